What follows belongs to an exercise in optimizing a design on an open flow for small area; a production flow would make more cautious choices.
At most, simulation tests tie the RTL to the original design; equivalence was not proved.
Order is by start time. A run may have started before the one above it ended, and the first run may already hold edits.
Not every run is shown, and edits may drop behaviour that the tests do not exercise.
Function not checked in runs 10 and 11: the RTL went through the layout flow alone.
No activity file was given, so power comes from the tool's default toggle rates.

File: flow/design.v
module audio_serial_to_parallel (
	input AUD_BCK,     
	input rst,         
	input AUD_LRCK,    
	input AUD_ADCDAT,
	output reg [15:0] AUD_outL,
	output reg [15:0] AUD_outR
);
reg [3:0] counter;
reg LRprev;
reg newR;
reg newL;
reg outDone;  
reg [15:0] audL_temp;
reg [15:0] audR_temp;
always@(posedge AUD_BCK)  
begin	
	if (rst) begin
		counter = 4'b1111;
		LRprev = 1'b0;
		outDone = 1'b1;
		audL_temp = 16'b0;
		audR_temp = 16'b0;
		newL = 1'b0;
		newR = 1'b0;
		AUD_outL <= 16'b0;
		AUD_outR <= 16'b0;
	end else begin
	newL = LRprev && ~AUD_LRCK;
	newR = ~LRprev && AUD_LRCK;
	LRprev = AUD_LRCK;
	if(~outDone) begin  
		if(AUD_LRCK) begin
			audR_temp[counter] = AUD_ADCDAT;
		end else begin
			audL_temp[counter] = AUD_ADCDAT;
		end
	end
	if(counter > 4'b0) begin
		counter = counter - 4'b1;
	end else begin
		outDone = 1'b1;
	end
	if(newR || newL) begin
		counter = 4'b1111;
		outDone = 1'b0;
		if(newR) begin
			AUD_outL <= audL_temp;
		end else if (newL) begin
			AUD_outR <= audR_temp;
		end
	end
	end
end
endmodule
module movingAverageFilter(
	output reg [17:0] addr_out,
	output reg signed [15:0] data_out,
	output reg rwb,
	input wire BCK,
	input wire rst,  
	input wire LRCK,
	input wire signed [15:0] inL,
	input wire signed [15:0] inR,
	input wire signed [15:0] memoryRead,
	output reg signed [15:0] outL,
	output reg signed [15:0] outR
);
	reg LRCK_prev;
	localparam signed [15:0] avgLength = 80;  
	integer accumulatorL;
	integer accumulatorR;
	reg [7:0] BCKCounter;  
	localparam integer gain = 2;
always @(posedge BCK) begin
	if (rst) begin
		BCKCounter = 8'b0;
		accumulatorL = 0;
		accumulatorR = 0;
		LRCK_prev = LRCK;
		addr_out <= 18'b0;
		data_out <= 16'sb0;
		rwb <= 1'b1;
		outL <= 16'sb0;
		outR <= 16'sb0;
	end else begin
	BCKCounter = (LRCK != LRCK_prev)?8'b1:BCKCounter + 1;  
	case (BCKCounter)
		8'd2:	rwb <= 1;
		8'd3: begin
			accumulatorL = LRCK ? (accumulatorL+inL-memoryRead) : accumulatorL;
			accumulatorR = LRCK ? accumulatorR : (accumulatorR+inR-memoryRead);
			outL <= LRCK?(accumulatorL/avgLength*gain):outL ;  
			outR <= LRCK? outR:(accumulatorR/avgLength*gain);
			data_out <= LRCK?inL:inR;
			rwb <= 0;  
		end
		8'd4: rwb <= 1;
		8'd5: addr_out <= (addr_out == (avgLength-1))? 18'b0:(addr_out + 1);  
	endcase
	LRCK_prev = LRCK;
	end
end
endmodule
module audio_parallel_to_serial (
	input AUD_BCK,     
	input rst,         
	input AUD_LRCK,    
	output reg AUD_DATA,
	input [15:0] AUD_inL,
	input [15:0] AUD_inR
);
reg [3:0] counter;
reg LRprev;
reg go;
reg LorR;
always@(negedge AUD_BCK)  
begin
	if (rst) begin
		counter = 4'hF;
		LorR = 1'b0;
		AUD_DATA = 1'b0;
	end else begin
		if(go == 1'b1) begin
			counter = 4'hF;
			LorR = AUD_LRCK;  
		end
		AUD_DATA = LorR?(AUD_inR[counter]):(AUD_inL[counter]);
		if(counter != 4'b0) begin
			counter = counter - 1;
		end
	end
end
always @(posedge AUD_BCK) begin
	if (rst) begin
		go = 1'b0;
		LRprev = 1'b0;
	end else begin
	if(LRprev != AUD_LRCK) begin
			go = 1'b1;  
		end else begin
			go = 1'b0;
	end
	LRprev = AUD_LRCK;
	end
end
endmodule
module i2s_mavg (
	input         clk,         
	input         rst,         
	input         lrck,        
	input         adcdat,      
	input         dsp_en,      
	input  [15:0] sram_rdata,  
	output [17:0] sram_addr,   
	output [15:0] sram_wdata,  
	output        sram_we_n,   
	output        dacdat       
);
	wire [15:0] inL, inR;
	wire [15:0] fL, fR;
	wire dat_dsp, dat_pass;
	audio_serial_to_parallel u_des (
		.AUD_BCK(clk), .rst(rst), .AUD_LRCK(lrck), .AUD_ADCDAT(adcdat),
		.AUD_outL(inL), .AUD_outR(inR)
	);
	movingAverageFilter u_mavg (
		.addr_out(sram_addr), .data_out(sram_wdata), .rwb(sram_we_n),
		.BCK(clk), .rst(rst), .LRCK(lrck), .inL(inL), .inR(inR),
		.memoryRead(sram_rdata), .outL(fL), .outR(fR)
	);
	audio_parallel_to_serial u_ser_dsp (
		.AUD_BCK(clk), .rst(rst), .AUD_LRCK(lrck), .AUD_DATA(dat_dsp),
		.AUD_inL(fL), .AUD_inR(fR)
	);
	audio_parallel_to_serial u_ser_pass (
		.AUD_BCK(clk), .rst(rst), .AUD_LRCK(lrck), .AUD_DATA(dat_pass),
		.AUD_inL(inL), .AUD_inR(inR)
	);
	assign dacdat = dsp_en ? dat_dsp : dat_pass;
endmodule
File: flow/run.sh
#!/bin/bash
# synth_recipe.tcl (not shown) runs the flow's synth.tcl, then flattens the netlist and writes it again
# the make line also repeats each setting of config.mk as NAME=value (left out here)
make -C /OpenROAD-flow-scripts/flow DESIGN_CONFIG=/design/flow/config.mk WORK_HOME=/design/flow/orfs CLKGATE_MAP_FILE= SYNTH_SCRIPT=/design/flow/synth_recipe.tcl finish
File: flow/config.mk
export PLATFORM = sky130hd
export DESIGN_NAME = i2s_mavg
export DESIGN_NICKNAME = i2s_mavg
export VERILOG_FILES = /design/flow/design.v
export SDC_FILE = /design/flow/constraint.sdc
export NUM_CORES = 4
export LEC_CHECK = 0
export CAP_MARGIN = 20
export CORE_MARGIN = 2
export CORE_UTILIZATION = 40
export SLEW_MARGIN = 20
File: flow/constraint.sdc
create_clock -name core_clock -period 20.0 [get_ports {clk}]
set_input_delay 4.0000 -clock core_clock [delete_from_list [all_inputs] [get_ports {clk}]]
set_output_delay 4.0000 -clock core_clock [all_outputs]
set_load 0.01 [all_outputs]
==> results by group, run 1 <==
Outcome
  – Status: finished clean

Detailed routing
  – Post-route ant nets: 0
  – WL/cell: 18.3 µm
  – Post-Route WL: 75700 µm
  – Drt first pass iters: 6
  – Via Count: 24900
  – Detailed Route Iter0 Violations: 2253
  – Vias per cell: 6.03
  – DRC viols: 0

Placed design
  – RD Place Congestion: 0.914
  – Post-DP HPWL: 57200 µm
  – Placed cell areas: 25700 µm²
  – # port buffers: 56

Die
  – Rows: 91
  – Die H: 253 µm
  – Initial Util: 40.2%
  – Die area: 63900 µm²
  – IO Pins: 57
  – Die X-Extent: 253 µm
  – Core outline area: 61500 µm²

STA
  – Highest clock rate: 54.5 MHz
  – Clock skew: 60.7 ps
  – Unrepaired setup endpoints after global routing: false
  – Slew of the pin with the lowest slew margin: 1090 ps
  – WHS: 455 ps
  – Fin crit period: 18360 ps
  – Setup TNS: 0 ps
  – Worst slew margin: 27.0%
  – Final Hold Viols: 0
  – Final Cycle Share: 91.8%
  – Slew Limit Fails: 0
  – Setup violators final: 0

Logic synthesis
  – Synth cell types: 138
  – Asr flop ratio synth: 0%
  – Yosys warnings: 3
  – Mapped Cells: 3371
  – Synthesized flop and latch total: 221
  – Sequential share of the synthesized area: 17.9%
  – Number of synthesized flops with an enable pin: 0
  – Ys flop type: dfxtp_1
  – Netlist Area Pre-Place: 24700 µm²
  – Synthesized Nets: 3534
  – Synthesized area per cell: 7.34 µm²

Worst setup path
  – CP required: 20480 ps
  – Critical path buffers and inverters: 4
  – Crit path max-delay family: compound AO/OA/AOI/OAI gates
  – Worst Path Max Fanout: 18
  – Crit path kind: primary input to flip-flop
  – Crit path DAT: 18840 ps
  – CP peak stage delay: 870 ps
  – Startpoint types: primary input
  – CP endpoint kind: flip-flop
  – Worst path slowest cell: o211ai_1

Clock tree
  – Resized Gates After CTS: 0
  – Clk pin slew, worst setup/hold paths: 60 ps
  – CTS Buffer Depth: 3
  – CTS Root Cell: clkbuf_16
  – CTS tree: done
  – Clk latency of the worst-skew pair: 610 ps
  – TritonCTS Sinks: 221
  – # hold bufs at CTS: 0
  – Post-CTS Setup Bufs: 0
  – Cts bufs inserted: 27
  – H-Tree Depth: 1

Global routing
  – Antenna violations before repair: 0
  – Vias in the first global route: 22500
  – Grt ovf: 0
  – Global-route usage over all layers: 23.1%
  – First-pass GRT wire length: 122000 µm
  – Largest net degree at the start of global routing: 79

Cells and area
  – Layout area overhead: 8.06%
  – Filler cell count: 6361
  – Design area: 26700 µm²
  – Share of cells above drive strength 1: 7.33%
  – Commonest non-fill, non-tap cell in the layout: nor2_1
  – # nets final: 3486
  – Number of diodes: 0
  – Most frequent cells in the layout: 408 x nor2_1, 352 x nand2_1, 259 x inv_1

Job
  – Max Cap Viol: 0

Hold path
  – Hold/Removal Path Class: flip-flop to flip-flop
final cells by class:
class	count	area [µm²]	area share, %
sequential	221	4420	16.5
tap	790	988	3.70
inverter	248	931	3.48
clock inverter	28	211	0.791
multi-input combinational	2726	18600	69.7
clock buffer	31	733	2.74
timing repair buffer	87	808	3.02
cells by family after synthesis:
| family | Yosys count | synth area share (%) |
|---|---|---|
| and+or+nand+nor | 1303 | 25.3 |
| xor gates and xnor gates | 189 | 6.72 |
| buffers and inverters | 424 | 6.98 |
| adders and majority gates | 145 | 9.18 |
| DFF | 221 | 17.9 |
| AOI/OAI and AO/OA | 995 | 29.2 |
| muxes | 94 | 4.78 |
state kept, by name (all words and copies together), names as in the netlist, 8 cells and up:
| signal | cells |
|---|---|
| u_des.AUD_outL | 16 |
| u_des.AUD_outR | 16 |
| u_des.audL_temp | 16 |
| u_des.audR_temp | 16 |
| u_mavg.BCKCounter | 8 |
| u_mavg.accumulatorL | 32 |
| u_mavg.accumulatorR | 32 |
| u_mavg.addr_out | 18 |
| u_mavg.data_out | 16 |
| u_mavg.outL | 15 |
| u_mavg.outR | 15 |
layer usage:
metal  vias up  wire, µm  track usage [%]
li1      12200         -                -
met1     11800     36400             33.5
met2       724     33700             36.6
met3       103      3820             1.92
met4         0      1800             5.78
met5         -         0                0
cell usage after synthesis, types with 12 or more instances:
library cell  number  area share [%]
a211oi_1          93             2.8
a21o_1            39             1.2
a21oi_1          208             4.2
a21oi_2           12            0.42
a221oi_1          13            0.46
a22oi_1           33             1.0
a31oi_1           51             1.3
and2_1            24            0.61
and3_1            36            0.91
buf_2             28            0.57
buf_4             15            0.46
clkbuf_1         118             1.8
dfxtp_1          221              18
fa_1              62             5.0
ha_1              80             4.0
inv_1            248             3.8
mux2_2            15            0.68
mux2i_1           59             2.4
mux4_2            17             1.5
nand2_1          354             5.4
nand2b_1          24            0.61
nand3_1          104             2.1
nand4_1           45             1.1
nor2_1           410             6.2
nor2b_1           14            0.35
nor3_1           111             2.2
nor4_1            40             1.0
o2111ai_1         22            0.78
o211ai_1          52             1.6
o21a_1            33             1.0
o21ai_0          125             2.5
o21ai_1           29            0.59
o221ai_1          19            0.67
o22ai_1           13            0.33
o31ai_1           30            0.91
or2_2             14            0.35
or3_1             25            0.63
xnor2_1          104             3.7
xor2_1            84             3.0
per-stage QoR:
stage	worst slack [ps]	utilization [%]	std cells
finish	1640	43.5	4131
global route	432	43.5	4131
floorplan	1780	-	3371
detailed placement	1410	41.9	4070
global placement	1260	41.9	4070
CTS	1940	43.4	4128
final timing paths:
| check | from | to | slack [ps] | cells past startpoint |
|---|---|---|---|---|
| hold / removal | u_mavg.accumulatorL[10] | u_mavg.accumulatorL[10] | 460 | 2 |
| setup reg to reg | u_des.AUD_outL[15] | u_mavg.outL[7] | 4850 | 48 |
| setup / recovery | sram_rdata[15] | u_mavg.outL[7] | 1640 | 48 |
| hold reg to reg | u_mavg.accumulatorL[10] | u_mavg.accumulatorL[10] | 460 | 2 |
worst register-to-register path, delay by kind of cell, from the launching register on:
family | cells | cell delay, ps
adders and majority gates | 3 | 1100
AOI/OAI and AO/OA | 22 | 7030
buffers and inverters | 4 | 890
and+or+nand+nor | 16 | 4590
xor gates and xnor gates | 3 | 890
DFF | 1 | 550
Power of run 1 is left out: the tool's default activity adds up to more than one toggle a clock period on the data nets, which glitch-free logic cannot reach.
==> run 2, diff against run 1 <==
==> flow/design.v (replaced) <==
module i2s_mavg (
	input         clk,         
	input         rst,         
	input         lrck,        
	input         adcdat,      
	input         dsp_en,      
	input  [15:0] sram_rdata,  
	output [17:0] sram_addr,   
	output [15:0] sram_wdata,  
	output        sram_we_n,   
	output        dacdat       
);
	reg        lrp;     
	reg  [3:0] cnt;     
	reg        done;    
	reg [15:0] sL, sR;  
	wire tog = lrp ^ lrck;
	always @(posedge clk) begin
		if (rst) begin
			lrp  <= 1'b0;
			cnt  <= 4'hF;
			done <= 1'b1;
		end else begin
			lrp <= lrck;
			if (tog) begin
				cnt  <= 4'hF;
				done <= 1'b0;
			end else if (cnt != 4'h0)
				cnt <= cnt - 4'h1;
			else
				done <= 1'b1;
		end
	end
	always @(posedge clk) begin
		if (rst) begin
			sL <= 16'h0;
			sR <= 16'h0;
		end else if (!done && !tog) begin
			if (lrck) sR[cnt] <= adcdat;
			else      sL[cnt] <= adcdat;
		end
	end
	localparam [2:0] C0 = 3'd0, C1 = 3'd1, C2 = 3'd2, C3 = 3'd3, C4 = 3'd4,
	                 C5 = 3'd5, P1 = 3'd6, P2 = 3'd7;
	reg [2:0] fc;
	reg       we_n;
	reg [6:0] addr;
	reg       d15;      
	always @(posedge clk) begin
		if (rst) begin
			fc   <= C0;
			we_n <= 1'b1;
			addr <= 7'd0;
			d15  <= 1'b0;
		end else begin
			case (fc)
				C0:      fc <= P1;
				P1:      fc <= tog ? P1 : P2;
				P2:      fc <= tog ? P1 : C3;
				C1:      fc <= tog ? C1 : C2;
				C2:      fc <= tog ? C1 : C3;
				C3:      fc <= tog ? C1 : C4;
				C4:      fc <= tog ? C1 : C5;
				default: fc <= tog ? C1 : C5;
			endcase
			if (!tog) begin
				if (fc == C1 || fc == P1) we_n <= 1'b1;
				if (fc == C2 || fc == P2) begin
					we_n <= 1'b0;
					d15  <= lrck ? sL[15] : sR[15];
				end
				if (fc == C3) we_n <= 1'b1;
				if (fc == C4) addr <= (addr == 7'd79) ? 7'd0 : addr + 7'd1;
			end
		end
	end
	wire showL = lrp ^ (fc == C1 || fc == C2);
	assign sram_wdata = {d15, showL ? sL[14:0] : sR[14:0]};
	reg z1, z2;
	always @(posedge clk) begin
		z1 <= z1 & ~rst;
		z2 <= z2 & ~rst;
	end
	wire wcyc = (fc == C3 && ((cnt == 4'd13 && !done) || (cnt == 4'd12 && done))
	                      && d15 == (lrp ? sL[15] : sR[15]))
	         || (fc == C1 && cnt == 4'hF && !done && d15 == (lrp ? sR[15] : sL[15]));
	assign sram_addr  = {{6{z1}}, {5{z2}}, addr};
	assign sram_we_n  = we_n | ~wcyc;
	reg signed [22:0] accA, accB;
	wire upd = (fc == C3);
	wire signed [22:0] sum = accB + {{7{sram_wdata[15]}}, sram_wdata}
	                              - {{7{sram_rdata[15]}}, sram_rdata};
	wire signed [22:0] nb = upd ? sum : accB;
	always @(posedge clk) begin
		if (rst) begin
			accA <= 23'sd0;
			accB <= 23'sd0;
		end else if (tog) begin
			accA <= nb;
			accB <= accA;
		end else
			accB <= nb;
	end
	wire go = (cnt == 4'hF) & ~done;
	reg  lor;
	wire lor_n = go ? lrck : lor;
	reg  dpass, ddsp;
	reg  [2:0] rr;
	wire [22:0] biased = accA + (accA[22] ? 23'd79 : 23'd0);
	wire [18:0] y = biased[22:4];
	reg  [2:0] r0;
	always @(*) begin
		case (y[18:15])
			4'd0, 4'd5, 4'd11:        r0 = 3'd0;  
			4'd1, 4'd6, 4'd12:        r0 = 3'd1;
			4'd2, 4'd7, 4'd8, 4'd13:  r0 = 3'd2;
			4'd3, 4'd9, 4'd14:        r0 = 3'd3;
			default:                  r0 = 3'd4;  
		endcase
	end
	wire [3:0] cm1 = cnt - 4'd1;
	wire [2:0] rc  = (cnt == 4'hF) ? r0 : rr;
	wire [3:0] t   = {rc, y[cm1]};
	wire       qb  = (t >= 4'd5);
	wire [3:0] tr  = qb ? t - 4'd5 : t;
	always @(negedge clk) begin
		if (rst) begin
			lor   <= 1'b0;
			dpass <= 1'b0;
			ddsp  <= 1'b0;
		end else begin
			lor <= lor_n;
			if (cnt != 4'h0 || !done)
				dpass <= lor_n ? sR[cnt] : sL[cnt];
			ddsp <= (cnt != 4'h0) & qb;
		end
		rr <= tr[2:0];
	end
	assign dacdat = dsp_en ? ddsp : dpass;
endmodule
==> run 2 against run 1 <==
Still clean. Wire length fell by 72%. Via count fell by 72%. Clock skew barely moved. Non-clock buffer count fell by 22. First-iteration DRC count fell by 76%. Synthesized cell count fell by 70%. Global-route usage fell by 1.8 points. Flip-flop and latch count fell by 117. Worst hold slack improved by 24 ps. Utilization rose by 2.2 points. Register-to-register slack improved by 1100 ps. Highest routed layer unchanged.
==> results by group, run 2 <==
Cells and area
  – Layout area overhead: 12.3%
  – Filler cell count: 1992 (-69%)
  – # nets final: 1089 (-69%)
  – Design area: 8850 µm² (-67%)
  – Commonest non-fill, non-tap cell in the layout: nor2_1
  – Number of diodes: 0 (unchanged)
  – Most frequent cells in the layout: 148 x nor2_1, 104 x dfxtp_1, 90 x nand2_1
  – Share of cells above drive strength 1: 6.42% (-0.91 points)

Worst setup path
  – CP required: 10290 ps (-10190 ps)
  – R2R setup slack: 5910 ps (+1060 ps)
  – Worst R2R End: rr[1]
  – Startpoint types: primary input
  – Crit path cell chain: clkdlybuf4s50_1 -> mux2i_1 -> buf_4 -> mux4_2 -> o2111ai_1 -> o211ai_1 -> o22ai_1 -> nor2_1
  – Critical path buffers and inverters: 2 (-2)
  – Crit path kind: primary input to flip-flop
  – Worst Path Max Fanout: 13 (-5)
  – CP endpoint kind: flip-flop
  – Crit path depth: 8 (-83%)
  – Reg2reg path depth: 14 (-71%)
  – Worst r2r src: accA[22]
  – Crit path max-delay family: buffers and inverters
  – CP peak stage delay: 630 ps (-240 ps)
  – Crit path DAT: 6000 ps (-12840 ps)
  – Worst path slowest cell: clkdlybuf4s50_1

Detailed routing
  – Detailed Route Iter0 Violations: 533 (-76%)
  – Vias per cell: 5.51 (-8.6%)
  – Post-Route WL: 21400 µm (-72%)
  – Via Count: 7033 (-72%)
  – WL/cell: 16.7 µm (-8.7%)
  – Post-route ant nets: 0 (unchanged)
  – DRC viols: 0 (unchanged)
  – Drt first pass iters: 5 (-1)

Logic synthesis
  – Sequential share of the synthesized area: 26.4% (+8.5 points)
  – Largest area contributor in the netlist: dfxtp_1
  – Count leader, synth: nor2_1
  – Synthesized area per cell: 7.90 µm² (+7.6%)
  – Ys flop type: dfxtp_1
  – Number of synthesized flops with an enable pin: 0 (unchanged)
  – Mapped Cells: 998 (-70%)
  – Top cells by area, synth: dfxtp_1 26%, nor2_1 7.0%, ha_1 6.2%
  – Netlist Area Pre-Place: 7880 µm² (-68%)
  – Synth cell types: 71 (-49%)
  – Yosys warnings: 1 (-2)
  – Post-synth top cells: 148 x nor2_1, 104 x dfxtp_1, 90 x nand2_1
  – Asr flop ratio synth: 0% (unchanged)
  – Yosys top cell area share: 26.4% (+8.5 points)
  – Synthesized Nets: 1080 (-69%)
  – Synthesized flop and latch total: 104 (-53%)

Global routing
  – Global-route usage over all layers: 21.3% (-1.8 points)
  – Grt ovf: 0 (unchanged)
  – Vias in the first global route: 6474 (-71%)
  – Largest net degree at the start of global routing: 80 (+1.3%)
  – Antenna violations before repair: 1 (+1)
  – First-pass GRT wire length: 34700 µm (-72%)

Clock tree
  – CTS Root Cell: clkbuf_16
  – Resized Gates After CTS: 0 (unchanged)
  – H-Tree Depth: 3 (+2)
  – CTS Buffer Depth: 2 (-1)
  – TritonCTS Sinks: 104 (-53%)
  – # hold bufs at CTS: 0 (unchanged)
  – Post-CTS Setup Bufs: 0 (unchanged)
  – Cts bufs inserted: 9 (-67%)
  – Clk pin slew, worst setup/hold paths: 70 ps (about the same)
  – CTS tree: done
  – Clk latency of the worst-skew pair: 420 ps (-190 ps)

Die
  – Die area: 20800 µm² (-67%)
  – Initial Util: 40.6% (+0.39 points)
  – Die H: 144 µm (-43%)
  – Rows: 51 (-44%)
  – Die X-Extent: 144 µm (-43%)
  – Core outline area: 19400 µm² (-68%)
  – IO Pins: 57 (unchanged)

STA
  – Unrepaired setup endpoints after global routing: false
  – Worst slew margin: 41.7% (+15 points)
  – Slew Limit Fails: 0 (unchanged)
  – Clock skew: 60.5 ps (-0.204 ps)
  – Final Hold Viols: 0 (unchanged)
  – Setup violators final: 0 (unchanged)
  – Slew of the pin with the lowest slew margin: 869 ps (-221 ps)
  – Setup TNS: 0 ps (unchanged)

Hold path
  – Hold/Removal Path Class: flip-flop to flip-flop
  – Hold path startpoint: we_n
  – Hold endpoint: we_n
  – Cell count of the worst hold path: 1 (-1)

Placed design
  – Post-DP HPWL: 15800 µm (-72%)
  – Placed cell areas: 8540 µm² (-67%)
  – # port buffers: 56 (unchanged)
  – RD Place Congestion: 0.881 (-3.6%)

Outcome
  – Status: finished clean

Job
  – Max Cap Viol: 0 (unchanged)

Pwr
  – Maximum vdd drop: 33.5 µV
  – Static Leakage: 3.56 nW
  – Pwr dens: 72.5 nW/µm²
  – Tot Pwr: 642 µW
run 2: changes by cell type after synthesis, moves of 53 or more:
cell / previous run / this run
dfxtp_1: 221 / 104
xnor2_1: 104 / 16
clkbuf_1: 118 / 50
nor2_1: 410 / 148
nand3_1: 104 / 17
a21oi_1: 208 / 50
xor2_1: 84 / 11
a211oi_1: 93 / 40
inv_1: 248 / 55
nand2_1: 354 / 90
o21ai_0: 125 / 35
nor3_1: 111 / 21
run 2: stage by stage:
| stage | cells | util [%] | setup slack (ps) | hold slack, ps |
|---|---|---|---|---|
| 6_report | 1277 | 45.6 | 4290 | 480 |
| 3_3_place_gp | 1256 | 44.0 | 3960 | 465 |
| 4_1_cts | 1277 | 45.6 | 4310 | 484 |
| 3_5_place_dp | 1256 | 44.0 | 3900 | 464 |
| 2_1_floorplan | 998 | - | 4430 | 448 |
| 5_1_grt | 1277 | 45.6 | 4130 | 495 |
run 2: report_power, final:
part / internal [mW] / switching, mW / total [mW] / leakage (nW)
sequential: 0.224 / 0.0212 / 0.245 / 0.850
clock: 0.0999 / 0.0892 / 0.189 / 0.175
combinational: 0.0853 / 0.122 / 0.207 / 2.53
run 2: how the worst max path moves through the flow:
| stage | from | end | slack (ps) |
|---|---|---|---|
| after global routing | lrck | dpass | 4130 |
| after global placement | lrck | dpass | 3960 |
| after CTS | lrck | dpass | 4310 |
| final | lrck | dpass | 4290 |
| after floorplan | lrck | dpass | 4430 |
| after detailed placement | lrck | dpass | 3900 |
run 2: kinds of logic (layout without fill, tap and decap cells):
kind of cell               Yosys count  in the layout  synth area share, %
muxes                               52             52                 7.52
DFF                                104            104                 26.4
adders and majority gates           61             61                 11.8
xor gates and xnor gates            27             27                 3.00
buffers and inverters              128            142                 6.81
AOI/OAI and AO/OA                  253            253                 22.0
and+or+nand+nor                    373            373                 22.5
run 2: metal layers:
metal,vias up,GRT usage (%),part of all wire [%]
met2,151,32.8,45
li1,3570,-,-
met4,0,7.72,2.6
met1,3278,29.9,48
met5,-,0,0
met3,34,3.64,4.3
run 2: final cells by class:
| class | count | area [µm²] | area share (%) |
|---|---|---|---|
| timing repair buffer | 65 | 623 | 7.04 |
| tap | 265 | 332 | 3.75 |
| clock buffer | 11 | 233 | 2.63 |
| inverter | 55 | 206 | 2.33 |
| sequential | 104 | 2080 | 23.5 |
| multi-input combinational | 766 | 5300 | 59.8 |
| clock inverter | 11 | 82.6 | 0.933 |
run 2: worst register-to-register path: stages (launching register included):
cell and delay [ps]:
dfxtp_1 750, ha_1 340, or3_4 150, o221ai_1 210, o31a_2 490, o21ai_0 230
nand2_1 130, ha_1 250, or4bb_1 470, mux2i_1 140, a221oi_1 70, a22oi_1 180
nand3_1 170, a21oi_2 260, mux2i_1 210
==> run 3, diff against run 2 <==
--- a/flow/design.v
+++ b/flow/design.v
@@ -86,28 +86,63 @@
 	         || (fc == C1 && cnt == 4'hF && !done && d15 == (lrp ? sR[15] : sL[15]));
 	assign sram_addr  = {{6{z1}}, {5{z2}}, addr};
 	assign sram_we_n  = we_n | ~wcyc;
-	reg signed [22:0] accA, accB;
+	reg [22:0] accA, accB;
 	wire upd = (fc == C3);
-	wire signed [22:0] sum = accB + {{7{sram_wdata[15]}}, sram_wdata}
-	                              - {{7{sram_rdata[15]}}, sram_rdata};
-	wire signed [22:0] nb = upd ? sum : accB;
+	wire [16:0] e;
+	wire [16:0] ec;
+	assign ec[0] = 1'b1;
+	genvar gi;
+	generate
+		for (gi = 0; gi < 16; gi = gi + 1) begin : g_sub
+			wire a = sram_wdata[gi], b = ~sram_rdata[gi];
+			assign e[gi] = a ^ b ^ ec[gi];
+			if (gi < 15) assign ec[gi+1] = (a & b) | (ec[gi] & (a ^ b));
+			else         assign ec[16]   = (a & b) | (ec[gi] & (a ^ b));
+		end
+	endgenerate
+	assign e[16] = sram_wdata[15] ^ ~sram_rdata[15] ^ ec[16];
+	wire [22:0] g = {{6{e[16] & upd}}, e & {17{upd}}};
+	wire [22:0] sum;
+	wire [23:0] sc;
+	assign sc[0] = 1'b0;
+	generate
+		for (gi = 0; gi < 23; gi = gi + 1) begin : g_acc
+			assign sum[gi]  = accB[gi] ^ g[gi] ^ sc[gi];
+			assign sc[gi+1] = (accB[gi] & g[gi]) | (sc[gi] & (accB[gi] ^ g[gi]));
+		end
+	endgenerate
 	always @(posedge clk) begin
 		if (rst) begin
-			accA <= 23'sd0;
-			accB <= 23'sd0;
+			accA <= 23'd0;
+			accB <= 23'd0;
 		end else if (tog) begin
-			accA <= nb;
+			accA <= sum;
 			accB <= accA;
 		end else
-			accB <= nb;
+			accB <= sum;
 	end
 	wire go = (cnt == 4'hF) & ~done;
 	reg  lor;
 	wire lor_n = go ? lrck : lor;
 	reg  dpass, ddsp;
 	reg  [2:0] rr;
-	wire [22:0] biased = accA + (accA[22] ? 23'd79 : 23'd0);
-	wire [18:0] y = biased[22:4];
+	wire sg = accA[22];
+	wire [18:0] ah = accA[22:4];
+	wire [18:0] y;
+	wire [19:0] yc;
+	assign yc[0] = sg & (accA[3:0] != 4'd0);
+	assign y[0] = ah[0] ^ yc[0];
+	assign yc[1] = ah[0] & yc[0];
+	assign y[1] = ah[1] ^ yc[1];
+	assign yc[2] = ah[1] & yc[1];
+	assign y[2] = ah[2] ^ sg ^ yc[2];
+	assign yc[3] = (ah[2] & sg) | (yc[2] & (ah[2] ^ sg));
+	generate
+		for (gi = 3; gi < 19; gi = gi + 1) begin : g_y
+			assign y[gi] = ah[gi] ^ yc[gi];
+			assign yc[gi+1] = ah[gi] & yc[gi];
+		end
+	endgenerate
 	reg  [2:0] r0;
 	always @(*) begin
 		case (y[18:15])
==> flow/flow/run.sh (new file) <==
#!/bin/bash
# Standard synthesis, then the combinational logic re-mapped by ABC for area
# (flip-flops untouched), then the standard layout with the ports buffered by
# the smallest buffer cell.
set -euo pipefail
R=$(pwd)/orfs/results/${FLOW_PLATFORM}/i2s_mavg/base
LIB=${FLOW_HOME}/platforms/${FLOW_PLATFORM}/lib/sky130_fd_sc_hd__tt_025C_1v80.lib
bash standard.sh synth > synth.log 2>&1
cp $R/1_2_yosys.v $R/1_2_yosys_standard.v
sed -e "s#LIBFILE#$LIB#g" -e "s#NETIN#$R/1_2_yosys_standard.v#" -e "s#NETOUT#$R/1_2_yosys_area.v#" \
    -e "s#TOP#${FLOW_TOP}#" -e "s#ABCSCRIPT#$(pwd)/flow/area.abc#" flow/reabc.ys > reabc_run.ys
yosys -l reabc.log reabc_run.ys > /dev/null 2>&1
cp $R/1_2_yosys_area.v $R/1_2_yosys.v
export BUFFER_PORTS_ARGS="-buffer_cell sky130_fd_sc_hd__buf_1"
bash standard.sh finish > finish.log 2>&1
==> flow/flow/area.abc (new file) <==
strash
&get -n
&deepsyn -T 10
&put
dch -f
map -a
==> flow/flow/reabc.ys (new file) <==
# Re-map the combinational logic of the standard synthesis for area.
# The flip-flops are kept as they are (same cells, names and connections).
read_liberty -ignore_miss_func LIBFILE
read_verilog NETIN
hierarchy -top TOP
blackbox sky130_fd_sc_hd__dfxtp_1 sky130_fd_sc_hd__dfxtp_2 sky130_fd_sc_hd__dfxtp_4
flatten
rename -hide w:*.*
opt -purge
techmap
opt -purge
abc -liberty LIBFILE -script ABCSCRIPT -dont_use *probe* -dont_use *lpflow* -dont_use *clkdly* -dont_use *dlygate* -dont_use *clkbuf* -dont_use *clkinv*
opt_clean -purge
hilomap -singleton -hicell sky130_fd_sc_hd__conb_1 HI -locell sky130_fd_sc_hd__conb_1 LO
setundef -zero
insbuf -buf sky130_fd_sc_hd__buf_1 A X
check
stat -liberty LIBFILE
write_verilog -noattr -nohex -nodec NETOUT
==> flow/standard.sh (new file) <==
#!/bin/bash
# synth_recipe.tcl (not shown) runs the flow's synth.tcl, then flattens the netlist and writes it again
# the make line also repeats each setting of config.mk as NAME=value (left out here)
make -C /OpenROAD-flow-scripts/flow DESIGN_CONFIG=/design/flow/config.mk WORK_HOME=/design/flow/orfs CLKGATE_MAP_FILE= SYNTH_SCRIPT=/design/flow/synth_recipe.tcl "${@:-finish}"
--- a/flow/config.mk
+++ b/flow/config.mk
@@ -8,4 +8,5 @@
 export CAP_MARGIN = 20
 export CORE_MARGIN = 2
 export CORE_UTILIZATION = 40
+export CTS_BUF_LIST = sky130_fd_sc_hd__clkbuf_8
 export SLEW_MARGIN = 20
removed: flow/run.sh
==> run 3 against run 2 <==
Sequential power fell by 6%. Cell count fell by 16%. Still clean on timing, DRC and antenna. First-iteration DRC count fell by 48%. Die area decreased by 28%. Count of clock-buffer cells in the layout shrank 2. Utilization down 0.41 points. Via count down 22%. Synthesized area fell by 29%. Flip-flop and latch count stayed put. Combinational power down 45%. Wire length shrank 32%. Global-route usage shrank 0.84 points.
==> results by group, run 3 <==
Detailed routing
  – Post-route ant nets: 0 (unchanged)
  – WL/cell: 13.6 µm (-19%)
  – Via Count: 5495 (-22%)
  – Post-Route WL: 14600 µm (-32%)
  – Drt first pass iters: 5 (unchanged)
  – DRC viols: 0 (unchanged)
  – Vias per cell: 5.12 (-7.1%)
  – Detailed Route Iter0 Violations: 279 (-48%)

Logic synthesis
  – Yosys warnings: 1 (unchanged)
  – Synthesized area per cell: 6.77 µm² (-14%)
  – Netlist Area Pre-Place: 5580 µm² (-29%)
  – Synthesized Nets: 845 (-22%)
  – Mapped Cells: 824 (-17%)

STA
  – Clock skew: 48.7 ps (-11.8 ps)
  – Slew Limit Fails: 0 (unchanged)
  – Worst slew margin: 47.2% (+5.6 points)
  – Setup TNS: 0 ps (unchanged)
  – Slew of the pin with the lowest slew margin: 783 ps (-85.9 ps)
  – Setup violators final: 0 (unchanged)
  – Final Hold Viols: 0 (unchanged)
  – Unrepaired setup endpoints after global routing: false

Clock tree
  – Post-CTS Setup Bufs: 0 (unchanged)
  – TritonCTS Sinks: 104 (unchanged)
  – CTS Buffer Depth: 2 (unchanged)
  – Resized Gates After CTS: 0 (unchanged)
  – Clk latency of the worst-skew pair: 430 ps (about the same)
  – Cts bufs inserted: 9 (unchanged)
  – CTS tree: done
  – CTS Root Cell: clkbuf_8
  – H-Tree Depth: 3 (unchanged)
  – Clk pin slew, worst setup/hold paths: 90 ps (+20 ps)
  – # hold bufs at CTS: 0 (unchanged)

Die
  – Rows: 43 (-16%)
  – Initial Util: 40.5% (-0.11 points)
  – Core outline area: 13800 µm² (-29%)
  – IO Pins: 57 (unchanged)
  – Die X-Extent: 122 µm (-15%)
  – Die area: 14900 µm² (-28%)
  – Die H: 122 µm (-15%)

Global routing
  – Vias in the first global route: 4961 (-23%)
  – Largest net degree at the start of global routing: 40 (-50%)
  – First-pass GRT wire length: 23900 µm (-31%)
  – Antenna violations before repair: 0 (-1)
  – Global-route usage over all layers: 20.4% (-0.84 points)
  – Grt ovf: 0 (unchanged)

Worst setup path
  – Crit path kind: flip-flop to output pin
  – Worst R2R End: rr[1]
  – Crit path DAT: 11160 ps (+5160 ps)
  – Startpoint types: flip-flop
  – Critical Path End: dacdat
  – Reg2reg path depth: 33 (+19)
  – Crit path launch: dpass
  – CP required: 16000 ps (+5710 ps)
  – Worst r2r src: accA[1]
  – CP endpoint kind: output pin
  – R2R setup slack: 5650 ps (-260 ps)
  – Worst Path Max Fanout: 2 (-11)

Pwr
  – Maximum vdd drop: 43.9 µV (+31%)
  – Pwr dens: 77.6 nW/µm² (+7.1%)
  – Static Leakage: 2.43 nW (-32%)
  – Tot Pwr: 484 µW (-25%)

Cells and area
  – Final Util: 45.2% (-0.41 points)
  – Share of cells above drive strength 1: 3.58% (-2.8 points)
  – Layout area overhead: 11.6%
  – # nets final: 910 (-16%)
  – Number of diodes: 0 (unchanged)
  – Commonest non-fill, non-tap cell in the layout: inv_1
  – Most frequent cells in the layout: 149 x inv_1, 132 x o21ai_0, 116 x nand2_1

Job
  – Max Cap Viol: 0 (unchanged)

Placed design
  – Post-DP HPWL: 11000 µm (-30%)
  – # port buffers: 56 (unchanged)
  – RD Place Congestion: 0.939 (+6.6%)

Hold path
  – Hold/Removal Path Class: flip-flop to flip-flop

Outcome
  – Status: finished clean
## run 3: layer usage
metal | vias to the layer above | share of wire (%) | track usage (%)
li1 | 2866 | - | -
met1 | 2473 | 49 | 28.0
met2 | 132 | 44 | 31.9
met3 | 24 | 5.2 | 3.70
met4 | 0 | 2.3 | 7.90
met5 | - | 0 | 0
## run 3: per-stage QoR
step | area (µm²) | worst slack, ps | instances | hold WS [ps]
after floorplan | 5580 | 5050 | 824 | 448
after global placement | 6020 | 4720 | 1053 | 462
after detailed placement | 6020 | 4700 | 1053 | 459
after CTS | 6230 | 4840 | 1074 | 475
after global routing | 6230 | 4720 | 1074 | 509
final | 6230 | 4840 | 1074 | 473
## run 3: worst min path at each step
stage	startpoint	endpoint	slack (ps)	depth (start not counted)
detailed placement	addr[3]	addr[3]	460	2
global placement	z2	z2	460	2
finish	addr[3]	addr[3]	470	2
floorplan	z2	z2	450	2
global route	addr[3]	addr[3]	510	2
CTS	addr[3]	addr[3]	480	2
## run 3: where the power goes
| part | switching [mW] | total, mW | internal (mW) |
|---|---|---|---|
| logic | 0.0774 | 0.114 | 0.0363 |
| clock network | 0.0752 | 0.139 | 0.0639 |
| registers | 0.00927 | 0.231 | 0.222 |
| total | 0.162 | 0.484 | 0.322 |
## run 3: area by class of cell
class                      count  area (µm²)
sequential                   104        2080
tap                          180         225
clock buffer                   9         124
clock inverter                13        92.6
multi-input combinational    567        2930
fill                        1511        7540
timing repair buffer          61         248
inverter                     140         526
## run 3: critical path: stages, from the launching register on
cell and delay [ps]:
dfxtp_1 290, inv_1 40, o21ai_0 210, buf_1 200
==> run 4, diff against run 3 <==
--- a/flow/design.v
+++ b/flow/design.v
@@ -87,28 +87,18 @@
 	assign sram_addr  = {{6{z1}}, {5{z2}}, addr};
 	assign sram_we_n  = we_n | ~wcyc;
 	reg [22:0] accA, accB;
+	wire upr = (fc == C2 || fc == P2) && !tog;
 	wire upd = (fc == C3);
-	wire [16:0] e;
-	wire [16:0] ec;
-	assign ec[0] = 1'b1;
+	wire [15:0] xo = ({16{upd}} & sram_wdata) | ({16{upr}} & ~sram_rdata);
+	wire [22:0] x  = {{7{xo[15]}}, xo};
+	wire [22:0] sum;
+	wire [23:0] sc;
+	assign sc[0] = upr;
 	genvar gi;
 	generate
-		for (gi = 0; gi < 16; gi = gi + 1) begin : g_sub
-			wire a = sram_wdata[gi], b = ~sram_rdata[gi];
-			assign e[gi] = a ^ b ^ ec[gi];
-			if (gi < 15) assign ec[gi+1] = (a & b) | (ec[gi] & (a ^ b));
-			else         assign ec[16]   = (a & b) | (ec[gi] & (a ^ b));
-		end
-	endgenerate
-	assign e[16] = sram_wdata[15] ^ ~sram_rdata[15] ^ ec[16];
-	wire [22:0] g = {{6{e[16] & upd}}, e & {17{upd}}};
-	wire [22:0] sum;
-	wire [23:0] sc;
-	assign sc[0] = 1'b0;
-	generate
 		for (gi = 0; gi < 23; gi = gi + 1) begin : g_acc
-			assign sum[gi]  = accB[gi] ^ g[gi] ^ sc[gi];
-			assign sc[gi+1] = (accB[gi] & g[gi]) | (sc[gi] & (accB[gi] ^ g[gi]));
+			assign sum[gi]  = accB[gi] ^ x[gi] ^ sc[gi];
+			assign sc[gi+1] = (accB[gi] & x[gi]) | (sc[gi] & (accB[gi] ^ x[gi]));
 		end
 	endgenerate
 	always @(posedge clk) begin
==> run 4 against run 3 <==
Synthesized area fell by 6.6%. Worst hold slack improved by 1.4 ps. Largest power group unchanged. Cell count decreased by 7.8%.
==> results by group, run 4 <==
Worst setup path
  – Startpoint types: primary input
  – Critical path buffers and inverters: 3 (+1)
  – Crit path DAT: 5750 ps (-5410 ps)
  – Crit path max-delay family: compound AO/OA/AOI/OAI gates
  – CP dominant cell by count: inv_1
  – CP peak stage delay: 360 ps (+70 ps)
  – CP endpoint kind: flip-flop
  – Worst path slowest cell: a221o_2
  – Crit path cell chain: buf_1 -> inv_1 -> nand2_1 -> o21ai_0 -> inv_1 -> o211ai_1 -> o2111ai_1 -> a221o_2 -> a32oi_1 -> a311oi_1
  – Worst Path Max Fanout: 7 (+5)
  – Crit path kind: primary input to flip-flop
  – CP required: 10280 ps (-5720 ps)

Pwr
  – Part of the power in registers: 49.2% (+1.4 points)
  – Tot Pwr: 478 µW (-1.3%)
  – Switching portion of total power: 34.5% (+1.0 points)
  – Static Leakage: 2.27 nW (-6.8%)
  – Psw: 165 µW (+1.7%)
  – Pwr dens: 81.8 nW/µm² (+5.4%)
  – Clock power share: 26.1% (-2.7 points)
  – Combinational share of power: 24.7% (+1.2 points)
  – Maximum vdd drop: 48.0 µV (+9.4%)
  – Internal power: 313 µW (-2.7%)

STA
  – Clock skew: 53.3 ps (+4.59 ps)
  – Slew Limit Fails: 0 (unchanged)
  – Slew of the pin with the lowest slew margin: 721 ps (-62.7 ps)
  – Setup TNS: 0 ps (unchanged)
  – Final Hold Viols: 0 (unchanged)
  – Setup violators final: 0 (unchanged)
  – Worst slew margin: 51.8% (+4.6 points)
  – Unrepaired setup endpoints after global routing: false

Cells and area
  – # nets final: 834 (-8.4%)
  – Design area: 5840 µm² (-6.3%)
  – Layout area overhead: 11.9%
  – Commonest non-fill, non-tap cell in the layout: o21ai_0
  – Final Util: 46.1% (+0.84 points)
  – Most frequent cells in the layout: 141 x o21ai_0, 121 x nand2_1, 111 x inv_1
  – Number of diodes: 0 (unchanged)
  – Final cell count without fillers: 990 (-7.8%)
  – Share of cells above drive strength 1: 2.81% (-0.77 points)
  – Filler cell count: 1329 (-12%)

Placed design
  – RD Place Congestion: 0.924 (-1.6%)
  – Placed cell areas: 5660 µm² (-6.0%)
  – # port buffers: 56 (unchanged)
  – Post-DP HPWL: 11100 µm (+0.94%)
  – Placed Cells: 969 (-8.0%)

Clock tree
  – Resized Gates After CTS: 0 (unchanged)
  – Cts bufs inserted: 9 (unchanged)
  – TritonCTS Sinks: 104 (unchanged)
  – CTS tree: done
  – Clk pin slew, worst setup/hold paths: 90 ps (about the same)
  – H-Tree Depth: 3 (unchanged)
  – CTS Buffer Depth: 2 (unchanged)
  – Post-CTS Setup Bufs: 0 (unchanged)
  – # hold bufs at CTS: 0 (unchanged)
  – CTS Root Cell: clkbuf_8
  – Clk latency of the worst-skew pair: 420 ps (about the same)

Logic synthesis
  – Netlist Area Pre-Place: 5220 µm² (-6.6%)
  – Mapped Cells: 746 (-9.5%)
  – Synthesized area per cell: 6.99 µm² (+3.2%)
  – Yosys warnings: 1 (unchanged)
  – Synthesized Nets: 767 (-9.2%)

Die
  – Initial Util: 41.2% (+0.63 points)
  – Die area: 14000 µm² (-6.4%)
  – Die X-Extent: 118 µm (-3.2%)
  – Die H: 118 µm (-3.2%)
  – IO Pins: 57 (unchanged)
  – Core outline area: 12700 µm² (-8.0%)
  – Rows: 41 (-4.7%)

Detailed routing
  – DRC viols: 0 (unchanged)
  – Post-Route WL: 14800 µm (+1.6%)
  – Drt first pass iters: 5 (unchanged)
  – Detailed Route Iter0 Violations: 457 (+64%)
  – Vias per cell: 5.32 (+3.9%)
  – Via Count: 5265 (-4.2%)
  – Post-route ant nets: 0 (unchanged)
  – WL/cell: 15.0 µm (+10%)

Global routing
  – Global-route usage over all layers: 21.9% (+1.5 points)
  – Largest net degree at the start of global routing: 29 (-28%)
  – First-pass GRT wire length: 24800 µm (+3.7%)
  – Grt ovf: 0 (unchanged)
  – Vias in the first global route: 4973 (+0.24%)
  – Antenna violations before repair: 0 (unchanged)

Outcome
  – Status: finished clean

Job
  – Max Cap Viol: 0 (unchanged)

Hold path
  – Hold/Removal Path Class: flip-flop to flip-flop
## run 4: per-stage QoR
| stage | worst slack [ps] | hold slack, ps |
|---|---|---|
| floorplan | 4540 | 439 |
| global placement | 4240 | 453 |
| detailed placement | 4140 | 461 |
| CTS | 4560 | 476 |
| global route | 4390 | 511 |
| finish | 4530 | 474 |
## run 4: power groups by stage
stage | Clock [mW] | Sequential, mW | Combinational [mW]
after floorplan | 0.00217 | 0.236 | 0.0856
after global placement | 0.00217 | 0.239 | 0.113
after detailed placement | 0.00217 | 0.239 | 0.116
after CTS | 0.128 | 0.235 | 0.116
after global routing | 0.137 | 0.237 | 0.134
final | 0.125 | 0.235 | 0.118
## run 4: final cells by class
class | count | area, µm² | share of cell area (%)
Inverter | 105 | 394 | 6.75
Tap cell | 172 | 215 | 3.69
Multi-Input combinational cell | 524 | 2690 | 46.1
Clock buffer | 9 | 124 | 2.12
Clock inverter | 13 | 62.6 | 1.07
Timing Repair Buffer | 63 | 270 | 4.63
Sequential cell | 104 | 2080 | 35.7
## run 4: worst paths after layout
check             startpoint  endpoint  slack, ps  depth (start not counted)
setup reg to reg     accA[3]     rr[1]       5720                         35
setup / recovery        lrck     dpass       4530                         10
hold reg to reg           z2        z2        470                          2
hold / removal            z2        z2        470                          2
## run 4: worst reg2reg max path: cells and delay by family, from the launching register on
kind,cells,cell delay [ps]
and+or+nand+nor,23,2790
buffers and inverters,9,710
AOI/OAI and AO/OA,3,390
DFF,1,320
## run 4: routing by layer
metal	vias up	part of all wire (%)	global-route usage [%]
met1	2412	47	30.5
met2	206	44	34.5
met4	0	0.96	4.89
li1	2636	-	-
met5	-	0	0
met3	11	8.0	4.97
==> run 5, diff against run 4 <==
==> flow/flow/area.abc (replaced) <==
strash
&get -n
&deepsyn -T 10
&put
dch -f
amap
==> run 5 against run 4 <==
Combinational power up 81%. Worst hold slack better by 24 ps. Count of clock-buffer cells in the layout up 1. Final area down 3.6%. Cell count down 5.6%. Register-to-register slack worse by 760 ps. Setup slack better by 83 ps. Global-route usage up 0.75 points. Die area down 4.0%. Critical endpoint unchanged. Largest cell class unchanged.
==> results by group, run 5 <==
Placed design
  – Placed cell areas: 5410 µm² (-4.4%)
  – Post-DP HPWL: 10800 µm (-3.1%)
  – # port buffers: 56 (unchanged)
  – RD Place Congestion: 0.923 (-0.12%)

Worst setup path
  – Worst R2R End: rr[0]
  – CP required: 10290 ps (about the same)
  – Crit path kind: primary input to flip-flop
  – Worst r2r src: accA[22]
  – Reg2reg path depth: 28 (-20%)
  – R2R setup slack: 4960 ps (-760 ps)
  – CP endpoint kind: flip-flop
  – Worst Path Max Fanout: 7 (unchanged)
  – Crit path DAT: 5680 ps (-70 ps)
  – Startpoint types: primary input

Logic synthesis
  – Yosys warnings: 1 (unchanged)
  – Netlist Area Pre-Place: 5000 µm² (-4.1%)
  – Synthesized Nets: 719 (-6.3%)
  – Synthesized area per cell: 7.16 µm² (+2.5%)
  – Mapped Cells: 698 (-6.4%)

Die
  – Rows: 40 (-2.4%)
  – Die area: 13400 µm² (-4.0%)
  – IO Pins: 57 (unchanged)
  – Die X-Extent: 116 µm (-2.0%)
  – Core outline area: 12100 µm² (-4.4%)
  – Initial Util: 41.3% (+0.13 points)
  – Die H: 116 µm (-2.0%)

STA
  – Slew of the pin with the lowest slew margin: 731 ps (+10.3 ps)
  – Clock skew: 48.6 ps (-4.68 ps)
  – Slew Limit Fails: 0 (unchanged)
  – Final Hold Viols: 0 (unchanged)
  – Setup violators final: 0 (unchanged)
  – Unrepaired setup endpoints after global routing: false
  – Worst slew margin: 50.8% (-1.0 points)
  – Setup TNS: 0 ps (unchanged)

Clock tree
  – Post-CTS Setup Bufs: 0 (unchanged)
  – Resized Gates After CTS: 0 (unchanged)
  – CTS tree: done
  – Cts bufs inserted: 9 (unchanged)
  – # hold bufs at CTS: 0 (unchanged)
  – H-Tree Depth: 3 (unchanged)
  – CTS Buffer Depth: 2 (unchanged)
  – Clk latency of the worst-skew pair: 420 ps (about the same)
  – Clk pin slew, worst setup/hold paths: 110 ps (+20 ps)
  – TritonCTS Sinks: 104 (unchanged)
  – CTS Root Cell: clkbuf_8

Detailed routing
  – Post-route ant nets: 0 (unchanged)
  – Via Count: 5240 (-0.47%)
  – Vias per cell: 5.60 (+5.4%)
  – Drt first pass iters: 5 (unchanged)
  – Detailed Route Iter0 Violations: 437 (-4.4%)
  – DRC viols: 0 (unchanged)
  – Post-Route WL: 14700 µm (-0.71%)
  – WL/cell: 15.7 µm (+5.1%)

Cells and area
  – # nets final: 783 (-6.1%)
  – Most frequent cells in the layout: 123 x nor2_1, 104 x dfxtp_1, 102 x o21ai_0
  – Filler cell count: 1285 (-3.3%)
  – Design area: 5630 µm² (-3.6%)
  – Share of cells above drive strength 1: 2.61% (-0.20 points)
  – Number of diodes: 0 (unchanged)
  – Layout area overhead: 12.5%
  – Commonest non-fill, non-tap cell in the layout: nor2_1

Hold path
  – Cell count of the worst hold path: 2 (unchanged)
  – Hold/Removal Path Class: flip-flop to flip-flop
  – Hold endpoint: accB[3]
  – Hold path startpoint: accA[3]

Pwr
  – Static Leakage: 2.09 nW (-7.9%)
  – Tot Pwr: 604 µW (+26%)
  – Maximum vdd drop: 61.4 µV (+28%)
  – Pwr dens: 107 nW/µm² (+31%)

Global routing
  – Grt ovf: 0 (unchanged)
  – Vias in the first global route: 4788 (-3.7%)
  – Global-route usage over all layers: 22.7% (+0.75 points)
  – Largest net degree at the start of global routing: 48 (+66%)
  – Antenna violations before repair: 0 (unchanged)
  – First-pass GRT wire length: 23700 µm (-4.3%)

Outcome
  – Status: finished clean

Job
  – Max Cap Viol: 0 (unchanged)
[run 5: area by class of cell]
cell class,instances,area (µm²),share of cell area [%]
Clock inverter,12,86.3,1.53
Inverter,89,334,5.94
Multi-Input combinational cell,492,2540,45.1
Sequential cell,104,2080,37.0
Tap cell,168,210,3.74
Clock buffer,10,138,2.45
Timing Repair Buffer,60,240,4.27
[run 5: worst max-delay path, cell delays in order]
cell and delay [ps]:
buf_1 150, nand2_1 70, o21ai_0 280, inv_1 270, o22ai_1 200, nor2_1 60
nor4_1 250, o21ai_0 110, a31oi_1 220, a211oi_1 70
[run 5: worst max-delay path by stage]
stage | slack, ps | end | cells past startpoint | start
global placement | 4410 | dpass | 9 | lrck
detailed placement | 4310 | dpass | 10 | lrck
floorplan | 4720 | dpass | 8 | lrck
global route | 4280 | rr[0] | 28 | accA[22]
finish | 4610 | dpass | 10 | lrck
CTS | 4700 | dpass | 10 | lrck
[run 5: stage by stage]
step | worst slack, ps | cells | hold WS, ps | utilization (%)
after floorplan | 4720 | 698 | 428 | -
after global placement | 4410 | 914 | 462 | 44.6
after detailed placement | 4310 | 914 | 466 | 44.6
after CTS | 4700 | 935 | 493 | 46.5
after global routing | 4280 | 935 | 511 | 46.5
final | 4610 | 935 | 498 | 46.5
[run 5: layer usage]
layer / GRT usage (%) / share of wire, % / vias to the layer above
li1: - / - / 2613
met1: 29.9 / 45 / 2389
met2: 36.5 / 45 / 208
met3: 5.75 / 7.7 / 30
met4: 7.14 / 2.2 / 0
met5: 0 / 0 / -
[run 5: power breakdown]
part           leakage [nW]  total, mW  internal [mW]  switching, mW
sequential            0.844      0.249          0.233         0.0166
combinational          1.11      0.213         0.0728          0.140
clock                 0.136      0.142         0.0633         0.0788
total                  2.09      0.604          0.369          0.235
==> run 6, diff against run 5 <==
--- a/flow/config.mk
+++ b/flow/config.mk
@@ -8,5 +8,6 @@
 export CAP_MARGIN = 20
 export CORE_MARGIN = 2
 export CORE_UTILIZATION = 40
-export CTS_BUF_LIST = sky130_fd_sc_hd__clkbuf_8
+export CTS_BUF_LIST = sky130_fd_sc_hd__clkbuf_16
+export CTS_CLUSTER_SIZE = 40
 export SLEW_MARGIN = 20
==> run 6 against run 5 <==
Still clean. Final area up 1.5%. Total power up 6.0%. Worst hold slack better by 0.93 ps. Die area unchanged. Via count about the same. Sequential power about the same. Utilization up 0.71 points. Clock power up 25%. Count of clock-buffer cells in the layout unchanged. Setup slack worse by 55 ps. Non-clock buffer count unchanged. Combinational power about the same. Largest cell class unchanged. Largest power group unchanged.
==> results by group, run 6 <==
Global routing
  – M1 GR Usage: 29.9% (-0.032 points)
  – Met3 Use GR: 5.44% (-0.31 points)
  – M2 GR Usage: 37.0% (+0.47 points)
  – Global-route usage over all layers: 22.5% (-0.14 points)
  – Antenna violations before repair: 0 (unchanged)
  – Vias in the first global route: 4769 (-0.40%)
  – Gr busiest metal: met2
  – Grt ovf: 0 (unchanged)
  – First-pass GRT wire length: 23700 µm (about the same)
  – Largest net degree at the start of global routing: 48 (unchanged)

Logic synthesis
  – Netlist Area Pre-Place: 5000 µm² (unchanged)
  – Synthesized area per cell: 7.16 µm² (unchanged)
  – Yosys warnings: 1 (unchanged)
  – Synthesized Nets: 719 (unchanged)
  – Mapped Cells: 698 (unchanged)

Clock tree
  – Cts bufs inserted: 9 (unchanged)
  – Resized Gates After CTS: 0 (unchanged)
  – Clk pin slew, worst setup/hold paths: 70 ps (-40 ps)
  – CTS Buffer Depth: 2 (unchanged)
  – Clk latency of the worst-skew pair: 410 ps (about the same)
  – CTS Root Cell: clkbuf_16
  – # hold bufs at CTS: 0 (unchanged)
  – TritonCTS Sinks: 104 (unchanged)
  – CTS tree: done
  – H-Tree Depth: 3 (unchanged)
  – Post-CTS Setup Bufs: 0 (unchanged)

Worst setup path
  – CP required: 10270 ps (-20 ps)
  – Crit path kind: primary input to flip-flop
  – CP peak stage delay: 290 ps (about the same)
  – Worst Path Max Fanout: 7 (unchanged)
  – Critical path buffers and inverters: 2 (unchanged)
  – Worst path slowest cell: o21ai_0
  – Crit path max-delay family: compound AO/OA/AOI/OAI gates
  – CP dominant cell by count: o21ai_0
  – Crit path depth: 10 (unchanged)
  – Reg2reg path depth: 28 (unchanged)
  – Crit path DAT: 5720 ps (+40 ps)
  – Startpoint types: primary input
  – CP endpoint kind: flip-flop
  – Crit path cell chain: buf_1 -> nand2_1 -> o21ai_0 -> inv_1 -> o22ai_1 -> nor2_1 -> nor4_1 -> o21ai_0 -> a31oi_1 -> a211oi_1

Placed design
  – Post-DP HPWL: 10800 µm (unchanged)
  – # port buffers: 56 (unchanged)
  – RD Place Congestion: 0.923 (unchanged)
  – Placed Cells: 914 (unchanged)

Die
  – IO Pins: 57 (unchanged)
  – Die X-Extent: 116 µm (unchanged)
  – Rows: 40 (unchanged)
  – Initial Util: 41.3% (unchanged)
  – Core outline area: 12100 µm² (unchanged)
  – Die H: 116 µm (unchanged)
  – Die area: 13400 µm² (unchanged)

Pwr
  – Psw: 241 µW (+2.3%)
  – Pwr dens: 112 nW/µm² (+4.4%)
  – Static Leakage: 2.13 nW (+2.0%)
  – Tot Pwr: 640 µW (+6.0%)
  – Maximum vdd drop: 72.0 µV (+17%)
  – Clock power share: 27.8% (+4.3 points)
  – Switching portion of total power: 37.6% (-1.3 points)
  – Part of the power in registers: 39.0% (-2.3 points)
  – Internal power: 399 µW (+8.3%)
  – Combinational share of power: 33.3% (-1.9 points)

Cells and area
  – Multi-input gate area: 2540 µm² (unchanged)
  – Filler cell count: 1277 (-0.62%)
  – Register area: 2080 µm² (unchanged)
  – Final cell count without fillers: 935 (unchanged)
  – Layout area overhead: 14.2%
  – Commonest non-fill, non-tap cell in the layout: nor2_1
  – Number of diodes: 0 (unchanged)
  – # nets final: 783 (unchanged)
  – Most frequent cells in the layout: 123 x nor2_1, 104 x dfxtp_1, 102 x o21ai_0
  – Final Util: 47.2% (+0.71 points)
  – Share of cells above drive strength 1: 2.61% (unchanged)

Detailed routing
  – Drt first pass iters: 7 (+2)
  – Detailed Route Iter0 Violations: 506 (+16%)
  – Via Count: 5244 (+0.076%)
  – Post-route ant nets: 0 (unchanged)
  – WL/cell: 15.7 µm (-0.14%)
  – DRC viols: 0 (unchanged)
  – Vias per cell: 5.61 (about the same)
  – Post-Route WL: 14700 µm (-0.14%)

Hold path
  – Cell count of the worst hold path: 2 (unchanged)
  – Hold/Removal Path Class: flip-flop to flip-flop

Outcome
  – Status: finished clean

STA
  – Worst slew margin: 49.7% (-1.0 points)
  – Unrepaired setup endpoints after global routing: false
  – Final Hold Viols: 0 (unchanged)
  – Clock skew: 67.4 ps (+18.8 ps)
  – Slew Limit Fails: 0 (unchanged)
  – Slew of the pin with the lowest slew margin: 746 ps (+15.6 ps)
  – Setup violators final: 0 (unchanged)
  – Setup TNS: 0 ps (unchanged)

Job
  – Max Cap Viol: 0 (unchanged)
run 6: worst paths after layout:
kind / endpoint / startpoint / slack [ps]
hold / removal: accB[3] / accA[3] / 500
setup reg to reg: rr[0] / accA[22] / 5070
setup / recovery: dpass / lrck / 4550
hold reg to reg: accB[3] / accA[3] / 500
run 6: power groups by stage:
stage | Sequential [mW] | Clock [mW] | Combinational [mW]
floorplan | 0.249 | 0.00217 | 0.152
global placement | 0.253 | 0.00217 | 0.204
detailed placement | 0.253 | 0.00217 | 0.210
CTS | 0.249 | 0.181 | 0.211
global route | 0.252 | 0.191 | 0.239
finish | 0.249 | 0.178 | 0.213
run 6: tightest hold or removal path, cell delays in order (launching register included):
cell and delay [ps]:
dfxtp_1 320, inv_1 70, o22ai_1 80
run 6: area by class of cell:
cell class | count | share of cell area, %
flip-flops and latches | 104 | 36.4
well taps | 168 | 3.68
repair buffers | 60 | 4.20
multi-input cells | 492 | 44.4
clock buffers | 10 | 4.38
inverters | 89 | 5.85
clock inverters | 12 | 1.05
run 6: through the flow:
step	instance area, µm²	hold WS [ps]	worst slack (ps)
CTS	5710	493	4680
finish	5710	499	4550
floorplan	5000	428	4720
global route	5710	512	4390
global placement	5410	462	4410
detailed placement	5410	466	4310
run 6: metal layers:
layer | up-vias | wire length (µm)
li1 | 2620 | -
met1 | 2401 | 6790
met2 | 208 | 6660
met3 | 15 | 1050
met4 | 0 | 202
met5 | - | 0
==> run 7, diff against run 6 <==
--- a/flow/config.mk
+++ b/flow/config.mk
@@ -8,6 +8,6 @@
 export CAP_MARGIN = 20
 export CORE_MARGIN = 2
 export CORE_UTILIZATION = 40
-export CTS_BUF_LIST = sky130_fd_sc_hd__clkbuf_16
-export CTS_CLUSTER_SIZE = 40
+export CTS_BUF_LIST = sky130_fd_sc_hd__clkbuf_8
+export CTS_CLUSTER_SIZE = 26
 export SLEW_MARGIN = 20
==> run 7 against run 6 <==
Still clean. Setup slack improved by 55 ps. Total power decreased by 5.6%. Synthesized area stayed put. Non-clock buffer count unchanged. Worst hold slack got worse by 0.93 ps. Critical path depth did not move. Die area unchanged. Via count about the same. Cell count unchanged. Critical path type unchanged. Critical endpoint unchanged. Largest power group unchanged.
==> results by group, run 7 <==
Detailed routing
  – DRC viols: 0 (unchanged)
  – Post-route ant nets: 0 (unchanged)
  – Post-Route WL: 14700 µm (+0.14%)
  – Drt first pass iters: 5 (-2)
  – Detailed Route Iter0 Violations: 437 (-14%)
  – WL/cell: 15.7 µm (+0.14%)
  – Via Count: 5240 (-0.076%)
  – Vias per cell: 5.60 (about the same)

STA
  – Slew Limit Fails: 0 (unchanged)
  – WHS: 498 ps (-0.925 ps)
  – Clock skew: 48.6 ps (-18.8 ps)
  – Slew of the pin with the lowest slew margin: 731 ps (-15.6 ps)
  – Final Hold Viols: 0 (unchanged)
  – Worst slew margin: 50.8% (+1.0 points)
  – Setup violators final: 0 (unchanged)
  – Setup TNS: 0 ps (unchanged)
  – PnR worst setup slack: 4610 ps (+54.9 ps)
  – Unrepaired setup endpoints after global routing: false

Placed design
  – RD Place Congestion: 0.923 (unchanged)
  – Dpl ws: 4310 ps (unchanged)
  – # port buffers: 56 (unchanged)
  – Post-DP HPWL: 10800 µm (unchanged)
  – Placed cell areas: 5410 µm² (unchanged)

Clock tree
  – CTS Buffer Depth: 2 (unchanged)
  – TritonCTS Sinks: 104 (unchanged)
  – H-Tree Depth: 3 (unchanged)
  – Resized Gates After CTS: 0 (unchanged)
  – CTS Root Cell: clkbuf_8
  – # hold bufs at CTS: 0 (unchanged)
  – Post-CTS Setup Bufs: 0 (unchanged)
  – CTS tree: done
  – Cts bufs inserted: 9 (unchanged)
  – Clk latency of the worst-skew pair: 420 ps (about the same)
  – Clk pin slew, worst setup/hold paths: 110 ps (+40 ps)

Worst setup path
  – Critical path buffers and inverters: 2 (unchanged)
  – Worst Path Max Fanout: 7 (unchanged)
  – CP endpoint kind: flip-flop
  – Crit path launch: lrck
  – CP dominant cell by count: o21ai_0
  – Worst r2r src: accA[22]
  – Crit path DAT: 5680 ps (-40 ps)
  – Crit path kind: primary input to flip-flop
  – Worst path slowest cell: o21ai_0
  – CP required: 10290 ps (+20 ps)
  – Startpoint types: primary input
  – CP peak stage delay: 280 ps (about the same)
  – Crit path cell chain: buf_1 -> nand2_1 -> o21ai_0 -> inv_1 -> o22ai_1 -> nor2_1 -> nor4_1 -> o21ai_0 -> a31oi_1 -> a211oi_1
  – Crit path max-delay family: compound AO/OA/AOI/OAI gates

Die
  – Die H: 116 µm (unchanged)
  – Core outline area: 12100 µm² (unchanged)
  – Rows: 40 (unchanged)
  – Die X-Extent: 116 µm (unchanged)
  – Initial Util: 41.3% (unchanged)
  – Die area: 13400 µm² (unchanged)
  – IO Pins: 57 (unchanged)

Cells and area
  – Share of cells above drive strength 1: 2.61% (unchanged)
  – Number of diodes: 0 (unchanged)
  – Design area: 5630 µm² (-1.5%)
  – Filler cell count: 1285 (+0.63%)
  – Layout area overhead: 12.5%
  – Final Util: 46.5% (-0.71 points)
  – # nets final: 783 (unchanged)
  – Most frequent cells in the layout: 123 x nor2_1, 104 x dfxtp_1, 102 x o21ai_0
  – Commonest non-fill, non-tap cell in the layout: nor2_1

Hold path
  – Hold/Removal Path Class: flip-flop to flip-flop
  – Hold path startpoint: accA[3]

Logic synthesis
  – Synthesized Nets: 719 (unchanged)
  – Synthesized area per cell: 7.16 µm² (unchanged)
  – Mapped Cells: 698 (unchanged)
  – Netlist Area Pre-Place: 5000 µm² (unchanged)
  – Yosys warnings: 1 (unchanged)

Outcome
  – Status: finished clean

Global routing
  – Grt ovf: 0 (unchanged)
  – Antenna violations before repair: 0 (unchanged)
  – Global-route usage over all layers: 22.7% (+0.14 points)
  – Vias in the first global route: 4788 (+0.40%)
  – First-pass GRT wire length: 23700 µm (about the same)
  – Largest net degree at the start of global routing: 48 (unchanged)

Pwr
  – Pwr dens: 107 nW/µm² (-4.2%)
  – Static Leakage: 2.09 nW (-1.9%)
  – Maximum vdd drop: 61.4 µV (-15%)

Job
  – Max Cap Viol: 0 (unchanged)
run 7: final timing paths:
check	slack, ps	endpoint	cells past startpoint
hold / removal	500	accB[3]	2
setup reg to reg	4960	rr[0]	28
setup / recovery	4610	dpass	10
hold reg to reg	500	accB[3]	2
run 7: worst register-to-register path, delay by kind of cell (launching register included):
kind	cells	cell delay, ps
AO/OA/AOI/OAI	7	1110
AND/OR/NAND/NOR	18	3150
buffers and inverters	3	320
flip-flops	1	410
run 7: metal layers:
layer | part of all wire (%) | track usage [%] | vias up
met5 | 0 | 0 | -
met4 | 2.2 | 7.14 | 0
met3 | 7.7 | 5.75 | 30
met2 | 45 | 36.5 | 208
met1 | 45 | 29.9 | 2389
li1 | - | - | 2613
run 7: power breakdown:
group          switching (mW)  total (mW)  internal, mW
sequential             0.0166       0.249         0.233
combinational           0.140       0.213        0.0728
clock                  0.0788       0.142        0.0633
total                   0.235       0.604         0.369
run 7: area by class of cell:
type / instances / area [µm²] / share of cell area (%)
inverter: 89 / 334 / 5.94
clock buffer: 10 / 138 / 2.45
timing repair buffer: 60 / 240 / 4.27
clock inverter: 12 / 86.3 / 1.53
tap: 168 / 210 / 3.74
multi-input combinational: 492 / 2540 / 45.1
sequential: 104 / 2080 / 37.0
run 7: through the flow:
step                      total power [mW]  instances
after floorplan                      0.402        698
after global placement               0.458        914
after detailed placement             0.465        914
after CTS                            0.606        935
after global routing                 0.648        935
final                                0.604        935
==> run 8, diff against run 7 <==
--- a/flow/design.v
+++ b/flow/design.v
@@ -112,9 +112,9 @@
 			accB <= sum;
 	end
 	wire go = (cnt == 4'hF) & ~done;
-	reg  lor;
+	reg  lor;           
 	wire lor_n = go ? lrck : lor;
-	reg  dpass, ddsp;
+	reg  dph;           
 	reg  [2:0] rr;
 	wire sg = accA[22];
 	wire [18:0] ah = accA[22:4];
@@ -148,18 +148,12 @@
 	wire [3:0] t   = {rc, y[cm1]};
 	wire       qb  = (t >= 4'd5);
 	wire [3:0] tr  = qb ? t - 4'd5 : t;
-	always @(negedge clk) begin
-		if (rst) begin
-			lor   <= 1'b0;
-			dpass <= 1'b0;
-			ddsp  <= 1'b0;
-		end else begin
-			lor <= lor_n;
-			if (cnt != 4'h0 || !done)
-				dpass <= lor_n ? sR[cnt] : sL[cnt];
-			ddsp <= (cnt != 4'h0) & qb;
-		end
-		rr <= tr[2:0];
+	wire dpass = rst ? 1'b0 : (cnt != 4'h0 || !done) ? (lor_n ? sR[cnt] : sL[cnt]) : dph;
+	wire ddsp  = ~rst & (cnt != 4'h0) & qb;
+	always @(posedge clk) begin
+		lor <= ~rst & lor_n;
+		dph <= dpass;
+		rr  <= tr[2:0];
 	end
 	assign dacdat = dsp_en ? ddsp : dpass;
 endmodule
--- a/flow/config.mk
+++ b/flow/config.mk
@@ -9,5 +9,4 @@
 export CORE_MARGIN = 2
 export CORE_UTILIZATION = 40
 export CTS_BUF_LIST = sky130_fd_sc_hd__clkbuf_8
-export CTS_CLUSTER_SIZE = 26
 export SLEW_MARGIN = 20
==> run 8 against run 7 <==
Sequential share of layout area rose by 0.15 points. Count of clock-buffer cells in the layout rose by 1. Combinational power rose by 8%. Wire length fell by 2.9%. Utilization fell by 0.25 points. Via count fell by 2.3%. Synthesized area fell by 1.2%. Critical path depth fell by 1. Worst hold slack got worse by 5.1 ps. Flip-flop and latch count fell by 1. Register-to-register slack improved by 8300 ps. Global-route usage fell by 0.35 points. Critical endpoint is now dacdat. Largest power group unchanged.
==> results by group, run 8 <==
Cells and area
  – Multi-input gate area: 2460 µm² (-2.8%)
  – Most frequent cells in the layout: 103 x dfxtp_1, 101 x o21ai_0, 100 x inv_1
  – # nets final: 765 (-2.3%)
  – Commonest non-fill, non-tap cell in the layout: dfxtp_1
  – Layout area overhead: 12.4%
  – Share of cells above drive strength 1: 2.54% (-0.071 points)
  – Final Util: 46.2% (-0.25 points)
  – Filler cell count: 1233 (-4.0%)
  – Number of diodes: 0 (unchanged)
  – Register area: 2060 µm² (-0.96%)

Placed design
  – # port buffers: 56 (unchanged)
  – RD Place Congestion: 0.953 (+3.2%)
  – Post-DP HPWL: 10400 µm (-3.8%)

Detailed routing
  – Post-Route WL: 14300 µm (-2.9%)
  – Post-route ant nets: 0 (unchanged)
  – WL/cell: 16.0 µm (+1.3%)
  – Drt first pass iters: 5 (unchanged)
  – Vias per cell: 5.72 (+2.0%)
  – Detailed Route Iter0 Violations: 433 (-0.92%)
  – Via Count: 5122 (-2.3%)
  – DRC viols: 0 (unchanged)

Die
  – Die X-Extent: 115 µm (-0.60%)
  – Rows: 40 (unchanged)
  – Initial Util: 41.1% (-0.17 points)
  – Die area: 13300 µm² (-1.2%)
  – Die H: 115 µm (-0.60%)
  – Core outline area: 12000 µm² (-0.83%)
  – IO Pins: 57 (unchanged)

Worst setup path
  – Crit path DAT: 6000 ps (+320 ps)
  – Crit path launch: lrck
  – Worst r2r src: fc[0]
  – Crit path kind: primary input to output pin
  – CP required: 16000 ps (+5710 ps)
  – Critical Path End: dacdat
  – Startpoint types: primary input
  – CP endpoint kind: output pin
  – Worst R2R End: accB[22]
  – Reg2reg path depth: 47 (+68%)
  – Worst Path Max Fanout: 5 (-2)
  – R2R setup slack: 13290 ps (+8330 ps)

Logic synthesis
  – Synthesized Nets: 705 (-1.9%)
  – Netlist Area Pre-Place: 4940 µm² (-1.2%)
  – Mapped Cells: 684 (-2.0%)
  – Synthesized area per cell: 7.22 µm² (+0.80%)
  – Yosys warnings: 1 (unchanged)

STA
  – Setup violators final: 0 (unchanged)
  – Clock skew: 8.84 ps (-39.8 ps)
  – Final Cycle Share: 50.0%
  – Slew of the pin with the lowest slew margin: 763 ps (+32.2 ps)
  – Fin crit period: 10000 ps
  – Worst slew margin: 49.0% (-1.8 points)
  – Slew Limit Fails: 0 (unchanged)
  – Setup TNS: 0 ps (unchanged)
  – Highest clock rate: 100 MHz
  – Final Hold Viols: 0 (unchanged)
  – Unrepaired setup endpoints after global routing: false

Clock tree
  – TritonCTS Sinks: 103 (-0.96%)
  – CTS tree: done
  – CTS Buffer Depth: 2 (unchanged)
  – Resized Gates After CTS: 0 (unchanged)
  – Clk latency of the worst-skew pair: 380 ps (-40 ps)
  – H-Tree Depth: 3 (unchanged)
  – Post-CTS Setup Bufs: 0 (unchanged)
  – CTS Root Cell: clkbuf_8
  – # hold bufs at CTS: 0 (unchanged)
  – Clk pin slew, worst setup/hold paths: 90 ps (-20 ps)
  – Cts bufs inserted: 9 (unchanged)

Global routing
  – Largest net degree at the start of global routing: 48 (unchanged)
  – Vias in the first global route: 4726 (-1.3%)
  – Global-route usage over all layers: 22.3% (-0.35 points)
  – Grt ovf: 0 (unchanged)
  – Antenna violations before repair: 0 (unchanged)
  – First-pass GRT wire length: 23300 µm (-1.7%)

Outcome
  – Status: finished clean

Pwr
  – Maximum vdd drop: 56.7 µV (-7.6%)
  – Pwr dens: 111 nW/µm² (+3.9%)
  – Tot Pwr: 619 µW (+2.5%)
  – Static Leakage: 2.05 nW (-1.7%)

Hold path
  – Hold/Removal Path Class: flip-flop to flip-flop

Job
  – Max Cap Viol: 0 (unchanged)
-- run 8: changes by cell type in the layout (fill, tap and decap cells not counted), sizes merged, moves of 3 or more --
cell     delta
a2111oi     +3
a21oi      -19
o22ai       +6
nor2       -26
a32oi       -4
and2        -3
nand3       -3
nand2      +20
a211oi      +6
-- run 8: area by class of cell --
class,count,share of cell area (%)
Clock inverter,5,1.31
Timing Repair Buffer,61,4.46
Clock buffer,11,2.73
Sequential cell,103,37.2
Inverter,98,6.63
Multi-Input combinational cell,471,44.4
Tap cell,147,3.31
-- run 8: how the worst min path moves through the flow --
stage	start	end	cells past startpoint	slack (ps)
5_1_grt	accA[0]	accB[0]	2	530
3_5_place_dp	accA[0]	accB[0]	2	480
4_1_cts	accA[0]	accB[0]	2	500
3_3_place_gp	accA[0]	accB[0]	2	480
6_report	accA[0]	accB[0]	2	490
2_1_floorplan	accA[0]	accA[0]	2	460
-- run 8: metal layers --
metal  global-route usage [%]  wire, µm  up-vias
li1                         -         -     2558
met5                        0         0        -
met3                     4.16       964       33
met1                     30.2      6610     2329
met4                     11.1       499        0
met2                     34.2      6220      202
-- run 8: critical path: stages --
cell and delay [ps]:
buf_1 120, o22ai_1 400, inv_1 180, a2111oi_0 500
nor4_1 130, nor3_1 240, inv_1 70, o32ai_1 150
buf_1 190
-- run 8: per-stage QoR --
stage               hold WS, ps  setup WS [ps]  cell area (µm²)  std cells
finish                      493          10000             5550        896
global route                530           9780             5550        896
CTS                         496          10070             5550        896
detailed placement          479          10080             5330        880
global placement            476          10280             5330        880
floorplan                   462          10740             4940        684
-- run 8: power by group --
| part | total, mW | internal (mW) | switching (mW) |
|---|---|---|---|
| logic | 0.231 | 0.0746 | 0.157 |
| clock network | 0.148 | 0.0764 | 0.0713 |
| registers | 0.240 | 0.227 | 0.0132 |
==> run 9, diff against run 8 <==
--- a/flow/config.mk
+++ b/flow/config.mk
@@ -7,6 +7,6 @@
 export LEC_CHECK = 0
 export CAP_MARGIN = 20
 export CORE_MARGIN = 2
-export CORE_UTILIZATION = 40
+export CORE_UTILIZATION = 70
 export CTS_BUF_LIST = sky130_fd_sc_hd__clkbuf_8
 export SLEW_MARGIN = 20
==> run 9 against run 8 <==
Total power decreased by 2.6%. Count of clock-buffer cells in the layout decreased by 1. Flip-flop and latch count unchanged. Synthesized area unchanged. Die area decreased by 42%. Setup slack improved by 180 ps. Combinational power about the same. Utilization increased by 34 points. Maximum frequency increased by 1.8%. Sequential share of layout area increased by 0.66 points. Clock skew increased by 2.6 ps. Worst hold slack improved by 10 ps. Critical endpoint unchanged. Largest power group unchanged.
==> results by group, run 9 <==
Detailed routing
  – Post-Route WL: 13800 µm (-3.7%)
  – Via Count: 5345 (+4.4%)
  – Post-route ant nets: 0 (unchanged)
  – Drt first pass iters: 6 (+1)
  – DRC viols: 0 (unchanged)
  – Detailed Route Iter0 Violations: 605 (+40%)
  – WL/cell: 16.3 µm (+2.2%)
  – Vias per cell: 6.33 (+11%)

Placed design
  – # port buffers: 56 (unchanged)
  – Post-DP HPWL: 9750 µm (-5.9%)
  – Dpl ws: 10290 ps (+209 ps)
  – RD Place Congestion: 1.02 (+7.4%)

STA
  – Fin crit period: 9830 ps (-176 ps)
  – Setup violators final: 0 (unchanged)
  – Slew Limit Fails: 0 (unchanged)
  – Highest clock rate: 102 MHz (+1.8%)
  – Unrepaired setup endpoints after global routing: false
  – PnR worst setup slack: 10180 ps (+176 ps)
  – Setup TNS: 0 ps (unchanged)
  – Final Hold Viols: 0 (unchanged)
  – Final Cycle Share: 49.1% (-0.88 points)
  – Slew of the pin with the lowest slew margin: 734 ps (-29.5 ps)
  – Clock skew: 11.5 ps (+2.63 ps)
  – Worst slew margin: 51.0% (+2.0 points)

Die
  – Die X-Extent: 88.0 µm (-24%)
  – Initial Util: 72.7% (+32 points)
  – Die area: 7740 µm² (-42%)
  – Rows: 30 (-25%)
  – Die H: 88.0 µm (-24%)
  – Core outline area: 6790 µm² (-43%)
  – IO Pins: 57 (unchanged)

Pwr
  – Static Leakage: 2.04 nW (-0.92%)
  – Pwr dens: 110 nW/µm² (-0.88%)
  – Maximum vdd drop: 94.6 µV (+67%)

Clock tree
  – # hold bufs at CTS: 0 (unchanged)
  – Clk latency of the worst-skew pair: 370 ps (about the same)
  – CTS Root Cell: clkbuf_8
  – CTS tree: done
  – H-Tree Depth: 3 (unchanged)
  – CTS Buffer Depth: 2 (unchanged)
  – TritonCTS Sinks: 103 (unchanged)
  – Cts bufs inserted: 9 (unchanged)
  – Resized Gates After CTS: 0 (unchanged)
  – Post-CTS Setup Bufs: 0 (unchanged)
  – Clk pin slew, worst setup/hold paths: 90 ps (about the same)

Logic synthesis
  – Synthesized area per cell: 7.22 µm² (unchanged)
  – Yosys warnings: 1 (unchanged)
  – Netlist Area Pre-Place: 4940 µm² (unchanged)
  – Mapped Cells: 684 (unchanged)
  – Synthesized Nets: 705 (unchanged)

Worst setup path
  – CP peak stage delay: 430 ps (-70 ps)
  – Crit path DAT: 5820 ps (-180 ps)
  – CP required: 16000 ps (about the same)
  – Crit path kind: primary input to output pin
  – Worst path slowest cell: a2111oi_0
  – Crit path cell chain: buf_1 -> o22ai_1 -> inv_1 -> a2111oi_0 -> nor4_1 -> nor3_1 -> inv_1 -> o32ai_1 -> buf_1
  – Worst Path Max Fanout: 5 (unchanged)
  – Startpoint types: primary input
  – Crit path max-delay family: compound AO/OA/AOI/OAI gates
  – CP endpoint kind: output pin
  – Critical path buffers and inverters: 4 (unchanged)

Cells and area
  – Commonest non-fill, non-tap cell in the layout: dfxtp_1
  – Number of diodes: 0 (unchanged)
  – Filler cell count: 491 (-60%)
  – Share of cells above drive strength 1: 2.54% (+0.0034 points)
  – Most frequent cells in the layout: 103 x dfxtp_1, 101 x o21ai_0, 99 x inv_1
  – Final Util: 80.3% (+34 points)
  – # nets final: 764 (-0.13%)
  – Layout area overhead: 10.4%

Outcome
  – Status: finished clean

Global routing
  – Vias in the first global route: 4682 (-0.93%)
  – Grt ovf: 0 (unchanged)
  – Antenna violations before repair: 0 (unchanged)
  – Global-route usage over all layers: 36.1% (+14 points)
  – First-pass GRT wire length: 21900 µm (-6.3%)
  – Largest net degree at the start of global routing: 48 (unchanged)

Hold path
  – Hold/Removal Path Class: flip-flop to flip-flop

Job
  – Max Cap Viol: 0 (unchanged)
==> run 9: report_power, final <==
part	internal [mW]	total [mW]	switching (mW)
sequential	0.227	0.240	0.0137
combinational	0.0739	0.230	0.156
clock	0.0609	0.132	0.0710
==> run 9: area by class of cell <==
class                      count  area (µm²)  area share (%)
inverter                      98         368            6.74
sequential                   103        2060            37.8
timing repair buffer          60         240            4.40
tap                           96         120            2.20
clock inverter                 6        61.3            1.12
multi-input combinational    471        2460            45.2
clock buffer                  10         138            2.52
==> run 9: worst paths after layout <==
kind	start	end	slack [ps]	cells after the start
worst max-delay path	lrck	dacdat	10180	9
worst min-delay path	sR[4]	sR[4]	500	2
worst max register to register	fc[0]	accA[22]	13180	47
worst min register to register	sR[4]	sR[4]	500	2
==> run 9: per-layer routing <==
| metal | vias up | global-route usage [%] | routed length [µm] |
|---|---|---|---|
| met5 | - | 0 | 0 |
| met4 | 0 | 16.8 | 563 |
| met3 | 62 | 9.52 | 1450 |
| met2 | 366 | 56.0 | 6230 |
| met1 | 2358 | 47.1 | 5520 |
| li1 | 2559 | - | - |
==> run 9: stage by stage <==
| stage | power (mW) | cells | hold WS, ps | cell area (µm²) |
|---|---|---|---|---|
| after CTS | 0.596 | 844 | 502 | 5450 |
| after global placement | 0.458 | 828 | 471 | 5260 |
| final | 0.603 | 844 | 503 | 5450 |
| after floorplan | 0.393 | 684 | 462 | 4940 |
| after detailed placement | 0.466 | 828 | 489 | 5260 |
| after global routing | 0.632 | 844 | 521 | 5450 |
==> run 9: worst min-delay path, cell delays in order, from the launching register on <==
cell and delay [ps]:
dfxtp_1 330, o21ai_0 60, o21ai_0 70
==> run 10, diff against run 9 <==
--- a/flow/design.v
+++ b/flow/design.v
@@ -114,7 +114,7 @@
 	wire go = (cnt == 4'hF) & ~done;
 	reg  lor;           
 	wire lor_n = go ? lrck : lor;
-	reg  dph;           
+	reg  dpass, ddsp;   
 	reg  [2:0] rr;
 	wire sg = accA[22];
 	wire [18:0] ah = accA[22:4];
@@ -148,12 +148,19 @@
 	wire [3:0] t   = {rc, y[cm1]};
 	wire       qb  = (t >= 4'd5);
 	wire [3:0] tr  = qb ? t - 4'd5 : t;
-	wire dpass = rst ? 1'b0 : (cnt != 4'h0 || !done) ? (lor_n ? sR[cnt] : sL[cnt]) : dph;
-	wire ddsp  = ~rst & (cnt != 4'h0) & qb;
 	always @(posedge clk) begin
 		lor <= ~rst & lor_n;
-		dph <= dpass;
 		rr  <= tr[2:0];
+	end
+	always @(negedge clk or posedge rst) begin
+		if (rst) begin
+			dpass <= 1'b0;
+			ddsp  <= 1'b0;
+		end else begin
+			if (cnt != 4'h0 || !done)
+				dpass <= lor_n ? sR[cnt] : sL[cnt];
+			ddsp <= (cnt != 4'h0) & qb;
+		end
 	end
 	assign dacdat = dsp_en ? ddsp : dpass;
 endmodule
--- a/flow/flow/run.sh
+++ b/flow/flow/run.sh
@@ -1,7 +1,7 @@
 #!/bin/bash
 # Standard synthesis, then the combinational logic re-mapped by ABC for area
 # (flip-flops untouched), then the standard layout with the ports buffered by
-# the smallest buffer cell.
+# the smallest buffer cell and a clock tree without dummy loads.
 set -euo pipefail
 R=$(pwd)/orfs/results/${FLOW_PLATFORM}/i2s_mavg/base
 LIB=${FLOW_HOME}/platforms/${FLOW_PLATFORM}/lib/sky130_fd_sc_hd__tt_025C_1v80.lib
@@ -12,4 +12,6 @@
 yosys -l reabc.log reabc_run.ys > /dev/null 2>&1
 cp $R/1_2_yosys_area.v $R/1_2_yosys.v
 export BUFFER_PORTS_ARGS="-buffer_cell sky130_fd_sc_hd__buf_1"
+# the standard clock tree arguments, without the dummy balancing loads
+export CTS_ARGS="-sink_clustering_enable -repair_clock_nets -buf_list sky130_fd_sc_hd__clkbuf_8 -dont_use_dummy_load"
 bash standard.sh finish > finish.log 2>&1
--- a/flow/flow/reabc.ys
+++ b/flow/flow/reabc.ys
@@ -3,7 +3,7 @@
 read_liberty -ignore_miss_func LIBFILE
 read_verilog NETIN
 hierarchy -top TOP
-blackbox sky130_fd_sc_hd__dfxtp_1 sky130_fd_sc_hd__dfxtp_2 sky130_fd_sc_hd__dfxtp_4
+blackbox sky130_fd_sc_hd__*df* sky130_fd_sc_hd__*dl*
 flatten
 rename -hide w:*.*
 opt -purge
--- a/flow/config.mk
+++ b/flow/config.mk
@@ -5,8 +5,8 @@
 export SDC_FILE = /design/flow/constraint.sdc
 export NUM_CORES = 4
 export LEC_CHECK = 0
-export CAP_MARGIN = 20
+export CAP_MARGIN = 0
 export CORE_MARGIN = 2
 export CORE_UTILIZATION = 70
 export CTS_BUF_LIST = sky130_fd_sc_hd__clkbuf_8
-export SLEW_MARGIN = 20
+export SLEW_MARGIN = 0
==> run 10 against run 9 <==
Still clean. First-iteration DRC count is 0.50% lower. Global-route usage decreased by 0.54 points. Wire length down 0.99%. Synthesized cell count shrank 1.6%. Clock skew grew 28 ps. Combinational power shrank 19%. Via count is 0.49% higher.
==> results by group, run 10 <==
Worst setup path
  – Crit path kind: flip-flop to output pin
  – Reg2reg path depth: 22 (-53%)
  – Worst path slowest cell: dfrtn_1
  – Worst Path Max Fanout: 2 (-3)
  – Crit path DAT: 11140 ps (+5320 ps)
  – CP endpoint kind: output pin
  – Crit path cell chain: inv_1 -> o21ai_0 -> buf_1
  – Startpoint types: flip-flop
  – CP required: 16000 ps (about the same)
  – CP peak stage delay: 380 ps (-50 ps)

Cells and area
  – Share of cells above drive strength 1: 1.78% (-0.76 points)
  – # nets final: 753 (-1.4%)
  – Final cell count without fillers: 826 (-2.1%)
  – Filler cell count: 525 (+6.9%)
  – Most frequent cells in the layout: 103 x o21ai_0, 102 x dfxtp_1, 91 x nor2_1
  – Design area: 5380 µm² (-1.3%)
  – Final Util: 78.8% (-1.5 points)
  – Commonest non-fill, non-tap cell in the layout: o21ai_0
  – Layout area overhead: 8.89%
  – Number of diodes: 0 (unchanged)

Detailed routing
  – Vias per cell: 6.50 (+2.7%)
  – Via Count: 5371 (+0.49%)
  – DRC viols: 0 (unchanged)
  – Post-route ant nets: 0 (unchanged)
  – Detailed Route Iter0 Violations: 602 (-0.50%)
  – WL/cell: 16.5 µm (+1.2%)
  – Drt first pass iters: 7 (+1)
  – Post-Route WL: 13600 µm (-0.99%)

Global routing
  – Grt ovf: 0 (unchanged)
  – Global-route usage over all layers: 35.6% (-0.54 points)
  – Antenna violations before repair: 0 (unchanged)
  – Largest net degree at the start of global routing: 49 (+2.1%)
  – First-pass GRT wire length: 21800 µm (-0.44%)
  – Vias in the first global route: 4823 (+3.0%)

Pwr
  – Pwr dens: 98.6 nW/µm² (-11%)
  – Tot Pwr: 531 µW (-12%)
  – Static Leakage: 1.98 nW (-2.9%)
  – Maximum vdd drop: 62.1 µV (-34%)

Logic synthesis
  – Yosys warnings: 1 (unchanged)
  – Synthesized Nets: 694 (-1.6%)
  – Synthesized area per cell: 7.34 µm² (+1.7%)
  – Netlist Area Pre-Place: 4940 µm² (about the same)
  – Mapped Cells: 673 (-1.6%)

Outcome
  – Status: finished clean

Clock tree
  – TritonCTS Sinks: 104 (+0.97%)
  – H-Tree Depth: 3 (unchanged)
  – Clk pin slew, worst setup/hold paths: 90 ps (about the same)
  – Post-CTS Setup Bufs: 0 (unchanged)
  – # hold bufs at CTS: 0 (unchanged)
  – Cts bufs inserted: 9 (unchanged)
  – CTS Buffer Depth: 2 (unchanged)
  – CTS Root Cell: clkbuf_8
  – Resized Gates After CTS: 0 (unchanged)
  – Clk latency of the worst-skew pair: 370 ps (about the same)
  – CTS tree: done

Job
  – Max Cap Viol: 0 (unchanged)

Hold path
  – Cell count of the worst hold path: 2 (unchanged)
  – Hold/Removal Path Class: flip-flop to flip-flop

Placed design
  – Placed cell areas: 5260 µm² (about the same)
  – # port buffers: 56 (unchanged)
  – RD Place Congestion: 0.978 (-4.4%)
  – Dpl ws: 5050 ps (-5240 ps)
  – Post-DP HPWL: 9870 µm (+1.2%)
  – Placed Cells: 817 (-1.3%)

STA
  – Unrepaired setup endpoints after global routing: false
  – Setup violators final: 0 (unchanged)
  – Worst slew margin: 31.8% (-19 points)
  – Slew Limit Fails: 0 (unchanged)
  – PnR worst setup slack: 4860 ps (-5320 ps)
  – Setup TNS: 0 ps (unchanged)
  – Clock skew: 39.2 ps (+27.7 ps)
  – Slew of the pin with the lowest slew margin: 1020 ps (+286 ps)
  – WHS: 501 ps (-1.92 ps)
  – Final Hold Viols: 0 (unchanged)

Die
  – Rows: 30 (unchanged)
  – IO Pins: 57 (unchanged)
  – Die area: 7750 µm² (about the same)
  – Initial Util: 72.3% (-0.36 points)
  – Die H: 88.0 µm (about the same)
  – Core outline area: 6830 µm² (+0.55%)
  – Die X-Extent: 88.0 µm (about the same)
==> run 10: cell types whose count changed in the layout (fill, tap and decap cells not counted), moves of 6 or more <==
cell / before / now
inv_1: 99 / 86
nor2_1: 97 / 91
a21oi_1: 17 / 27
a211oi_1: 9 / 0
==> run 10: path summary, 6_finish.rpt <==
check	from	endpoint	slack (ps)
worst max-delay path	dpass	dacdat	4860
worst min-delay path	sL[0]	sL[0]	500
worst max register to register	accA[22]	ddsp	5490
worst min register to register	sL[0]	sL[0]	500
max in group asynchronous	rst	ddsp	6050
min in group asynchronous	rst	dpass	13720
==> run 10: cell type report <==
| class | instances | area, µm² | area share (%) |
|---|---|---|---|
| repair buffers | 60 | 240 | 4.46 |
| multi-input cells | 471 | 2480 | 46.1 |
| well taps | 96 | 120 | 2.23 |
| flip-flops and latches | 104 | 2090 | 38.9 |
| clock buffers | 9 | 124 | 2.30 |
| inverters | 86 | 323 | 6.00 |
==> run 10: power breakdown <==
group / total [mW] / internal (mW) / switching [mW]
combinational: 0.186 / 0.0611 / 0.125
sequential: 0.240 / 0.227 / 0.0129
clock: 0.105 / 0.0406 / 0.0640
==> run 10: critical path, delay by kind of cell, from the launching register on <==
family / cells / cell delay (ps)
flip-flops: 1 / 380
AO/OA/AOI/OAI: 1 / 200
buffers and inverters: 2 / 230
==> run 10: routing by layer <==
metal  GRT usage [%]  up-vias  wire length [µm]
met5               0        -                 0
met4            13.2        0               457
met2            58.5      359              6180
li1                -     2540                 -
met1            44.2     2403              5490
met3            10.9       69              1500
==> run 11, diff against run 10 <==
--- a/flow/config.mk
+++ b/flow/config.mk
@@ -5,8 +5,8 @@
 export SDC_FILE = /design/flow/constraint.sdc
 export NUM_CORES = 4
 export LEC_CHECK = 0
-export CAP_MARGIN = 0
+export CAP_MARGIN = 20
 export CORE_MARGIN = 2
 export CORE_UTILIZATION = 70
 export CTS_BUF_LIST = sky130_fd_sc_hd__clkbuf_8
-export SLEW_MARGIN = 0
+export SLEW_MARGIN = 20
==> run 11 against run 10 <==
Via count is the same. Clock skew stayed put. Cell count stayed put. Critical path depth unchanged. Clock power is essentially flat. Flip-flop and latch count unchanged. Register-to-register slack is essentially flat. Highest routed layer unchanged.
==> results by group, run 11 <==
Outcome
  – Status: finished clean

Placed design
  – Placed cell areas: 5260 µm² (unchanged)
  – # port buffers: 56 (unchanged)
  – RD Place Congestion: 0.978 (unchanged)
  – Post-DP HPWL: 9870 µm (unchanged)

Clock tree
  – Cts bufs inserted: 9 (unchanged)
  – TritonCTS Sinks: 104 (unchanged)
  – CTS Buffer Depth: 2 (unchanged)
  – # hold bufs at CTS: 0 (unchanged)
  – H-Tree Depth: 3 (unchanged)
  – Resized Gates After CTS: 0 (unchanged)
  – Clk latency of the worst-skew pair: 370 ps (about the same)
  – Clk pin slew, worst setup/hold paths: 90 ps (about the same)
  – CTS tree: done
  – Post-CTS Setup Bufs: 0 (unchanged)
  – CTS Root Cell: clkbuf_8

Die
  – IO Pins: 57 (unchanged)
  – Initial Util: 72.3% (unchanged)
  – Die H: 88.0 µm (unchanged)
  – Rows: 30 (unchanged)
  – Die X-Extent: 88.0 µm (unchanged)
  – Core outline area: 6830 µm² (unchanged)
  – Die area: 7750 µm² (unchanged)

Worst setup path
  – Worst Path Max Fanout: 2 (unchanged)
  – Crit path DAT: 11140 ps (about the same)
  – CP endpoint kind: output pin
  – Worst r2r src: accA[22]
  – CP required: 16000 ps (about the same)
  – Crit path launch: dpass
  – R2R setup slack: 5490 ps (about the same)
  – Startpoint types: flip-flop
  – Crit path kind: flip-flop to output pin

STA
  – Worst slew margin: 31.8% (unchanged)
  – Slew of the pin with the lowest slew margin: 1020 ps (unchanged)
  – Setup violators final: 0 (unchanged)
  – Unrepaired setup endpoints after global routing: false
  – Slew Limit Fails: 0 (unchanged)
  – Setup TNS: 0 ps (unchanged)
  – Clock skew: 39.2 ps (unchanged)
  – Final Hold Viols: 0 (unchanged)

Logic synthesis
  – Netlist Area Pre-Place: 4940 µm² (unchanged)
  – Synthesized area per cell: 7.34 µm² (unchanged)
  – Synthesized Nets: 694 (unchanged)
  – Yosys warnings: 1 (unchanged)
  – Mapped Cells: 673 (unchanged)

Pwr
  – Static Leakage: 1.98 nW (unchanged)
  – Maximum vdd drop: 62.1 µV (unchanged)
  – Pwr dens: 98.6 nW/µm² (unchanged)

Global routing
  – Grt ovf: 0 (unchanged)
  – Antenna violations before repair: 0 (unchanged)
  – First-pass GRT wire length: 21800 µm (unchanged)
  – Largest net degree at the start of global routing: 49 (unchanged)
  – Global-route usage over all layers: 35.6% (unchanged)
  – Vias in the first global route: 4823 (unchanged)

Cells and area
  – Most frequent cells in the layout: 103 x o21ai_0, 102 x dfxtp_1, 91 x nor2_1
  – Share of cells above drive strength 1: 1.78% (unchanged)
  – # nets final: 753 (unchanged)
  – Number of diodes: 0 (unchanged)
  – Final Util: 78.8% (unchanged)
  – Commonest non-fill, non-tap cell in the layout: o21ai_0
  – Design area: 5380 µm² (unchanged)
  – Layout area overhead: 8.89% (unchanged)
  – Filler cell count: 525 (unchanged)

Detailed routing
  – DRC viols: 0 (unchanged)
  – Detailed Route Iter0 Violations: 602 (unchanged)
  – Drt first pass iters: 7 (unchanged)
  – WL/cell: 16.5 µm (unchanged)
  – Post-route ant nets: 0 (unchanged)
  – Post-Route WL: 13600 µm (unchanged)
  – Vias per cell: 6.50 (unchanged)
  – Via Count: 5371 (unchanged)

Hold path
  – Hold path startpoint: sL[0]
  – Hold/Removal Path Class: flip-flop to flip-flop

Job
  – Max Cap Viol: 0 (unchanged)
-- run 11: report_power, final --
group	switching, mW	total [mW]	internal [mW]
combinational	0.125	0.186	0.0611
clock	0.0640	0.105	0.0406
sequential	0.0129	0.240	0.227
-- run 11: final timing paths --
kind                            cells after the start     end
worst max-delay path                                3  dacdat
worst min-delay path                                2   sL[0]
worst max register to register                     22    ddsp
worst min register to register                      2   sL[0]
max in group asynchronous                           3    ddsp
min in group asynchronous                           3   dpass
-- run 11: final cells by class --
class                           instances  area (µm²)  area share, %
Tap cell                               96         120           2.23
Sequential cell                       104        2090           38.9
Inverter                               86         323           6.00
Multi-Input combinational cell        471        2480           46.1
Clock buffer                            9         124           2.30
Timing Repair Buffer                   60         240           4.46
-- run 11: metrics by stage --
step | total power [mW] | setup slack (ps) | instances | hold slack, ps
floorplan | 0.367 | 5290 | 673 | 464
global placement | 0.415 | 5100 | 817 | 481
detailed placement | 0.424 | 5050 | 817 | 487
CTS | 0.525 | 4880 | 826 | 500
global route | 0.556 | 4800 | 826 | 523
finish | 0.531 | 4860 | 826 | 501
-- run 11: routing by layer --
metal  track usage [%]  wire length, µm  vias to the layer above
met5                 0                0                        -
met4              13.2              457                        0
met3              10.9             1500                       69
met2              58.5             6180                      359
met1              44.2             5490                     2403
li1                  -                -                     2540
-- run 11: worst max-delay path: stages, from the launching register on --
cell and delay (ps):
dfrtn_1 380, inv_1 50, o21ai_0 200, buf_1 180
==> run 12, diff against run 11 <==
--- a/flow/design.v
+++ b/flow/design.v
@@ -111,9 +111,6 @@
 		end else
 			accB <= sum;
 	end
-	wire go = (cnt == 4'hF) & ~done;
-	reg  lor;           
-	wire lor_n = go ? lrck : lor;
 	reg  dpass, ddsp;   
 	reg  [2:0] rr;
 	wire sg = accA[22];
@@ -149,7 +146,6 @@
 	wire       qb  = (t >= 4'd5);
 	wire [3:0] tr  = qb ? t - 4'd5 : t;
 	always @(posedge clk) begin
-		lor <= ~rst & lor_n;
 		rr  <= tr[2:0];
 	end
 	always @(negedge clk or posedge rst) begin
@@ -158,7 +154,7 @@
 			ddsp  <= 1'b0;
 		end else begin
 			if (cnt != 4'h0 || !done)
-				dpass <= lor_n ? sR[cnt] : sL[cnt];
+				dpass <= lrp ? sR[cnt] : sL[cnt];
 			ddsp <= (cnt != 4'h0) & qb;
 		end
 	end
--- a/flow/config.mk
+++ b/flow/config.mk
@@ -9,4 +9,5 @@
 export CORE_MARGIN = 2
 export CORE_UTILIZATION = 70
 export CTS_BUF_LIST = sky130_fd_sc_hd__clkbuf_8
+export GPL_TIMING_DRIVEN = 0
 export SLEW_MARGIN = 20
==> run 12 against run 11 <==
Still clean on timing, DRC and antenna. Clock power hardly changed. Via count is 2.3% lower. Total power is 16% higher. Worst hold slack hardly changed. Largest power group is now combinational cells.
==> results by group, run 12 <==
Outcome
  – Status: finished clean

Detailed routing
  – WL/cell: 16.2 µm (-1.5%)
  – Post-Route WL: 13300 µm (-2.3%)
  – Drt first pass iters: 5 (-2)
  – Post-route ant nets: 0 (unchanged)
  – Detailed Route Iter0 Violations: 445 (-26%)
  – DRC viols: 0 (unchanged)
  – Via Count: 5248 (-2.3%)
  – Vias per cell: 6.41 (-1.5%)

Cells and area
  – Layout area overhead: 8.99% (about the same)
  – Most frequent cells in the layout: 107 x nor2_1, 102 x o21ai_0, 101 x dfxtp_1
  – Share of cells above drive strength 1: 1.76% (-0.022 points)
  – Final cell count without fillers: 819 (-0.85%)
  – # nets final: 762 (+1.2%)
  – Final Util: 78.8% (about the same)
  – Commonest non-fill, non-tap cell in the layout: nor2_1
  – Number of diodes: 0 (unchanged)

Worst setup path
  – R2R setup slack: 5440 ps (-50 ps)
  – Worst r2r src: accA[22]
  – Worst path slowest cell: dfrtn_1
  – Crit path cell chain: inv_1 -> o21ai_0 -> buf_1
  – Crit path DAT: 11130 ps (about the same)
  – CP endpoint kind: output pin
  – Crit path kind: flip-flop to output pin
  – CP peak stage delay: 440 ps (+60 ps)
  – CP required: 16000 ps (about the same)
  – Startpoint types: flip-flop
  – Worst R2R End: ddsp
  – Reg2reg path depth: 25 (+14%)
  – Worst Path Max Fanout: 2 (unchanged)

Placed design
  – Post-DP HPWL: 9590 µm (-2.8%)
  – RD Place Congestion: 0.938 (-4.1%)
  – # port buffers: 56 (unchanged)
  – Placed Cells: 810 (-0.86%)

Hold path
  – Cell count of the worst hold path: 2 (unchanged)
  – Hold/Removal Path Class: flip-flop to flip-flop
  – Hold path startpoint: accA[0]
  – Hold endpoint: accA[0]

STA
  – Slew of the pin with the lowest slew margin: 852 ps (-167 ps)
  – Setup violators final: 0 (unchanged)
  – Slew Limit Fails: 0 (unchanged)
  – Unrepaired setup endpoints after global routing: false
  – Final Hold Viols: 0 (unchanged)
  – Setup TNS: 0 ps (unchanged)
  – Clock skew: 46.1 ps (+6.92 ps)
  – Worst slew margin: 42.4% (+11 points)
  – WHS: 501 ps (-0.149 ps)

Clock tree
  – Cts bufs inserted: 9 (unchanged)
  – CTS Buffer Depth: 2 (unchanged)
  – # hold bufs at CTS: 0 (unchanged)
  – Clk pin slew, worst setup/hold paths: 110 ps (+20 ps)
  – H-Tree Depth: 3 (unchanged)
  – TritonCTS Sinks: 103 (-0.96%)
  – CTS Root Cell: clkbuf_8
  – CTS tree: done
  – Clk latency of the worst-skew pair: 380 ps (about the same)
  – Post-CTS Setup Bufs: 0 (unchanged)
  – Resized Gates After CTS: 0 (unchanged)

Die
  – Die X-Extent: 87.5 µm (-0.56%)
  – Rows: 30 (unchanged)
  – IO Pins: 57 (unchanged)
  – Core outline area: 6760 µm² (-1.1%)
  – Die H: 87.5 µm (-0.56%)
  – Die area: 7660 µm² (-1.1%)
  – Initial Util: 72.3% (about the same)

Job
  – Max Cap Viol: 0 (unchanged)

Global routing
  – First-pass GRT wire length: 21200 µm (-2.7%)
  – Global-route usage over all layers: 35.0% (-0.59 points)
  – Antenna violations before repair: 0 (unchanged)
  – Largest net degree at the start of global routing: 48 (-2.0%)
  – Grt ovf: 0 (unchanged)
  – Vias in the first global route: 4654 (-3.5%)

Logic synthesis
  – Synthesized area per cell: 7.25 µm² (-1.3%)
  – Mapped Cells: 674 (+0.15%)
  – Yosys warnings: 1 (unchanged)
  – Netlist Area Pre-Place: 4880 µm² (-1.2%)
  – Synthesized Nets: 695 (+0.14%)

Pwr
  – Tot Pwr: 614 µW (+16%)
  – Pwr dens: 115 nW/µm² (+17%)
  – Static Leakage: 1.97 nW (-0.31%)
  – Maximum vdd drop: 77.0 µV (+24%)
## run 12: final cells by class
type / count / area (µm²)
multi-input combinational: 475 / 2460
sequential: 103 / 2070
fill: 532 / 1430
inverter: 84 / 315
timing repair buffer: 56 / 211
clock buffer: 9 / 124
tap: 80 / 100
buffer: 12 / 45.0
## run 12: how the worst max path moves through the flow
stage | from | to | slack, ps | cells after the start
after CTS | dpass | dacdat | 4880 | 3
after detailed placement | dpass | dacdat | 5230 | 3
after floorplan | dpass | dacdat | 5300 | 2
after global placement | dpass | dacdat | 5240 | 3
after global routing | dpass | dacdat | 4820 | 3
final | dpass | dacdat | 4870 | 3
## run 12: stage by stage
stage	worst slack [ps]	instance area (µm²)
after global routing	4820	5320
after floorplan	5300	4880
after CTS	4880	5320
after detailed placement	5230	5200
final	4870	5320
after global placement	5240	5190
## run 12: report_power, final
| group | internal, mW | leakage (nW) | total, mW | switching (mW) |
|---|---|---|---|---|
| Sequential | 0.235 | 0.845 | 0.254 | 0.0191 |
| Combinational | 0.0867 | 1.06 | 0.257 | 0.170 |
| Clock | 0.0405 | 0.0647 | 0.103 | 0.0628 |
## run 12: critical path: cells and delay by family, from the launching register on
family,cells,cell delay (ps)
buffers and inverters,2,210
AO/OA/AOI/OAI,1,140
flip-flops,1,440
## run 12: per-layer routing
| layer | GRT usage [%] | wire length [µm] | up-vias |
|---|---|---|---|
| met4 | 15.4 | 396 | 0 |
| met5 | 0 | 0 | - |
| met2 | 58.0 | 6380 | 275 |
| li1 | - | - | 2540 |
| met1 | 44.2 | 5450 | 2392 |
| met3 | 7.16 | 1080 | 41 |
==> run 13, diff against run 12 <==
==> flow/flow/run.sh (replaced) <==
#!/bin/bash
# Standard synthesis; then its combinational logic is re-mapped by ABC for
# area (flip-flops untouched), trying several ABC scripts and keeping the
# smallest netlist; then the standard layout, with the ports buffered by the
# smallest buffer cell and a clock tree without dummy loads.
set -euo pipefail
W=$(pwd)
R=$W/orfs/results/${FLOW_PLATFORM}/i2s_mavg/base
LIB=${FLOW_HOME}/platforms/${FLOW_PLATFORM}/lib/sky130_fd_sc_hd__tt_025C_1v80.lib
bash standard.sh synth > synth.log 2>&1
cp $R/1_2_yosys.v $R/1_2_yosys_standard.v
mkdir -p $W/reabc
run_one() {
  local name=$1 pre=$2 seed=$3
  printf 'strash\n%s\n&get -n\n&deepsyn -T 10 -S %s\n&put\ndch -f\namap\n' "$pre" "$seed" > $W/reabc/$name.abc
  sed -e "s#LIBFILE#$LIB#g" -e "s#NETIN#$R/1_2_yosys_standard.v#" -e "s#NETOUT#$W/reabc/$name.v#" \
      -e "s#TOP#${FLOW_TOP}#" -e "s#ABCSCRIPT#$W/reabc/$name.abc#" $W/flow/reabc.ys > $W/reabc/$name.ys
  yosys -l $W/reabc/$name.log $W/reabc/$name.ys > /dev/null 2>&1 || true
}
n=0
for pre in "" "dc2"; do
  for seed in 0 3 7 11; do
    run_one "t${n}" "$pre" "$seed" &
    n=$((n+1))
    if (( n % ${NUM_CORES:-4} == 0 )); then wait; fi
  done
done
wait
best=""; barea=""
for l in $W/reabc/t*.log; do
  a=$(grep "Chip area" $l | awk '{print $NF}' || true)
  v=${l%.log}.v
  [[ -n "$a" && -s "$v" ]] || continue
  if [[ -z "$barea" ]] || awk "BEGIN{exit !($a < $barea)}"; then best=$v; barea=$a; fi
done
echo "best: $best $barea" > reabc.log
cat $W/reabc/t*.log >> reabc.log
cp $best $R/1_2_yosys.v
export BUFFER_PORTS_ARGS="-buffer_cell sky130_fd_sc_hd__buf_1"
export CTS_ARGS="-sink_clustering_enable -repair_clock_nets -buf_list sky130_fd_sc_hd__clkbuf_8 -dont_use_dummy_load"
bash standard.sh finish > finish.log 2>&1
--- a/flow/config.mk
+++ b/flow/config.mk
@@ -7,7 +7,7 @@
 export LEC_CHECK = 0
 export CAP_MARGIN = 20
 export CORE_MARGIN = 2
-export CORE_UTILIZATION = 70
+export CORE_UTILIZATION = 80
 export CTS_BUF_LIST = sky130_fd_sc_hd__clkbuf_8
 export GPL_TIMING_DRIVEN = 0
 export SLEW_MARGIN = 20
removed: flow/flow/area.abc
==> run 13 against run 12 <==
Synthesized area is the same. Synthesized cell count is the same. The flow now stops in 3_3_place_gp.
==> results by group, run 13 <==
Placed design
  – # port buffers: 56 (unchanged)

Outcome
  – First Err: [ERROR GPL-0301] Utilization 100.827 % exceeds 100%.
  – Status: aborted with a tool error
  – Failing step: 3_3_place_gp

Logic synthesis
  – Netlist Area Pre-Place: 4880 µm² (unchanged)
  – Mapped Cells: 674 (unchanged)
  – Synthesized Nets: 695 (unchanged)
  – Yosys warnings: 1 (unchanged)
  – Synthesized area per cell: 7.25 µm² (unchanged)

Die
  – Initial Util: 82.5% (+10 points)
  – IO Pins: 57 (unchanged)
  – Die H: 82.1 µm (-6.2%)
  – Die X-Extent: 82.1 µm (-6.2%)
  – Rows: 28 (-6.7%)
==> run 14, diff against run 13 <==
--- a/flow/design.v
+++ b/flow/design.v
@@ -76,16 +76,17 @@
 	end
 	wire showL = lrp ^ (fc == C1 || fc == C2);
 	assign sram_wdata = {d15, showL ? sL[14:0] : sR[14:0]};
-	reg z1, z2;
+	reg z1, z2, z3;
 	always @(posedge clk) begin
 		z1 <= z1 & ~rst;
 		z2 <= z2 & ~rst;
+		z3 <= z3 & ~rst;
 	end
 	wire wcyc = (fc == C3 && ((cnt == 4'd13 && !done) || (cnt == 4'd12 && done))
 	                      && d15 == (lrp ? sL[15] : sR[15]))
 	         || (fc == C1 && cnt == 4'hF && !done && d15 == (lrp ? sR[15] : sL[15]));
 	assign sram_addr  = {{6{z1}}, {5{z2}}, addr};
-	assign sram_we_n  = we_n | ~wcyc;
+	assign sram_we_n  = we_n | ~wcyc | z3;
 	reg [22:0] accA, accB;
 	wire upr = (fc == C2 || fc == P2) && !tog;
 	wire upd = (fc == C3);
--- a/flow/config.mk
+++ b/flow/config.mk
@@ -7,7 +7,7 @@
 export LEC_CHECK = 0
 export CAP_MARGIN = 20
 export CORE_MARGIN = 2
-export CORE_UTILIZATION = 80
+export CORE_UTILIZATION = 70
 export CTS_BUF_LIST = sky130_fd_sc_hd__clkbuf_8
 export GPL_TIMING_DRIVEN = 0
 export SLEW_MARGIN = 20
==> run 14 against run 13 <==
Now clean on timing, DRC and antenna. Synthesized area about the same. Synthesized cell count fell by 0.59%.
==> results by group, run 14 <==
Outcome
  – Status: finished clean

Die
  – Die X-Extent: 87.6 µm (+6.6%)
  – Die H: 87.6 µm (+6.6%)
  – Core outline area: 6790 µm²
  – Rows: 30 (+7.1%)
  – Die area: 7670 µm²
  – Initial Util: 72.0% (-11 points)
  – IO Pins: 57 (unchanged)

Logic synthesis
  – Synthesized Nets: 691 (-0.58%)
  – Synthesized area per cell: 7.30 µm² (+0.67%)
  – Yosys warnings: 1 (unchanged)
  – Netlist Area Pre-Place: 4890 µm² (about the same)
  – Mapped Cells: 670 (-0.59%)

Detailed routing
  – Post-Route WL: 13500 µm
  – WL/cell: 16.3 µm
  – Vias per cell: 6.32
  – Detailed Route Iter0 Violations: 671
  – Via Count: 5251
  – DRC viols: 0
  – Drt first pass iters: 6
  – Post-route ant nets: 0

Clock tree
  – Post-CTS Setup Bufs: 0
  – TritonCTS Sinks: 104
  – CTS Buffer Depth: 2
  – H-Tree Depth: 3
  – Clk latency of the worst-skew pair: 370 ps
  – CTS Root Cell: clkbuf_8
  – Resized Gates After CTS: 0
  – Clk pin slew, worst setup/hold paths: 90 ps
  – # hold bufs at CTS: 0
  – Cts bufs inserted: 9
  – CTS tree: done

Global routing
  – M2 GR Usage: 56.7%
  – Grt ovf: 0
  – Largest net degree at the start of global routing: 47
  – Gr busiest metal: met2
  – Antenna violations before repair: 0
  – M1 GR Usage: 48.0%
  – Global-route usage over all layers: 36.1%
  – First-pass GRT wire length: 21800 µm
  – Met3 Use GR: 9.52%
  – Vias in the first global route: 4713

Placed design
  – # port buffers: 56 (unchanged)
  – RD Place Congestion: 0.912
  – Placed Cells: 822
  – Post-DP HPWL: 9490 µm

Worst setup path
  – Crit path cell chain: inv_1 -> o21ai_0 -> buf_1
  – Crit path DAT: 11200 ps
  – Crit path kind: flip-flop to output pin
  – Worst Path Max Fanout: 2
  – CP peak stage delay: 390 ps
  – Worst r2r src: accA[22]
  – Critical path buffers and inverters: 2
  – CP endpoint kind: output pin
  – Crit path max-delay family: flip-flops
  – Startpoint types: flip-flop
  – CP required: 16000 ps
  – Crit path launch: dpass
  – Worst path slowest cell: dfrtn_1

Hold path
  – Hold path startpoint: z3
  – Hold/Removal Path Class: flip-flop to flip-flop

STA
  – Slew of the pin with the lowest slew margin: 1190 ps
  – Clock skew: 30.9 ps
  – Final Hold Viols: 0
  – Setup violators final: 0
  – Setup TNS: 0 ps
  – Unrepaired setup endpoints after global routing: false
  – Worst slew margin: 20.7%
  – Slew Limit Fails: 0

Pwr
  – Static Leakage: 2.04 nW
  – Maximum vdd drop: 72.0 µV
  – Pwr dens: 101 nW/µm²

Cells and area
  – Final cell count without fillers: 831
  – Most frequent cells in the layout: 102 x dfxtp_1, 99 x nor2_1, 97 x o21ai_0
  – Filler cell count: 530
  – Share of cells above drive strength 1: 1.90%
  – Number of diodes: 0
  – # nets final: 758
  – Commonest non-fill, non-tap cell in the layout: dfxtp_1
  – Layout area overhead: 9.44%

Job
  – Max Cap Viol: 0
==> run 14: path summary, 6_finish.rpt <==
path | depth (start not counted) | slack [ps] | to
min | 1 | 470 | z3
min reg2reg | 1 | 470 | z3
max reg2reg | 19 | 5470 | ddsp
max in group asynchronous | 2 | 6000 | ddsp
min in group asynchronous | 2 | 13750 | dpass
max | 3 | 4800 | dacdat
==> run 14: where the power goes <==
part	internal [mW]	switching (mW)
registers	0.227	0.0119
clock network	0.0406	0.0654
logic	0.0612	0.134
total	0.328	0.211
==> run 14: worst reg2reg max path: stages, from the launching register on <==
cell and delay [ps]:
dfxtp_1 390, o41ai_1 110, or2_0 250, nor2_1 160, nor2_1 90, nor3_1 230, nand2_1 150, nor3_1 580
nand4_1 260, nor2_1 260, inv_1 110, nor4_1 510, inv_1 160, nand3_1 130, a31oi_1 110, a41o_1 250
nor2b_1 200, nor2_1 100, nor2b_1 250, nor2_1 70
==> run 14: per-layer routing <==
layer  part of all wire, %  vias up
met1                    42     2347
met5                     0        -
met3                    10       43
li1                      -     2517
met4                   2.9        0
met2                    45      344
==> run 14: through the flow <==
stage          setup WS (ps)  total power, mW  utilization (%)  cell area [µm²]  hold slack, ps
3_5_place_dp            5190            0.432             76.9             5220             461
2_1_floorplan           5310            0.372                -             4890             439
3_3_place_gp            5160            0.423             76.8             5220             447
6_report                4800            0.539             78.7             5350             474
4_1_cts                 4830            0.532             78.7             5350             474
5_1_grt                 4750            0.566             78.7             5350             483
==> run 14: final cells by class <==
type                       count  area [µm²]  area share (%)
tap                           96         120            2.25
clock buffer                   9         124            2.32
timing repair buffer          56         211            3.95
multi-input combinational    473        2450            45.9
inverter                      81         304            5.68
buffer                        12        45.0           0.842
sequential                   104        2090            39.1
==> run 15, diff against run 14 <==
--- a/flow/flow/run.sh
+++ b/flow/flow/run.sh
@@ -18,7 +18,7 @@
   yosys -l $W/reabc/$name.log $W/reabc/$name.ys > /dev/null 2>&1 || true
 }
 n=0
-for pre in "" "dc2"; do
+for pre in "" "dc2" "dch" "resub -K 8"; do
   for seed in 0 3 7 11; do
     run_one "t${n}" "$pre" "$seed" &
     n=$((n+1))
@@ -37,5 +37,6 @@
 cat $W/reabc/t*.log >> reabc.log
 cp $best $R/1_2_yosys.v
 export BUFFER_PORTS_ARGS="-buffer_cell sky130_fd_sc_hd__buf_1"
+export PRE_GLOBAL_PLACE_TCL=$W/flow/pre_gpl.tcl
 export CTS_ARGS="-sink_clustering_enable -repair_clock_nets -buf_list sky130_fd_sc_hd__clkbuf_8 -dont_use_dummy_load"
 bash standard.sh finish > finish.log 2>&1
==> flow/flow/pre_gpl.tcl (new file) <==
# Remove the buffers synthesis left (they only split nets that drive several
# output ports) before the ports get their own buffers.
remove_buffers
==> run 15 against run 14 <==
Worst hold slack worse by 2.4 ps. Flip-flop and latch count did not move. Critical path type unchanged. Die area is the same. Sequential share of layout area rose by 0.35 points. Global-route usage fell by 1.7 points. Clock skew fell by 7.3 ps. First-iteration DRC count down 13%. Non-clock buffer count fell by 12. Synthesized cell count stayed put. Total power is 0.64% lower. Register-to-register slack better by 220 ps.
==> results by group, run 15 <==
Detailed routing
  – DRC viols: 0 (unchanged)
  – Drt first pass iters: 8 (+2)
  – Detailed Route Iter0 Violations: 581 (-13%)
  – WL/cell: 16.1 µm (-1.1%)
  – Post-route ant nets: 0 (unchanged)
  – Via Count: 5151 (-1.9%)
  – Vias per cell: 6.29 (-0.47%)
  – Post-Route WL: 13200 µm (-2.5%)

Clock tree
  – CTS tree: done
  – Resized Gates After CTS: 0 (unchanged)
  – CTS Root Cell: clkbuf_8
  – Clk latency of the worst-skew pair: 360 ps (about the same)
  – H-Tree Depth: 3 (unchanged)
  – # hold bufs at CTS: 0 (unchanged)
  – Cts bufs inserted: 9 (unchanged)
  – TritonCTS Sinks: 104 (unchanged)
  – Clk pin slew, worst setup/hold paths: 90 ps (about the same)
  – CTS Buffer Depth: 2 (unchanged)
  – Post-CTS Setup Bufs: 0 (unchanged)

Cells and area
  – Register area: 2090 µm² (unchanged)
  – Most frequent cells in the layout: 102 x dfxtp_1, 100 x nor2_1, 97 x o21ai_0
  – Commonest non-fill, non-tap cell in the layout: dfxtp_1
  – Number of diodes: 0 (unchanged)
  – Final Util: 78.0% (-0.70 points)
  – Final cell count without fillers: 819 (-1.4%)
  – Layout area overhead: 8.47%
  – # nets final: 746 (-1.6%)
  – Multi-input gate area: 2450 µm² (-0.10%)
  – Filler cell count: 513 (-3.2%)
  – Share of cells above drive strength 1: 1.80% (-0.11 points)

Global routing
  – Largest net degree at the start of global routing: 47 (unchanged)
  – Grt ovf: 0 (unchanged)
  – Vias in the first global route: 4440 (-5.8%)
  – First-pass GRT wire length: 20800 µm (-4.3%)
  – Global-route usage over all layers: 34.4% (-1.7 points)
  – Antenna violations before repair: 0 (unchanged)

Die
  – Initial Util: 72.0% (unchanged)
  – Die X-Extent: 87.6 µm (unchanged)
  – Rows: 30 (unchanged)
  – Core outline area: 6790 µm² (unchanged)
  – IO Pins: 57 (unchanged)
  – Die H: 87.6 µm (unchanged)
  – Die area: 7670 µm² (unchanged)

Worst setup path
  – Worst path slowest cell: dfrtn_1
  – Critical path buffers and inverters: 2 (unchanged)
  – Crit path DAT: 11250 ps (+50 ps)
  – Startpoint types: flip-flop
  – Worst Path Max Fanout: 2 (unchanged)
  – Crit path cell chain: inv_1 -> o21ai_0 -> buf_1
  – CP required: 16000 ps (about the same)
  – Crit path max-delay family: flip-flops
  – CP endpoint kind: output pin
  – CP peak stage delay: 400 ps (about the same)
  – Crit path kind: flip-flop to output pin

STA
  – Worst slew margin: 18.4% (-2.2 points)
  – Slew of the pin with the lowest slew margin: 1220 ps (+33.6 ps)
  – Clock skew: 23.6 ps (-7.29 ps)
  – Setup TNS: 0 ps (unchanged)
  – WHS: 472 ps (-2.42 ps)
  – Unrepaired setup endpoints after global routing: false
  – Slew Limit Fails: 0 (unchanged)
  – Setup violators final: 0 (unchanged)
  – Final Hold Viols: 0 (unchanged)

Placed design
  – Placed Cells: 810 (-1.5%)
  – RD Place Congestion: 0.929 (+1.9%)
  – # port buffers: 56 (unchanged)
  – Post-DP HPWL: 9460 µm (-0.33%)

Job
  – Max Cap Viol: 0 (unchanged)

Logic synthesis
  – Netlist Area Pre-Place: 4890 µm² (unchanged)
  – Synthesized area per cell: 7.30 µm² (unchanged)
  – Yosys warnings: 1 (unchanged)
  – Mapped Cells: 670 (unchanged)
  – Synthesized Nets: 691 (unchanged)

Pwr
  – Tot Pwr: 536 µW (-0.64%)
  – Pwr dens: 101 nW/µm² (+0.25%)
  – Maximum vdd drop: 82.4 µV (+14%)
  – Static Leakage: 2.03 nW (-0.68%)

Outcome
  – Status: finished clean

Hold path
  – Hold/Removal Path Class: flip-flop to flip-flop
## run 15: report_power, final
group,leakage [nW],internal (mW),switching (mW),total [mW]
Sequential,0.853,0.227,0.0122,0.239
Clock,0.0647,0.0406,0.0627,0.103
Combinational,1.11,0.0611,0.133,0.194
## run 15: worst paths after layout
| path | startpoint | end | slack [ps] | cells past startpoint |
|---|---|---|---|---|
| worst min-delay path | addr[6] | addr[6] | 470 | 2 |
| max in group asynchronous | rst | ddsp | 6010 | 2 |
| worst max-delay path | dpass | dacdat | 4750 | 3 |
| min in group asynchronous | rst | dpass | 13750 | 2 |
| worst min register to register | addr[6] | addr[6] | 470 | 2 |
| worst max register to register | accA[22] | ddsp | 5690 | 19 |
## run 15: final cells by class
| cell class | instances | area share (%) |
|---|---|---|
| Tap cell | 96 | 2.27 |
| Multi-Input combinational cell | 473 | 46.2 |
| Clock buffer | 9 | 2.34 |
| Sequential cell | 104 | 39.5 |
| Timing Repair Buffer | 56 | 3.99 |
| Inverter | 81 | 5.73 |
## run 15: per-layer routing
metal  routed length, µm  GRT usage [%]
met4                 362           14.1
met3                1140           3.77
met2                5990           55.2
met5                   0              0
met1                5700           47.7
## run 15: tightest hold or removal path, cell delays in order (launching register included)
cell and delay [ps]:
dfxtp_1 330, inv_1 50, a21oi_1 50
## run 15: per-stage QoR
stage | cell area [µm²] | setup slack, ps
2_1_floorplan | 4890 | 5310
3_3_place_gp | 5170 | 5160
3_5_place_dp | 5180 | 5150
4_1_cts | 5300 | 4790
5_1_grt | 5300 | 4730
6_report | 5300 | 4750

==> afterwards: timing with drivers on the ports <==
The results above use ideal ports. As a check the final layouts listed here were re-extracted and re-timed, cells and wires unchanged.
Step 1 (the two cells are an assumption about what drives the block):
set clk [get_ports {clk}]
set_driving_cell -lib_cell sky130_fd_sc_hd__clkbuf_16 $clk
set_driving_cell -lib_cell sky130_fd_sc_hd__buf_2 [delete_from_list [all_inputs] $clk]
Step 2 moves the port delays by t, midway between the first and last clock arrival at a register: inputs arrive t later, outputs are due t later. That takes back most of the time a late clock gives input paths.
Slacks: no drivers / after step 1 / after step 2; pairs: no drivers / after step 1.
run | shift t [ns] | setup slack, ns | worst setup path at the end | clock arrival spread, ns | worst slew at a driven data input, ns
run 8 | 0.406 | 9.999 / 9.977 / 9.977 | input to output | 0.009 / 0.009 | 0.04
run 9 | 0.393 | 10.175 / 10.146 / 10.146 | input to output | 0.012 / 0.012 | 0.03
After both steps setup and hold are still met in every run listed. For run 9, which loses most, drivers alone change the setup slack by -0.029 ns; drivers and shift together by -0.029 ns.
